From an optimization exercise on the open Yosys and OpenROAD flow, aimed at small area and a short achievable clock period; shortcuts taken in it are not production practice. Only simulation tests tie the RTL to the original design; equivalence was not proved. Order is by start time. A run may have started before the one above it ended, and the first run may already hold edits. The series may have gaps, and a smaller design here may also do less where the tests do not look.

<file path="flow/config.mk">
export PLATFORM = sky130hd
export DESIGN_NAME = disp_content
export DESIGN_NICKNAME = disp_content
export VERILOG_FILES = /design/flow/design.v
export SDC_FILE = /design/flow/constraint.sdc
export NUM_CORES = 4
export LEC_CHECK = 0
export CAP_MARGIN = 20
export CORE_MARGIN = 2
export CORE_UTILIZATION = 40
export SLEW_MARGIN = 20
</file>
<file path="flow/design.v">
`timescale 1ns / 1ps
module sec2bcd(seconds,h1,h2,m1,m2,s1,s2);
    input [16:0] seconds;
    output [3:0] h1,h2,m1,m2,s1,s2;
    wire[31:0] s=seconds%60;
    wire[31:0] m=(seconds/60)%60;
    wire[31:0] h=(seconds/3600)%24;
    assign h1=h/10;
    assign h2=h%10;
    assign m1=m/10;
    assign m2=m%10;
    assign s1=s/10;
    assign s2=s%10;
endmodule
`timescale 1ns / 1ps
module bin2dec8(bin,q7,q6,q5,q4,q3,q2,q1,q0);
input [25:0] bin;
output reg [3:0] q7,q6,q5,q4,q3,q2,q1,q0;
reg [5:0] i;
always @(*)
begin
    q7=0;
    q6=0;
    q5=0;
    q4=0;
    q3=0;
    q2=0;
    q1=0;
    q0=0;
    for(i=26;i>0;i=i-1)
    begin
        if(q7>=5)
            q7 = q7+3;
        if(q6>=5)
            q6 = q6+3;
        if(q5>=5)
            q5 = q5+3;
        if(q4>=5)
            q4 = q4+3;
        if(q3>=5)
            q3 = q3+3;
        if(q2>=5)
            q2 = q2+3;
        if(q1>=5)
            q1 = q1+3;
        if(q0>=5)
            q0 = q0+3;
        q7=q7<<1;
        q7[0]=q6[3];
        q6=q6<<1;
        q6[0]=q5[3];
        q5=q5<<1;
        q5[0]=q4[3];
        q4=q4<<1;
        q4[0]=q3[3];
        q3=q3<<1;
        q3[0]=q2[3];
        q2=q2<<1;
        q2[0]=q1[3];
        q1=q1<<1;
        q1[0]=q0[3];
        q0=q0<<1;
        q0[0]=bin[i-1];            
    end
end
endmodule
`timescale 1ns / 1ps
module disp_content(clk,
cur_mode, clk_status, hour_check_en, onehz,
main_seconds, sw_timerec,
alr_cur_set, alr_cur_set_mode, alr_music_cur, alr_len_cur, alr_sec_cur,
cd_seconds,
digits, disp_en);
input clk;
input [1:0] cur_mode;
input [1:0] clk_status;
input hour_check_en;
input onehz;
input [16:0] main_seconds;
input [25:0] sw_timerec;
input [1:0] alr_cur_set;
input [1:0] alr_cur_set_mode;
input [1:0] alr_music_cur;
input [1:0] alr_len_cur;
input [16:0] alr_sec_cur;
input [16:0] cd_seconds;
output [31:0] digits;
output reg [7:0] disp_en;
reg [3:0] d7,d6,d5,d4,d3,d2,d1,d0;
assign digits = {d7,d6,d5,d4,d3,d2,d1,d0};
wire [4:0] hour_chk_en_show;
assign hour_chk_en_show = {3'b0,hour_check_en};  
wire [3:0] ch1,ch2,cm1,cm2,cs1,cs2;
sec2bcd clock_conv(main_seconds,ch1,ch2,cm1,cm2,cs1,cs2);
wire [16:0] sw_seconds;
wire [6:0] sw_mms;
assign sw_seconds = sw_timerec / 100;
assign sw_mms = sw_timerec % 100;
wire [3:0] tmp1, tmp2, tmp3, tmp4, tmp5, tmp6;
wire [3:0] swd7,swd6,swd5,swd4,swd3,swd2,swd1,swd0;
bin2dec8 convmm({19'd0,sw_mms},tmp1,tmp2,tmp3,tmp4,tmp5,tmp6,swd1,swd0);
sec2bcd convsec(sw_seconds,swd7,swd6,swd5,swd4,swd3,swd2);
wire [3:0] alr_cur_num_disp = {2'b00,alr_cur_set};
wire [3:0] alr_music_num_disp = {2'b00,alr_music_cur};
reg [5:0] alr_len_disp_dec;
wire [3:0] alr_len_disp_full1,alr_len_disp_full2;
always @(posedge clk) begin
    case(alr_len_cur)
        0: alr_len_disp_dec <= 15;
        1: alr_len_disp_dec <= 30;
        2: alr_len_disp_dec <= 45;
        3: alr_len_disp_dec <= 60;
    endcase
end
wire tmpn1,tmpn2,tmpn3,tmpn4,tmpn5,tmpn6;
bin2dec8 alr_len_disp_conv({20'b0,alr_len_disp_dec},tmpn1,tmpn2,tmpn3,tmpn4,tmpn5,tmpn6,alr_len_disp_full1,alr_len_disp_full2);
wire [3:0] alr_time_disp1, alr_time_disp2,alr_time_disp3,alr_time_disp4;
wire tmpq1,tmpq2;
sec2bcd alr_time_conv(alr_sec_cur,alr_time_disp1, alr_time_disp2,alr_time_disp3,alr_time_disp4,tmpq1,tmpq2);
wire [3:0] cd1,cd2,cd3,cd4,cd5,cd6;
sec2bcd cd_disp_conv(cd_seconds,cd1,cd2,cd3,cd4,cd5,cd6);
always @(posedge clk) begin
    if(cur_mode==0) begin
        if(clk_status==0) begin
            {d7,d6,d5,d4,d3,d2,d1,d0} <= {hour_chk_en_show,4'b0,ch1,ch2,cm1,cm2,cs1,cs2};
            disp_en <= 8'b10111111;
        end else if (clk_status==1) begin 
            {d7,d6,d5,d4,d3,d2,d1,d0} <= {{3'b0,hour_check_en},4'b0,ch1,ch2,cm1,cm2,cs1,cs2};
            disp_en <= 8'b10111111;
        end else begin
            {d7,d6,d5,d4,d3,d2,d1,d0} <= {hour_chk_en_show,4'b0,ch1,ch2,cm1,cm2,cs1,cs2};
            if(onehz)
                disp_en <= 8'b00111111;
            else
                disp_en <= 8'b10111111;
        end
    end else if(cur_mode==1) begin
        {d7,d6,d5,d4,d3,d2,d1,d0} <= {swd7,swd6,swd5,swd4,swd3,swd2,swd1,swd0};
        disp_en <= 8'hff;
    end else if(cur_mode==2) begin
        {d7,d6,d5,d4,d3,d2,d1,d0} <= {alr_cur_num_disp,alr_music_num_disp,alr_len_disp_full1,alr_len_disp_full2,
                    alr_time_disp1, alr_time_disp2,alr_time_disp3,alr_time_disp4};
        if(!onehz) begin
            disp_en <= 8'b11111111;
        end else begin
            case (alr_cur_set_mode)
                0: disp_en <= 8'b01111111;
                1: disp_en <= 8'b10111111;
                2: disp_en <= 8'b11001111;
                3: disp_en <= 8'b11110000;
            endcase
        end
    end else if (cur_mode==3) begin
        {d7,d6,d5,d4,d3,d2,d1,d0} <= {4'b0,4'b0,cd1,cd2,cd3,cd4,cd5,cd6};
        disp_en <= 8'b00111111;
    end
end
endmodule
</file>
<file path="flow/constraint.sdc">
create_clock -name core_clock -period 25.0 [get_ports {clk}]
set_input_delay 5.0000 -clock core_clock [delete_from_list [all_inputs] [get_ports {clk}]]
set_output_delay 5.0000 -clock core_clock [all_outputs]
set_load 0.01 [all_outputs]
</file>
<file path="flow/run.sh">
#!/bin/bash
# synth_recipe.tcl (not shown) runs the flow's synth.tcl, then flattens the netlist and writes it again
# the make line also repeats each setting of config.mk as NAME=value (left out here)
make -C /OpenROAD-flow-scripts/flow DESIGN_CONFIG=/design/flow/config.mk WORK_HOME=/design/flow/orfs CLKGATE_MAP_FILE= SYNTH_SCRIPT=/design/flow/synth_recipe.tcl finish
</file>
==> results of run 1 <==
logic make-up after synthesis:
logic type / count (synthesis) / share of synthesized area (%)
adder cells (fa/ha/maj): 94 / 6.36
AND/OR/NAND/NOR: 906 / 26.6
XOR/XNOR: 180 / 9.93
flip-flops: 40 / 6.60
buffers and inverters: 263 / 6.46
multiplexers: 107 / 7.74
other: 1 / 0.0227
AO/OA/AOI/OAI: 865 / 36.3
what timing repair did:
item                       CTS  global route
gates resized for setup      0            17
setup endpoints to repair    0             7
setup buffers                0             3
hold buffers                 0             0
metal layers:
layer  global-route usage (%)  part of all wire [%]  vias to the layer above
met4                     3.45                   1.4                        0
li1                         -                     -                     9217
met1                     29.0                    49                     8388
met5                        0                     0                        -
met3                    0.998                   3.5                       57
met2                     34.5                    46                      427
state kept, by name, summed over array words and instances, names as in the netlist:
| register | flops |
|---|---|
| alr_len_disp_dec | 4 |
| d0 | 4 |
| d1 | 4 |
| d2 | 4 |
| d3 | 4 |
| d4 | 4 |
| d5 | 4 |
| d6 | 4 |
| d7 | 4 |
| disp_en | 4 |
critical path: cells and delay by family:
kind                     cells  cell delay, ps
buffers and inverters        4             910
multiplexers                 4            1440
adder cells (fa/ha/maj)      8            2090
XOR/XNOR                     5            1550
AND/OR/NAND/NOR             15            3740
AO/OA/AOI/OAI               33            8830
path summary, 6_finish.rpt:
| path | end |
|---|---|
| max reg2reg | d4[3] |
| min | d4[0] |
| max | d1[1] |
| min reg2reg | d4[0] |
cell usage after synthesis, types with 19 or more instances:
library cell / n / area share, %
mux2_2: 31 / 2.1
or3_1: 20 / 0.76
ha_1: 44 / 3.3
a21o_1: 36 / 1.6
nand2_1: 270 / 6.1
o211ai_1: 30 / 1.4
buf_2: 22 / 0.67
a21oi_1: 201 / 6.1
xor2_1: 56 / 3.0
o21a_1: 32 / 1.5
nor3_1: 62 / 1.9
o21ai_0: 153 / 4.6
o31ai_1: 19 / 0.86
nor2b_1: 33 / 1.2
nor2_1: 233 / 5.3
nand3_1: 72 / 2.2
a31oi_1: 45 / 1.7
edfxtp_1: 29 / 5.3
o21ai_1: 38 / 1.2
maj3_1: 49 / 3.0
mux2i_1: 58 / 3.5
clkbuf_1: 98 / 2.2
nand2b_1: 43 / 1.6
inv_1: 118 / 2.7
and3_1: 24 / 0.91
o22ai_1: 26 / 0.98
and2_1: 39 / 1.5
a211oi_1: 36 / 1.6
xnor2_1: 117 / 6.2
layout make-up:
type                    instances  area share (%)
inverters                     125            2.55
multi-input cells            2181            79.4
repair buffers                146            7.72
well taps                     532            3.62
clock inverters                 3          0.0953
flip-flops and latches         40            5.94
clock buffers                   5           0.681
metrics by stage:
step / std cells / util (%) / TNS, ps / setup slack [ps]
after global placement: 3021 / 44.3 / 0 / 928
final: 3032 / 45.0 / 0 / 1520
after detailed placement: 3021 / 44.3 / 0 / 525
after CTS: 3029 / 44.7 / 0 / 799
after global routing: 3032 / 45.0 / -45.5 / -45.5
after floorplan: 2484 / - / 0 / 4690
==> out/qor.csv, run 1 <==
metric,value,unit
max_freq,0.0426,GHz
ys_warn_count,10,
fillCellCount,4130,
hold_class,register to register,
num_rows,74,
crit_required,25100,ps
finalSetupViolations,0,
fin_skew,6.64,ps
drv_slew,0,
start_util,40.5,%
crit_arrival,23580,ps
crit_type,input port to register,
clk_path_buf_depth,2,
cts_sinks,40,
antenna_found_initial,0,
clk_pin_slew,70,ps
cts_tree,built,
ys_ff_latch,40,
dr_total_vias,18089,
grt_first_pass_wirelength,77800,um
die_x,207,um
final_common_cell,nand2_1,
worstSetupStartpoint,sw_timerec[21],
avgSynthCellArea,6.73,um^2
syn-cell-area,16500,um^2
cp-end-kind,register,
htree_levels,2,
wl_per_cell,15.4,um
synthArstFlopShare,0,%
grt_pass1_vias,15940,
holdCritStartpoint,alr_len_disp_dec[0],
cts_buffers,5,
grt_max_degree,40,
r2r_slack,23350,ps
ant_nets,0,
place_area,18100,um^2
worstSetupStartpointType,input port,
routabilityCongestion,0.916,
cp_max_fo,19,
hpwl,36600,um
final_cell_area,18400,um^2
overflow,0,
firstDrtPassIters,5,
slowest_delay,740,ps
finalWirelength,46700,um
cts_root_buf,clkbuf_16,
boundaryPins,132,
finalHoldViolCount,0,
drc,0,
synthFlopType,edfxtp_1,
maxCapViolations,0,
seq_area,1090,um^2
holdPathStages,1,
gr-usage-all-layers,20.4,%
fin_crit_sh,93.9,%
drive_above_1_share,7.00,%
dieArea,43000,um^2
status,timing/DRC/antenna clean,
portBuffers,128,
core,40800,um^2
fin_crit,23480,ps
multi_input_area,14600,um^2
drt_iter0_drc,1355,
critPathSlowestCell,clkdlybuf4s50_1,
synth_edf_count,29,
syn_to_final_growth,11.2,%
tightest_slew,1030,ps
vias_per_cell,5.97,
synthDistinctLibCells,134,
slew_headroom,31.2,%
dieHeight,207,um
ys_seq_area_share,6.60,%
syn_inst,2456,
r2r_cells,6,
worstReg2RegStart,alr_len_disp_dec[4],
diodes,0,
final_nets,2635,
whs,662,ps
crit_top_cell,ha_1,
layout_common_cells,"270 x nand2_1, 233 x nor2_1, 201 x a21oi_1, 153 x o21ai_0, 124 x clkdlybuf4s50_1",
worstSkewPairLatency,290,ps
Power of run 1 is not shown: default switching activity piles up to over one toggle a cycle in this logic, so the estimate is an artifact.
==> run 2: changes to the inputs <==
==> flow/design.v (replaced) <==
`timescale 1ns / 1ps
module disp_content(clk,
cur_mode, clk_status, hour_check_en, onehz,
main_seconds, sw_timerec,
alr_cur_set, alr_cur_set_mode, alr_music_cur, alr_len_cur, alr_sec_cur,
cd_seconds,
digits, disp_en);
input clk;
input [1:0] cur_mode;
input [1:0] clk_status;
input hour_check_en;
input onehz;
input [16:0] main_seconds;
input [25:0] sw_timerec;
input [1:0] alr_cur_set;
input [1:0] alr_cur_set_mode;
input [1:0] alr_music_cur;
input [1:0] alr_len_cur;
input [16:0] alr_sec_cur;
input [16:0] cd_seconds;
output [31:0] digits;
output [7:0] disp_en;
localparam K = 14;    
function [3:0] fix10;
    input [3:0] a;
    begin
        fix10[3] = a[3] | (a[2] & a[0]) | (a[2] & a[1]);
        fix10[2] = (a[3] & a[0]) | (a[2] & ~a[1] & ~a[0]);
        fix10[1] = (a[3] & ~a[0]) | (~a[2] & a[1]) | (a[1] & a[0]);
        fix10[0] = (a[3] & ~a[0]) | (~a[3] & ~a[2] & a[0]) | (a[2] & a[1] & ~a[0]);
    end
endfunction
function [2:0] fix6;
    input [2:0] a;
    begin
        fix6[2] = a[2] | (a[1] & a[0]);
        fix6[1] = (a[1] & ~a[0]) | (a[2] & a[0]);
        fix6[0] = (~a[2] & ~a[1] & a[0]) | (a[2] & ~a[0]);
    end
endfunction
function [27:0] step;
    input [27:0] s;
    input sw;
    input b;
    reg [3:0] q0, q1, q2, q4, q6, c0, c1, c2, c4, c6;
    reg [2:0] q3, q5, c3, c5;
    reg [1:0] q7;
    begin
        {q7, q6, q5, q4, q3, q2, q1, q0} = s;
        c0 = fix10(q0);
        c1 = sw ? fix10(q1) : {1'b0, fix6(q1[2:0])};
        c2 = fix10(q2);
        c3 = fix6(q3);
        c4 = fix10(q4);
        c5 = sw ? fix6(q5) : q5;
        c6 = fix10(q6);
        q7 = {q7[0], c6[3]};
        q6 = {c6[2:0], c5[2]};
        q5 = {c5[1:0], c4[3]};
        q4 = {c4[2:0], c3[2]};
        q3 = {c3[1:0], c2[3]};
        q2 = {c2[2:0], sw ? c1[3] : c1[2]};
        q1 = sw ? {c1[2:0], c0[3]} : {1'b0, c1[1:0], c0[3]};
        q0 = {c0[2:0], b};
        step = {q7, q6, q5, q4, q3, q2, q1, q0};
    end
endfunction
wire sw = (cur_mode == 2'd1);
wire al = (cur_mode == 2'd2);
reg [23:0] x;
always @(*) begin
    case (cur_mode)
        2'd0: x = {7'd0, main_seconds};
        2'd1: x = sw_timerec[23:0];
        2'd2: x = {7'd0, alr_sec_cur};
        default: x = {7'd0, cd_seconds};
    endcase
end
reg [27:0] sa;
integer i;
always @(*) begin
    sa = 28'd0;
    for (i = 23; i >= 24 - K; i = i - 1)
        sa = step(sa, sw, x[i]);
end
reg [27:0] st;           
reg [23-K:0] xl;         
reg st_sw, st_al;
reg [1:0] a7, a6;        
reg [1:0] len_q, len_d;  
reg en7, en6, en5, en3;
always @(posedge clk) begin
    st <= sa;
    xl <= x[23-K:0];
    st_sw <= sw;
    st_al <= al;
    a7 <= cur_mode == 2'd0 ? {1'b0, hour_check_en} : al ? alr_cur_set : 2'd0;
    a6 <= al ? alr_music_cur : 2'd0;
    len_q <= alr_len_cur;
    len_d <= len_q;
    en7 <= cur_mode == 2'd0 ? ~(clk_status[1] & onehz) : sw | (al & ~(onehz & alr_cur_set_mode == 2'd0));
    en6 <= sw | (al & ~(onehz & alr_cur_set_mode == 2'd1));
    en5 <= ~(al & onehz & alr_cur_set_mode == 2'd2);
    en3 <= ~(al & onehz & alr_cur_set_mode == 2'd3);
end
reg [27:0] sb;
always @(*) begin
    sb = st;
    for (i = 23 - K; i >= 0; i = i - 1)
        sb = step(sb, st_sw, xl[i]);
end
wire [3:0] q0 = sb[3:0];
wire [3:0] q1 = sb[7:4];
wire [3:0] q2 = sb[11:8];
wire [2:0] q3 = sb[14:12];
wire [3:0] q4 = sb[18:15];
wire [2:0] q5 = sb[21:19];
wire [3:0] q6 = sb[25:22];
wire [1:0] q7 = sb[27:26];
wire [1:0] h7 = {q7[1] & ~q6[2], q7[0]};
wire [3:0] h6 = {q6[3], q6[2] & ~q7[1], q6[1:0]};
wire z5 = ~st_sw & q5[1] & q4[2];
wire [2:0] h5 = {q5[2], q5[1] & ~z5, q5[0]};
wire [3:0] h4 = {q4[3], q4[2] & ~z5, q4[1:0]};
wire [2:0] len_t = len_d == 2'd0 ? 3'd1 : len_d == 2'd1 ? 3'd3 : len_d == 2'd2 ? 3'd4 : 3'd6;
wire [3:0] len_u = len_d[0] ? 4'd0 : 4'd5;
wire [1:0] r7 = h7 | a7;
wire [3:0] r6 = h6 | {2'b00, a6};
wire [2:0] r5 = st_al ? len_t : h5;
wire [3:0] r4 = st_al ? len_u : h4;
wire [2:0] r3 = st_al ? h5 : q3;
wire [3:0] r2 = st_al ? h4 : q2;
wire [3:0] r1 = st_al ? {1'b0, q3} : q1;
wire [3:0] r0 = st_al ? q2 : q0;
assign digits = {2'b00, r7, r6, 1'b0, r5, r4, 1'b0, r3, r2, r1, r0};
assign disp_en = {en7, en6, en5, en5, en3, en3, en3, en3};
endmodule
==> flow/flow/run.sh (new file) <==
#!/bin/bash
# Layout flow: ORFS synthesis without the full/half-adder extraction step
# (so ABC sees all of the logic) and with an area-oriented ABC script;
# every other step is the standard flow.
set -euo pipefail
here=$(pwd)
fdir=$here/flow
# synthesis script: the standard flow's own, with abc calls pointed at our ABC script
{
  echo "proc abc {args} {"
  echo "  set i [lsearch -exact \$args -script]"
  echo "  if {\$i >= 0} { lset args [expr {\$i + 1}] $fdir/abc_deep.script }"
  echo "  yosys abc {*}\$args"
  echo "}"
  cat $here/synth_recipe.tcl
} > $here/my_synth.tcl
# the make command standard.sh runs, with our synthesis script and no adder mapping
cmd=$(grep '^make ' $here/standard.sh | sed -e "s#SYNTH_SCRIPT=[^ ]*#SYNTH_SCRIPT=$here/my_synth.tcl ADDER_MAP_FILE=#" -e 's#"\${@:-finish}"##')
eval "$cmd synth" > $here/synth.log 2>&1
bash $here/standard.sh > $here/layout.log 2>&1
==> flow/flow/abc_deep.script (new file) <==
strash
&get -n
&deepsyn -T 40
&put
dch -f
map -a
topo
stime -c
buffer -c
upsize -c
dnsize -c
==> flow/standard.sh (new file) <==
#!/bin/bash
# synth_recipe.tcl (not shown) runs the flow's synth.tcl, then flattens the netlist and writes it again
# the make line also repeats each setting of config.mk as NAME=value (left out here)
make -C /OpenROAD-flow-scripts/flow DESIGN_CONFIG=/design/flow/config.mk WORK_HOME=/design/flow/orfs CLKGATE_MAP_FILE= SYNTH_SCRIPT=/design/flow/synth_recipe.tcl "${@:-finish}"
removed: flow/run.sh
==> run 2 against run 1 <==
- still clean
- die area shrank 61%
- area after synthesis shrank 61%
- worst hold slack got worse by 330 ps
- sequential share of layout area rose by 5.1 points
- first-iteration DRC count decreased by 73%
- wire length down 66%
- design area fell by 57%
- register-to-register slack improved by 1200 ps
- critical path depth shrank 24
- cell count is 48% lower
- non-clock buffer count decreased by 16
- critical endpoint is now digits[5]
==> out/qor.csv, run 2 <==
metric,value,unit,change
status,timing/DRC/antenna clean,,unchanged
cts_resized,0,,unchanged
worstSkewPairLatency,300,ps,was 290 ps
rsz0062_at_grt,false,,
hpwl,13300,um,was 36600 um
grt_pass1_vias,6423,,was 15940
cts_tree,built,,unchanged
crit_type,register to primary output,,was input port to register
final_nets,1437,,was 2635
ys_seq_area_share,13.8,%,was 6.60%
routabilityCongestion,0.809,,was 0.916
synth_edf_count,0,,was 29
dieArea,16900,um^2,was 43000 um^2
worstSetupStartpointType,register,,was input port
finalSetupViolations,0,,unchanged
finalHoldViolCount,0,,unchanged
layout_common_cells,"263 x nand2_1, 217 x nor2_1, 191 x inv_1, 124 x clkdlybuf4s50_1, 106 x a21oi_1",,"was 270 x nand2_1, 233 x nor2_1, 201 x a21oi_1, 153 x o21ai_0, 124 x clkdlybuf4s50_1"
cts_hold_buf,0,,unchanged
num_rows,46,,was 74
syn_inst,1228,,was 2456
cp-end-kind,primary output,,was register
instances_no_fill,1562,,was 3032
syn-cell-area,6370,um^2,was 16500 um^2
clk_pin_slew,80,ps,was 70 ps
overflow,0,,unchanged
syn_to_final_growth,25.2,%,was 11.2%
core,15700,um^2,was 40800 um^2
synthFlopType,dfxtp_1,,was edfxtp_1
firstDrtPassIters,5,,unchanged
largest-register,st,,
finalWirelength,16000,um,was 46700 um
maxCapViolations,0,,unchanged
cts_buffers,5,,unchanged
clk_path_buf_depth,2,,unchanged
tightest_slew,713,ps,was 1030 ps
slowest_delay,550,ps,was 740 ps
gr-usage-all-layers,19.0,%,was 20.4%
portBuffers,124,,was 128
fin_crit,13010,ps,was 23480 ps
max_freq,0.0769,GHz,was 0.0426 GHz
drv_slew,0,,unchanged
wl_per_cell,10.3,um,was 15.4 um
ys_warn_count,1,,was 10
synth_most_common_cell,nand2_1,,unchanged
grt_first_pass_wirelength,27200,um,was 77800 um
drc,0,,unchanged
boundaryPins,132,,unchanged
avgSynthCellArea,5.19,um^2,was 6.73 um^2
final_common_cell,nand2_1,,unchanged
post-place-cells,1554,,was 3021
htree_levels,2,,unchanged
tns,0,ps,unchanged
slew_headroom,52.4,%,was 31.2%
largest_reg_flops,20,,
drt_iter0_drc,364,,was 1355
ys_ff_latch,44,,was 40
fin_skew,0.170,ps,was 6.64 ps
drive_above_1_share,6.09,%,was 7.00%
start_util,40.5,%,about the same
netlist.top_cell.by_area,nand2_1,,was xnor2_1
cts_root_buf,clkbuf_16,,unchanged
critPathSlowestCell,clkdlybuf4s50_1,,unchanged
grt_max_degree,24,,was 40
synthArstFlopShare,0,%,unchanged
diodes,0,,unchanged
crit_arrival,8010,ps,was 23580 ps
fin_crit_sh,52.0,%,was 93.9%
vias_per_cell,4.85,,was 5.97
cts_setup_buffers,0,,unchanged
ys_top_cells_by_count,"263 x nand2_1, 217 x nor2_1, 191 x inv_1",,"was 270 x nand2_1, 233 x nor2_1, 201 x a21oi_1"
fillCellCount,1672,,was 4130
antenna_found_initial,0,,unchanged
crit_required,20000,ps,was 25100 ps
crit_top_cell,nand2_1,,was ha_1
synthDistinctLibCells,50,,was 134
hold_class,register to register,,unchanged
top_regs,"st: 20 flops, xl: 10 flops",,
dr_total_vias,7573,,was 18089
fin_util,50.8,%,was 45.0%
cts_sinks,44,,was 40
dieHeight,130,um,was 207 um
cp_max_fo,23,,was 19
netlist_top_cells_area,"nand2_1 15%, dfxtp_1 14%, nor2_1 13%, inv_1 11%, a21oi_1 8.3%",,"was xnor2_1 6.2%, nand2_1 6.1%, a21oi_1 6.1%, nor2_1 5.3%, edfxtp_1 5.3%"
die_x,130,um,was 207 um
ant_nets,0,,unchanged
synth_top_area_share,15.5,%,was 6.20%
[run 2: cell families (layout without fill, tap and decap cells)]
kind of cell | Yosys count | in the layout | synth area share, %
simple gates | 566 | 566 | 36.3
compound gates | 332 | 332 | 30.3
buf+inv | 260 | 372 | 16.0
flops | 44 | 44 | 13.8
xor+xnor | 24 | 24 | 3.30
other cells | 1 | 7 | 0.0589
mux | 1 | 1 | 0.177
[run 2: layout make-up]
class	count	area [um^2]	area share, %
sequential	44	881	11.0
clock buffer	5	125	1.57
timing repair buffer	130	1290	16.1
multi-input combinational	930	4490	56.3
tap	216	270	3.39
clock inverter	3	46.3	0.580
inverter	234	878	11.0
[run 2: layer usage]
layer / up-vias / share of wire, % / global-route usage, %
li1: 4198 / - / -
met1: 3218 / 49 / 25.4
met2: 148 / 44 / 32.5
met3: 9 / 5.3 / 3.16
met4: 0 / 1.1 / 3.67
met5: - / 0 / 0
[run 2: worst paths after layout]
kind	startpoint	to	slack [ps]	depth (start not counted)
worst max-delay path	st_sw	digits[5]	11990	45
worst min-delay path	len_q[0]	len_d[0]	340	0
worst max register to register	len_q[1]	len_d[1]	24590	0
worst min register to register	len_q[0]	len_d[0]	340	0
[run 2: per-stage QoR]
stage | setup WS [ps] | area, um^2 | hold slack [ps]
2_1_floorplan | 14310 | 6390 | 310
3_5_place_dp | 12340 | 7800 | 316
6_report | 11990 | 7980 | 335
5_1_grt | 10820 | 7980 | 348
3_3_place_gp | 12290 | 7800 | 329
4_1_cts | 11950 | 7980 | 337
[run 2: critical path, delay by kind of cell, from the launching register on]
family / cells / cell delay, ps
buffers and inverters: 11 / 2060
AOI/OAI and AO/OA: 7 / 1590
DFF: 1 / 300
xor gates and xnor gates: 3 / 540
and+or+nand+nor: 24 / 3230
Power of run 2 is left out for the same reason.
==> run 3: changes to the inputs <==
==> flow/flow/abc_deep.script (replaced) <==
strash
&get -n
&deepsyn -T 40
&put
dch -f
map
topo
stime -c
buffer -c
upsize -c
dnsize -c
==> run 3 against run 2 <==
- global-route usage increased by 1.6 points
- first-iteration DRC count increased by 28%
- worst hold slack got worse by 0.71 ps
==> out/qor.csv, run 3 <==
metric,value,unit,change
status,timing/DRC/antenna clean,,unchanged
hpwl,17000,um,was 13300 um
yosys.area_share.xor_xnor,1.14,%,was 3.30%
synth_top_family_by_area,simple AND/OR/NAND/NOR gates,,unchanged
diodes,0,,unchanged
cts_root_buf,clkbuf_16,,unchanged
top_regs,"st: 20 flops, xl: 10 flops",,unchanged
tightest_slew,798,ps,was 713 ps
grt_max_degree,47,,was 24
hold_class,register to register,,unchanged
cts_sinks,44,,unchanged
synthArstFlopShare,0,%,unchanged
drc,0,,unchanged
largest_reg_flops,20,,unchanged
dr_total_vias,9057,,was 7573
crit_top_cell,nand3_1,,was nand2_1
clk_path_buf_depth,2,,unchanged
gr-usage-all-layers,20.6,%,was 19.0%
core,18600,um^2,was 15700 um^2
cp_num_buf_inv,4,,was 11
cts_tree,built,,unchanged
cts_buffers,5,,unchanged
cp_top_family,compound AO/OA/AOI/OAI gates,,was simple AND/OR/NAND/NOR gates
syn_to_final_growth,20.8,%,was 25.2%
whs,334,ps,was 335 ps
finalSetupViolations,0,,unchanged
firstDrtPassIters,5,,unchanged
pre_cts_ws,13680,ps,was 12340 ps
synth_top_area_share,16.3,%,was 15.5%
worstSkewPairLatency,300,ps,about the same
crit_type,register to primary output,,unchanged
slew_headroom,46.7,%,was 52.4%
wl_per_cell,12.3,um,was 10.3 um
synthDistinctLibCells,77,,was 50
routabilityCongestion,0.847,,was 0.809
yosys-mux-area-fraction,0,%,was 0.177%
worstSetupStartpointType,register,,unchanged
dieHeight,142,um,was 130 um
htree_levels,2,,unchanged
tns,0,ps,unchanged
boundaryPins,132,,unchanged
ys_warn_count,1,,unchanged
clk_pin_slew,80,ps,about the same
syn-cell-area,7570,um^2,was 6370 um^2
maxCapViolations,0,,unchanged
num_rows,50,,was 46
slowest_delay,610,ps,was 550 ps
netlist.top_cell.by_area,nand2_1,,unchanged
ys_ff_latch,44,,unchanged
cp_max_fo,46,,was 23
synth_compound_area_share,38.0,%,was 30.3%
fin_crit,11770,ps,was 13010 ps
dieArea,20000,um^2,was 16900 um^2
synthFlopType,dfxtp_1,,unchanged
cp-end-kind,primary output,,unchanged
setup_ws,13230,ps,was 11990 ps
final_nets,1536,,was 1437
antenna_found_initial,0,,unchanged
fin_crit_sh,47.1,%,was 52.0%
finalHoldViolCount,0,,unchanged
syn_inst,1333,,was 1228
largest-register,st,,unchanged
avgSynthCellArea,5.68,um^2,was 5.19 um^2
ys_top_cells_by_count,"329 x nand2_1, 167 x inv_1, 147 x nor2_1",,"was 263 x nand2_1, 217 x nor2_1, 191 x inv_1"
overflow,0,,unchanged
synth-simple-area-share,38.4,%,was 36.3%
fin_skew,0.0682,ps,was 0.170 ps
grt_pass1_vias,8238,,was 6423
cts_setup_buffers,0,,unchanged
cts_hold_buf,0,,unchanged
ant_nets,0,,unchanged
synth_most_common_cell,nand2_1,,unchanged
synthAdderAreaFrac,0,%,unchanged
vias_per_cell,5.39,,was 4.85
portBuffers,124,,unchanged
layout_common_cells,"329 x nand2_1, 167 x inv_1, 147 x nor2_1, 124 x clkdlybuf4s50_1, 87 x nand3_1",,"was 263 x nand2_1, 217 x nor2_1, 191 x inv_1, 124 x clkdlybuf4s50_1, 106 x a21oi_1"
max_freq,0.0850,GHz,was 0.0769 GHz
drive_above_1_share,6.85,%,was 6.09%
start_util,40.6,%,was 40.5%
netlist_top_cells_area,"nand2_1 16%, dfxtp_1 12%, inv_1 8.3%, nor2_1 7.3%, nand3_1 5.8%",,"was nand2_1 15%, dfxtp_1 14%, nor2_1 13%, inv_1 11%, a21oi_1 8.3%"
synth_edf_count,0,,unchanged
rsz0062_at_grt,false,,unchanged
drt_iter0_drc,466,,was 364
final_common_cell,nand2_1,,unchanged
critPathSlowestCell,inv_2,,was clkdlybuf4s50_1
grt_first_pass_wirelength,35600,um,was 27200 um
ys_seq_area_share,11.6,%,was 13.8%
finalWirelength,20600,um,was 16000 um
cts_resized,0,,unchanged
crit_arrival,6770,ps,was 8010 ps
crit_required,20000,ps,about the same
die_x,142,um,was 130 um
drv_slew,0,,unchanged
run 3: metal layers:
metal / share of wire, % / routed length (um) / track usage, %
met1: 49 / 10200 / 27.6
met2: 45 / 9320 / 35.5
met3: 4.4 / 910 / 2.97
met4: 1.1 / 229 / 4.11
met5: 0 / 0 / 0
run 3: area by class of cell:
cell class	instances	area, um^2
Inverter	175	657
Sequential cell	44	881
Tap cell	234	293
Multi-Input combinational cell	1090	5890
Clock buffer	5	125
Fill cell	2035	9500
Timing Repair Buffer	128	1270
Clock inverter	3	25.0
run 3: final timing paths:
check                start         end  slack (ps)  depth (start not counted)
setup / recovery     st_sw  digits[12]       13230                         28
hold / removal    len_q[1]    len_d[1]         330                          0
setup reg to reg  len_q[0]    len_d[0]       24600                          0
hold reg to reg   len_q[1]    len_d[1]         330                          0
run 3: logic make-up after synthesis:
logic type	after synthesis
buffers and inverters	205
xor gates and xnor gates	9
and+or+nand+nor	661
AOI/OAI and AO/OA	413
other	1
DFF	44
run 3: metrics by stage:
step / cells / instance area, um^2 / util (%)
floorplan: 1339 / 7590 / -
detailed placement: 1671 / 8990 / 48.2
finish: 1679 / 9140 / 49.0
global placement: 1671 / 8990 / 48.2
CTS: 1679 / 9140 / 49.0
global route: 1679 / 9140 / 49.0
Power of run 3 is left out for the same reason.
==> run 4: changes to the inputs <==
==> flow/flow/run.sh (replaced) <==
#!/bin/bash
# Layout flow: the standard flow (standard.sh) with three changes:
#  - synthesis skips the full/half-adder extraction step, so ABC sees all
#    of the logic, and maps it with an area-oriented ABC script;
#  - input and output ports get sky130_fd_sc_hd__buf_1 buffers.
set -euo pipefail
here=$(pwd)
fdir=$here/flow
# synthesis script: the standard flow's own, with abc calls pointed at our ABC script
{
  echo "proc abc {args} {"
  echo "  set i [lsearch -exact \$args -script]"
  echo "  if {\$i >= 0} { lset args [expr {\$i + 1}] $fdir/abc_deep.script }"
  echo "  yosys abc {*}\$args"
  echo "}"
  cat $here/synth_recipe.tcl
} > $here/my_synth.tcl
sed -e "s#SYNTH_SCRIPT=[^ ]*#SYNTH_SCRIPT=$here/my_synth.tcl ADDER_MAP_FILE= 'BUFFER_PORTS_ARGS=-buffer_cell sky130_fd_sc_hd__buf_1'#" \
    $here/standard.sh > $here/my_flow.sh
bash $here/my_flow.sh synth > $here/synth.log 2>&1
bash $here/my_flow.sh > $here/layout.log 2>&1
==> flow/flow/abc_deep.script (replaced) <==
strash
&get -n
&deepsyn -T 40
&dch -f
&nf -p -R 1000 -E 100
&put
topo
stime -c
--- a/flow/config.mk
+++ b/flow/config.mk
@@ -8,4 +8,5 @@
 export CAP_MARGIN = 20
 export CORE_MARGIN = 2
-export CORE_UTILIZATION = 40
+export CORE_UTILIZATION = 55
+export CTS_BUF_LIST = sky130_fd_sc_hd__clkbuf_4 sky130_fd_sc_hd__clkbuf_8
 export SLEW_MARGIN = 20
==> run 4 against run 3 <==
- flip-flop and latch count unchanged
- global-route usage grew 4.5 points
- worst hold slack gained 3.5 ps
- worst setup slack worse by 2700 ps
==> out/qor.csv, run 4 <==
metric,value,unit,change
cp_top_family,compound AO/OA/AOI/OAI gates,,unchanged
overflow,0,,unchanged
grt_pass1_vias,5897,,was 8238
firstDrtPassIters,5,,unchanged
holdPathStages,0,,unchanged
syn-cell-area,5940,um^2,was 7570 um^2
ys_ff_latch,44,,unchanged
grt_max_degree,49,,was 47
cts_resized,0,,unchanged
vias_per_cell,5.58,,was 5.39
fin_util,63.8,%,was 49.0%
core,10400,um^2,was 18600 um^2
portBuffers,124,,unchanged
cp_num_buf_inv,4,,unchanged
worstSetupStartpointType,input port,,was register
dr_total_vias,6805,,was 9057
final_common_cell,nand2_1,,unchanged
finalWirelength,14000,um,was 20600 um
max_freq,0.0689,GHz,was 0.0850 GHz
boundaryPins,132,,unchanged
clk_path_buf_depth,2,,unchanged
slew_headroom,37.8,%,was 46.7%
die_x,108,um,was 142 um
tightest_slew,924,ps,was 798 ps
top_regs,"st: 20 flops, xl: 10 flops",,unchanged
ys_top_cells_by_count,"152 x nand2_1, 107 x a21oi_1, 107 x nor2_1",,"was 329 x nand2_1, 167 x inv_1, 147 x nor2_1"
status,timing/DRC/antenna clean,,unchanged
clk_pin_slew,110,ps,was 80 ps
crit_required,25220,ps,was 20000 ps
hpwl,11200,um,was 17000 um
crit_type,input port to register,,was register to primary output
drive_above_1_share,1.39,%,was 6.85%
syn_to_final_growth,11.9,%,was 20.8%
pre_cts_ws,10200,ps,was 13680 ps
hold_class,register to register,,unchanged
dieHeight,108,um,was 142 um
cts_buffers,5,,unchanged
drc,0,,unchanged
largest_reg_flops,20,,unchanged
finalSetupViolations,0,,unchanged
antenna_found_initial,0,,unchanged
layout_common_cells,"152 x nand2_1, 124 x buf_1, 107 x nor2_1, 107 x a21oi_1, 99 x o21ai_0",,"was 329 x nand2_1, 167 x inv_1, 147 x nor2_1, 124 x clkdlybuf4s50_1, 87 x nand3_1"
ant_nets,0,,unchanged
tns,0,ps,unchanged
wl_per_cell,11.5,um,was 12.3 um
drv_slew,0,,unchanged
fillCellCount,1070,,was 2035
cts_hold_buf,0,,unchanged
fin_crit,14500,ps,was 11770 ps
gr-usage-all-layers,25.1,%,was 20.6%
rsz0062_at_grt,false,,unchanged
finalHoldViolCount,0,,unchanged
final_nets,1174,,was 1536
largest-register,st,,unchanged
maxCapViolations,0,,unchanged
routabilityCongestion,0.849,,was 0.847
start_util,57.0,%,was 40.6%
avgSynthCellArea,6.22,um^2,was 5.68 um^2
dieArea,11600,um^2,was 20000 um^2
synth_most_common_cell,nand2_1,,unchanged
worstSkewPairLatency,320,ps,was 300 ps
synthDistinctLibCells,50,,was 77
critPathSlowestCell,clkinv_1,,was inv_2
drt_iter0_drc,315,,was 466
cp_num_cells,44,,was 28
diodes,0,,unchanged
cp-end-kind,register,,was primary output
fin_crit_sh,58.0,%,was 47.1%
synthFlopType,dfxtp_1,,unchanged
fin_skew,0.186,ps,was 0.0682 ps
htree_levels,2,,unchanged
netlist.top_cell.by_area,dfxtp_1,,was nand2_1
synth_edf_count,0,,unchanged
num_rows,37,,was 50
cts_root_buf,clkbuf_8,,was clkbuf_16
grt_first_pass_wirelength,24700,um,was 35600 um
crit_arrival,14720,ps,was 6770 ps
setup_ws,10500,ps,was 13230 ps
cts_setup_buffers,0,,unchanged
netlist_top_cells_area,"dfxtp_1 15%, nand2_1 9.6%, a21oi_1 9.0%, o21ai_0 8.3%, nor2_1 6.8%",,"was nand2_1 16%, dfxtp_1 12%, inv_1 8.3%, nor2_1 7.3%, nand3_1 5.8%"
r2r_cells,0,,unchanged
ys_seq_area_share,14.8,%,was 11.6%
slowest_delay,710,ps,was 610 ps
synth_top_area_share,14.8,%,was 16.3%
cts_tree,built,,unchanged
syn_inst,954,,was 1333
cp_max_fo,27,,was 46
ys_warn_count,1,,unchanged
cts_sinks,44,,unchanged
synthArstFlopShare,0,%,unchanged
==> run 4: cell count changes in the layout (fill, tap and decap cells not counted), sizes merged, moves of 40 or more <==
cell           delta
nand2           -183
inv             -175
clkdlybuf4s50   -124
buf             +123
nand3            -72
clkinv           +64
nor2             -48
nand2b           +40
==> run 4: final timing paths <==
check / end / slack [ps] / start
worst min-delay path: len_d[1] / 340 / len_q[1]
worst max register to register: len_d[0] / 24600 / len_q[0]
worst min register to register: len_d[1] / 340 / len_q[1]
worst max-delay path: st[6] / 10500 / cur_mode[1]
==> run 4: logic make-up (layout without fill, tap and decap cells) <==
| logic type | after synthesis | after routing | share of synthesized area [%] |
|---|---|---|---|
| xor gates and xnor gates | 43 | 43 | 6.34 |
| AOI/OAI and AO/OA | 358 | 358 | 37.0 |
| DFF | 44 | 44 | 14.8 |
| and+or+nand+nor | 412 | 412 | 32.0 |
| muxes | 19 | 19 | 4.13 |
| buffers and inverters | 77 | 200 | 5.63 |
| other | 1 | 7 | 0.0632 |
==> run 4: per-layer routing <==
metal | routed length [um] | track usage (%) | vias up
li1 | - | - | 3691
met1 | 6680 | 30.5 | 3002
met2 | 6670 | 46.7 | 95
met5 | 0 | 0 | -
met4 | 229 | 6.04 | 0
met3 | 441 | 2.97 | 17
==> run 4: area by class of cell <==
cell class,count,area [um^2],share of cell area (%)
inverter,65,244,3.67
timing repair buffer,127,488,7.35
sequential,44,881,13.3
multi-input combinational,839,4740,71.4
tap,136,170,2.56
clock buffer,5,68.8,1.04
clock inverter,3,46.3,0.697
==> run 4: metrics by stage <==
| step | cells | cell area [um^2] | hold slack [ps] |
|---|---|---|---|
| 3_5_place_dp | 1211 | 6530 | 314 |
| 5_1_grt | 1219 | 6640 | 347 |
| 6_report | 1219 | 6640 | 338 |
| 4_1_cts | 1219 | 6640 | 340 |
| 3_3_place_gp | 1211 | 6530 | 310 |
| 2_1_floorplan | 960 | 5960 | 310 |
Power of run 4 is left out for the same reason.
==> run 5: changes to the inputs <==
--- a/flow/flow/run.sh
+++ b/flow/flow/run.sh
@@ -2,5 +2,5 @@
 # Layout flow: the standard flow (standard.sh) with three changes:
 #  - synthesis skips the full/half-adder extraction step, so ABC sees all
-#    of the logic, and maps it with an area-oriented ABC script;
+#    of the logic, and maps it with an ABC script of its own;
 #  - input and output ports get sky130_fd_sc_hd__buf_1 buffers.
 set -euo pipefail
==> flow/flow/abc_deep.script (replaced) <==
strash
&get -n
&deepsyn -T 40
&put
dch -f
map -a
topo
stime -c
buffer -c
upsize -c
dnsize -c
==> run 5 against run 4 <==
- register-to-register slack about the same
- non-clock buffer count shrank 1
- worst setup slack gained 1800 ps
- clock skew grew 4.1 ps
- design area rose by 5.7%
- worst hold slack about the same
- critical endpoint is now digits[5]
- area after synthesis rose by 7.3%
- flip-flop and latch count did not move
- critical path type is now register to primary output
==> out/qor.csv, run 5 <==
metric,value,unit,change
cts_root_buf,clkbuf_8,,unchanged
layout_common_cells,"263 x nand2_1, 217 x nor2_1, 191 x inv_1, 124 x buf_1, 106 x a21oi_1",,"was 152 x nand2_1, 124 x buf_1, 107 x nor2_1, 107 x a21oi_1, 99 x o21ai_0"
syn_inst,1228,,was 954
syn-cell-area,6370,um^2,was 5940 um^2
diodes,0,,unchanged
fin_util,61.8,%,was 63.8%
start_util,56.0,%,was 57.0%
cts_buffers,5,,unchanged
netlist.top_cell.by_area,nand2_1,,was dfxtp_1
worstReg2RegStart,len_q[1],,was len_q[0]
crit_arrival,7690,ps,was 14720 ps
cp_max_fo,31,,was 27
synthFlopType,dfxtp_1,,unchanged
ys_warn_count,1,,unchanged
boundaryPins,132,,unchanged
ant_nets,0,,unchanged
crit_required,20000,ps,was 25220 ps
cts_tree,built,,unchanged
status,timing/DRC/antenna clean,,unchanged
finalSetupViolations,0,,unchanged
maxCapViolations,0,,unchanged
critPathSlowestCell,dfxtp_1,,was clkinv_1
holdPathStages,0,,unchanged
ys_top_cells_by_count,"263 x nand2_1, 217 x nor2_1, 191 x inv_1",,"was 152 x nand2_1, 107 x a21oi_1, 107 x nor2_1"
num_rows,39,,was 37
drt_iter0_drc,346,,was 315
synth_top_area_share,15.5,%,was 14.8%
gr-usage-all-layers,23.6,%,was 25.1%
grt_pass1_vias,6410,,was 5897
worstSetupStartpoint,st_sw,,was cur_mode[1]
finalWirelength,14700,um,was 14000 um
dieHeight,112,um,was 108 um
clk_path_buf_depth,2,,unchanged
timing.rr.end,len_d[1],,was len_d[0]
largest-register,st,,unchanged
synth_edf_count,0,,unchanged
slew_headroom,33.9,%,was 37.8%
hold_class,register to register,,unchanged
wl_per_cell,9.91,um,was 11.5 um
max_freq,0.0788,GHz,was 0.0689 GHz
firstDrtPassIters,7,,was 5
crit_type,register to primary output,,was input port to register
vias_per_cell,5.05,,was 5.58
syn_to_final_growth,10.3,%,was 11.9%
r2r_cells,0,,unchanged
worstSetupStartpointType,register,,was input port
tightest_slew,990,ps,was 924 ps
dr_total_vias,7494,,was 6805
cts_sinks,44,,unchanged
htree_levels,2,,unchanged
synthArstFlopShare,0,%,unchanged
drive_above_1_share,5.81,%,was 1.39%
fin_skew,4.28,ps,was 0.186 ps
drc,0,,unchanged
synth_most_common_cell,nand2_1,,unchanged
final_nets,1433,,was 1174
tns,0,ps,unchanged
cts_hold_buf,0,,unchanged
avgSynthCellArea,5.19,um^2,was 6.22 um^2
r2r_slack,24600,ps,about the same
slowest_delay,980,ps,was 710 ps
crit_path_end,digits[5],,was st[6]
finalHoldViolCount,0,,unchanged
crit_top_cell,nand2_1,,
cts_setup_buffers,0,,unchanged
grt_first_pass_wirelength,25800,um,was 24700 um
core,11400,um^2,was 10400 um^2
die_x,112,um,was 108 um
fin_crit_sh,50.8,%,was 58.0%
overflow,0,,unchanged
portBuffers,124,,unchanged
ys_seq_area_share,13.8,%,was 14.8%
drv_slew,0,,unchanged
routabilityCongestion,0.843,,was 0.849
cp-end-kind,primary output,,was register
top_regs,"st: 20 flops, xl: 10 flops",,unchanged
clk_pin_slew,110,ps,about the same
grt_max_degree,32,,was 49
worstSkewPairLatency,330,ps,was 320 ps
synthDistinctLibCells,50,,unchanged
ys_ff_latch,44,,unchanged
final_common_cell,nand2_1,,unchanged
antenna_found_initial,0,,unchanged
hpwl,12100,um,was 11200 um
netlist_top_cells_area,"nand2_1 15%, dfxtp_1 14%, nor2_1 13%, inv_1 11%, a21oi_1 8.3%",,"was dfxtp_1 15%, nand2_1 9.6%, a21oi_1 9.0%, o21ai_0 8.3%, nor2_1 6.8%"
largest_reg_flops,20,,unchanged
dieArea,12500,um^2,was 11600 um^2
fin_crit,12690,ps,was 14500 ps
rsz0062_at_grt,false,,unchanged
cts_resized,0,,unchanged
[run 5: final cells by class]
cell class              instances  area [um^2]
clock buffers                   5         68.8
flip-flops and latches         44          881
clock inverters                 3         46.3
well taps                     143          179
fillers                      1202         4350
inverters                     234          878
multi-input cells             930         4490
repair buffers                126          480
[run 5: how the worst min path moves through the flow]
| stage | from | to | slack (ps) |
|---|---|---|---|
| detailed placement | len_q[1] | len_d[1] | 320 |
| finish | len_q[0] | len_d[0] | 340 |
| floorplan | len_q[0] | len_d[0] | 310 |
| global route | len_q[0] | len_d[0] | 340 |
| CTS | len_q[0] | len_d[0] | 340 |
| global placement | len_q[1] | len_d[1] | 310 |
[run 5: logic make-up (layout without fill, tap and decap cells)]
logic type / Yosys count / count (layout) / share of synthesized area (%)
AOI/OAI and AO/OA: 332 / 332 / 30.3
xor gates and xnor gates: 24 / 24 / 3.30
buffers and inverters: 260 / 368 / 16.0
DFF: 44 / 44 / 13.8
muxes: 1 / 1 / 0.177
other: 1 / 7 / 0.0589
and+or+nand+nor: 566 / 566 / 36.3
[run 5: per-layer routing]
metal  wire length, um  share of wire [%]  GRT usage, %  vias up
li1                  -                  -             -     4188
met1              7140                 49          29.9     3140
met2              6730                 46          42.9      160
met3               729                5.0          3.70        6
met4               111               0.75          4.28        0
met5                 0                  0             0        -
[run 5: critical path, delay by kind of cell, from the launching register on]
kind / cells / cell delay [ps]
compound gates: 7 / 1590
xor+xnor: 2 / 460
buf+inv: 11 / 1220
flops: 1 / 980
simple gates: 25 / 3110
[run 5: per-stage QoR]
stage	setup slack [ps]	hold WS, ps	area (um^2)	std cells
CTS	12250	339	7020	1485
detailed placement	12650	316	6910	1477
global route	11280	343	7020	1485
finish	12310	338	7020	1485
floorplan	14310	310	6390	1234
global placement	12620	311	6910	1477
Power of run 5 is left out for the same reason.
==> run 6: changes to the inputs <==
==> flow/design.v (replaced) <==
`timescale 1ns / 1ps
module disp_content(clk,
cur_mode, clk_status, hour_check_en, onehz,
main_seconds, sw_timerec,
alr_cur_set, alr_cur_set_mode, alr_music_cur, alr_len_cur, alr_sec_cur,
cd_seconds,
digits, disp_en);
input clk;
input [1:0] cur_mode;
input [1:0] clk_status;
input hour_check_en;
input onehz;
input [16:0] main_seconds;
input [25:0] sw_timerec;
input [1:0] alr_cur_set;
input [1:0] alr_cur_set_mode;
input [1:0] alr_music_cur;
input [1:0] alr_len_cur;
input [16:0] alr_sec_cur;
input [16:0] cd_seconds;
output [31:0] digits;
output [7:0] disp_en;
localparam K = 17;    
function [3:0] fix10;
    input [3:0] a;
    begin
        fix10[3] = a[3] | (a[2] & a[0]) | (a[2] & a[1]);
        fix10[2] = (a[3] & a[0]) | (a[2] & ~a[1] & ~a[0]);
        fix10[1] = (a[3] & ~a[0]) | (~a[2] & a[1]) | (a[1] & a[0]);
        fix10[0] = (a[3] & ~a[0]) | (~a[3] & ~a[2] & a[0]) | (a[2] & a[1] & ~a[0]);
    end
endfunction
function [5:0] fix60;
    input [5:0] a;
    begin
        fix60 = (a >= 6'd30) ? a + 6'd2 : a;
    end
endfunction
function [24:0] step;
    input [24:0] st;
    input a;
    input b;
    reg [3:0] c0, c1;
    reg [5:0] s, m;
    reg [4:0] h;
    begin
        {h, m, s, c1, c0} = st;
        c0 = fix10(c0);
        c1 = fix10(c1);
        s = fix60(s);
        m = fix60(m);
        h = {h[3:0], m[5]};
        m = {m[4:0], s[5]};
        s = {s[4:0], c1[3] | b};
        c1 = {c1[2:0], c0[3]};
        c0 = {c0[2:0], a};
        step = {h, m, s, c1, c0};
    end
endfunction
function [6:0] dec60;
    input [5:0] v;
    reg [2:0] t;
    reg [5:0] u;
    begin
        t = v / 10;
        u = v - t * 10;
        dec60 = {t, u[3:0]};
    end
endfunction
wire sw = (cur_mode == 2'd1);
wire al = (cur_mode == 2'd2);
wire [23:0] xa = sw ? sw_timerec[23:0] : 24'd0;
reg [16:0] xb;
always @(*) begin
    case (cur_mode)
        2'd0: xb = main_seconds;
        2'd2: xb = alr_sec_cur;
        2'd3: xb = cd_seconds;
        default: xb = 17'd0;
    endcase
end
reg [24:0] sa;
integer i;
always @(*) begin
    sa = 25'd0;
    for (i = 23; i >= 24 - K; i = i - 1)
        sa = step(sa, xa[i], (i <= 16) ? xb[i] : 1'b0);
end
reg [24:0] st;           
reg [23-K:0] xl;         
reg st_sw, st_al;
reg [1:0] a7, a6;        
reg [1:0] len_q, len_d;  
reg en7, en6, en5, en3;
always @(posedge clk) begin
    st <= sa;
    xl <= xa[23-K:0] | xb[23-K:0];
    st_sw <= sw;
    st_al <= al;
    a7 <= cur_mode == 2'd0 ? {1'b0, hour_check_en} : al ? alr_cur_set : 2'd0;
    a6 <= al ? alr_music_cur : 2'd0;
    len_q <= alr_len_cur;
    len_d <= len_q;
    en7 <= cur_mode == 2'd0 ? ~(clk_status[1] & onehz) : sw | (al & ~(onehz & alr_cur_set_mode == 2'd0));
    en6 <= sw | (al & ~(onehz & alr_cur_set_mode == 2'd1));
    en5 <= ~(al & onehz & alr_cur_set_mode == 2'd2);
    en3 <= ~(al & onehz & alr_cur_set_mode == 2'd3);
end
reg [24:0] sb;
always @(*) begin
    sb = st;
    for (i = 23 - K; i >= 0; i = i - 1)
        sb = step(sb, st_sw & xl[i], ~st_sw & xl[i]);
end
wire [3:0] c0 = sb[3:0];
wire [3:0] c1 = sb[7:4];
wire [5:0] s = sb[13:8];
wire [5:0] m = sb[19:14];
wire [4:0] hr = sb[24:20];
wire [4:0] h = {hr[4] & ~hr[3], hr[3] & ~hr[4], hr[2:0]};
wire [6:0] p01 = dec60(st_al ? m : s);
wire [6:0] p23 = dec60(st_sw ? s : st_al ? {1'b0, h} : m);
wire [6:0] p45 = dec60(st_sw ? m : {1'b0, h});
wire [6:0] p67 = dec60({1'b0, h});
wire [2:0] len_t = len_d == 2'd0 ? 3'd1 : len_d == 2'd1 ? 3'd3 : len_d == 2'd2 ? 3'd4 : 3'd6;
wire [3:0] len_u = len_d[0] ? 4'd0 : 4'd5;
wire [1:0] r7 = st_sw ? p67[5:4] : a7;
wire [3:0] r6 = st_sw ? p67[3:0] : {2'b00, a6};
wire [6:0] r54 = st_al ? {len_t, len_u} : p45;
wire [6:0] r32 = p23;
wire [7:0] r10 = st_sw ? {c1, c0} : {1'b0, p01};
assign digits = {2'b00, r7, r6, 1'b0, r54, 1'b0, r32, r10};
assign disp_en = {en7, en6, en5, en5, en3, en3, en3, en3};
endmodule
==> run 6 against run 5 <==
- critical path type unchanged
- global-route usage grew 1.7 points
- wire length shrank 2.3%
- worst setup slack gained 660 ps
- highest routed layer unchanged
- register-to-register slack is essentially flat
- sequential share of layout area shrank 0.27 points
- design area shrank 4.8%
==> out/qor.csv, run 6 <==
metric,value,unit,change
status,timing/DRC/antenna clean,,unchanged
ys_warn_count,1,,unchanged
post-place-cells,1308,,was 1477
grt_pass1_vias,5893,,was 6410
synthDistinctLibCells,69,,was 50
slew_headroom,54.0,%,was 33.9%
grt_first_pass_wirelength,24600,um,was 25800 um
seq_area,821,um^2,was 881 um^2
cp_max_fo,4,,was 31
gr-usage-all-layers,25.3,%,was 23.6%
finalWirelength,14400,um,was 14700 um
layout_common_cells,"207 x nand2_1, 158 x inv_1, 157 x nor2_1, 124 x buf_1, 66 x a21oi_1",,"was 263 x nand2_1, 217 x nor2_1, 191 x inv_1, 124 x buf_1, 106 x a21oi_1"
synth_edf_count,0,,unchanged
avgSynthCellArea,5.73,um^2,was 5.19 um^2
synthAdderAreaFrac,0,%,unchanged
largest-register,st,,unchanged
fin_util,61.7,%,was 61.8%
core,10800,um^2,was 11400 um^2
grt_max_degree,29,,was 32
drt_iter0_drc,326,,was 346
clk_pin_slew,90,ps,was 110 ps
yosys.area_share.xor_xnor,5.28,%,was 3.30%
die_x,109,um,was 112 um
ys_seq_area_share,13.5,%,was 13.8%
syn-cell-area,6090,um^2,was 6370 um^2
grt_util_met2,46.6,%,was 42.9%
instances_no_fill,1316,,was 1485
fin_skew,0.115,ps,was 4.28 ps
dieHeight,109,um,was 112 um
hpwl,12100,um,about the same
ant_nets,0,,unchanged
top_regs,"st: 20 flops, xl: 7 flops",,"was st: 20 flops, xl: 10 flops"
synth_compound_area_share,27.1,%,was 30.3%
htree_levels,2,,unchanged
synth_most_common_cell,nand2_1,,unchanged
hold_class,register to register,,unchanged
largest_reg_flops,20,,unchanged
critPathSlowestCell,nor4_2,,was dfxtp_1
cts_resized,0,,unchanged
diodes,0,,unchanged
cts_tree,built,,unchanged
syn_inst,1062,,was 1228
ys_ff_latch,41,,was 44
ys_top_cells_by_count,"207 x nand2_1, 158 x inv_1, 158 x nor2_1",,"was 263 x nand2_1, 217 x nor2_1, 191 x inv_1"
synth_top_area_share,13.5,%,was 15.5%
drive_above_1_share,14.4,%,was 5.81%
maxCapViolations,0,,unchanged
synthArstFlopShare,0,%,unchanged
cts_buffers,5,,unchanged
drc,0,,unchanged
final_nets,1267,,was 1433
antenna_found_initial,0,,unchanged
final_common_cell,nand2_1,,unchanged
crit_required,20000,ps,about the same
vias_per_cell,5.08,,was 5.05
boundaryPins,132,,unchanged
cts_hold_buf,0,,unchanged
wl_per_cell,10.9,um,was 9.91 um
tightest_slew,690,ps,was 990 ps
dieArea,11900,um^2,was 12500 um^2
clk_path_buf_depth,2,,unchanged
synth_top_family_by_area,simple AND/OR/NAND/NOR gates,,unchanged
multi_input_area,4350,um^2,was 4490 um^2
syn_to_final_growth,9.85,%,was 10.3%
fin_crit,12030,ps,was 12690 ps
busiest_layer,met2,,unchanged
cts_sinks,41,,was 44
rsz0062_at_grt,false,,unchanged
worstSetupStartpointType,register,,unchanged
overflow,0,,unchanged
finalHoldViolCount,0,,unchanged
crit_arrival,7030,ps,was 7690 ps
synth-simple-area-share,38.7,%,was 36.3%
cp-end-kind,primary output,,unchanged
grtUsageMet3,2.93,%,was 3.70%
routabilityCongestion,0.876,,was 0.843
synthFlopType,dfxtp_1,,unchanged
cts_root_buf,clkbuf_8,,unchanged
tns,0,ps,unchanged
grt_use_met1,31.0,%,was 29.9%
finalSetupViolations,0,,unchanged
worstSkewPairLatency,310,ps,was 330 ps
fillCellCount,1146,,was 1202
dr_total_vias,6680,,was 7494
start_util,56.2,%,was 56.0%
yosys-mux-area-fraction,0,%,was 0.177%
drv_slew,0,,unchanged
portBuffers,124,,unchanged
max_freq,0.0831,GHz,was 0.0788 GHz
firstDrtPassIters,5,,was 7
cts_setup_buffers,0,,unchanged
num_rows,38,,was 39
crit_type,register to primary output,,unchanged
netlist.top_cell.by_area,dfxtp_1,,was nand2_1
netlist_top_cells_area,"dfxtp_1 13%, nand2_1 13%, inv_1 9.7%, nor2_1 9.7%, a21oi_1 5.4%",,"was nand2_1 15%, dfxtp_1 14%, nor2_1 13%, inv_1 11%, a21oi_1 8.3%"
fin_crit_sh,48.1,%,was 50.8%
slowest_delay,390,ps,was 980 ps
==> run 6: cell count changes after synthesis, sizes merged, moves of 6 or more <==
cell,change
a22oi,-12
xor2,+12
nand3,+14
nand4,+6
nor2,-40
nand2,-37
o211ai,-8
o22ai,-18
o21ai,-28
or2,+8
inv,-31
a21oi,-32
==> run 6: metal layers <==
metal | up-vias | wire length [um]
met3 | 16 | 475
met5 | - | 0
met4 | 0 | 219
met2 | 132 | 7000
li1 | 3636 | -
met1 | 2896 | 6690
==> run 6: logic make-up after synthesis <==
| kind of cell | Yosys count |
|---|---|
| simple gates | 512 |
| compound gates | 249 |
| buf+inv | 224 |
| flops | 41 |
| xor+xnor | 35 |
| other cells | 1 |
==> run 6: final timing paths <==
check,start,to,slack (ps),depth (start not counted)
setup / recovery,st[16],digits[3],12970,55
hold / removal,len_q[1],len_d[1],330,0
setup reg to reg,len_q[0],len_d[0],24610,0
hold reg to reg,len_q[1],len_d[1],330,0
==> run 6: worst max-delay path: cells and delay by family, from the launching register on <==
family	cells	cell delay, ps
AOI/OAI and AO/OA	11	1520
xor gates and xnor gates	5	990
buffers and inverters	7	490
DFF	1	350
and+or+nand+nor	32	3340
==> run 6: final cells by class <==
| cell class | count | share of cell area, % |
|---|---|---|
| clock buffers | 6 | 1.14 |
| clock inverters | 2 | 0.225 |
| inverters | 198 | 11.3 |
| multi-input cells | 801 | 65.0 |
| flip-flops and latches | 41 | 12.3 |
| well taps | 140 | 2.62 |
| repair buffers | 128 | 7.41 |
==> run 6: per-stage QoR <==
step	setup slack, ps	hold slack (ps)	instance area [um^2]
2_1_floorplan	14080	310	6100
3_3_place_gp	12960	311	6600
3_5_place_dp	12890	316	6600
4_1_cts	12960	336	6690
5_1_grt	11870	348	6690
6_report	12970	333	6690
Power of run 6 is left out for the same reason.
==> run 7: changes to the inputs <==
--- a/flow/design.v
+++ b/flow/design.v
@@ -119,8 +119,11 @@
 wire [4:0] hr = sb[24:20];
 wire [4:0] h = {hr[4] & ~hr[3], hr[3] & ~hr[4], hr[2:0]};
-wire [6:0] p01 = dec60(st_al ? m : s);
-wire [6:0] p23 = dec60(st_sw ? s : st_al ? {1'b0, h} : m);
-wire [6:0] p45 = dec60(st_sw ? m : {1'b0, h});
-wire [6:0] p67 = dec60({1'b0, h});
+wire [6:0] ds = dec60(s);
+wire [6:0] dm = dec60(m);
+wire [6:0] dh = dec60({1'b0, h});
+wire [6:0] p01 = st_al ? dm : ds;
+wire [6:0] p23 = st_sw ? ds : st_al ? dh : dm;
+wire [6:0] p45 = st_sw ? dm : dh;
+wire [6:0] p67 = dh;
 wire [2:0] len_t = len_d == 2'd0 ? 3'd1 : len_d == 2'd1 ? 3'd3 : len_d == 2'd2 ? 3'd4 : 3'd6;
 wire [3:0] len_u = len_d[0] ? 4'd0 : 4'd5;
==> run 7 against run 6 <==
- clock skew hardly changed
- register-to-register slack worse by 20 ps
- global-route usage is 0.77 points higher
- utilization is 0.064 points higher
- still clean
- highest routed layer unchanged
- flip-flop and latch count stayed put
- design area is 6.0% lower
- via count is 3.4% lower
- critical endpoint is now digits[2]
- synthesized cell count is 3.0% lower
- area after synthesis is 6.4% lower
- critical path type unchanged
==> out/qor.csv, run 7 <==
metric,value,unit,change
status,timing/DRC/antenna clean,,unchanged
syn_to_final_growth,10.4,%,was 9.85%
fin_crit,12200,ps,was 12030 ps
drc,0,,unchanged
boundaryPins,132,,unchanged
dr_total_vias,6453,,was 6680
grt_first_pass_wirelength,24400,um,was 24600 um
finalHoldViolCount,0,,unchanged
synthAdderAreaFrac,0,%,unchanged
layout_common_cells,"198 x nand2_1, 175 x nor2_1, 171 x inv_1, 124 x buf_1, 64 x a21oi_1",,"was 207 x nand2_1, 158 x inv_1, 157 x nor2_1, 124 x buf_1, 66 x a21oi_1"
maxCapViolations,0,,unchanged
synth_most_common_cell,nand2_1,,unchanged
slew_headroom,46.3,%,was 54.0%
gr-usage-all-layers,26.1,%,was 25.3%
ant_nets,0,,unchanged
top_regs,"st: 20 flops, xl: 7 flops",,unchanged
crit_required,20000,ps,about the same
ys_warn_count,1,,unchanged
start_util,55.9,%,was 56.2%
ys_seq_area_share,14.4,%,was 13.5%
syn_inst,1030,,was 1062
cts_tree,built,,unchanged
num_rows,37,,was 38
slowest_delay,790,ps,was 390 ps
seq_area,821,um^2,unchanged
max_freq,0.0820,GHz,was 0.0831 GHz
cp_num_buf_inv,6,,was 7
fin_skew,0.0326,ps,was 0.115 ps
multi_input_area,3980,um^2,was 4350 um^2
drive_above_1_share,10.1,%,was 14.4%
finalSetupViolations,0,,unchanged
whs,337,ps,was 333 ps
routabilityCongestion,0.903,,was 0.876
tns,0,ps,unchanged
synth_top_family_by_area,simple AND/OR/NAND/NOR gates,,unchanged
final_nets,1234,,was 1267
fillCellCount,1074,,was 1146
synthFlopType,dfxtp_1,,unchanged
diodes,0,,unchanged
crit_top_cell,nor2_1,,
antenna_found_initial,0,,unchanged
grt_max_degree,28,,was 29
cts_buffers,5,,unchanged
netlist_top_cells_area,"dfxtp_1 14%, nand2_1 13%, nor2_1 12%, inv_1 11%, a21oi_1 5.6%",,"was dfxtp_1 13%, nand2_1 13%, inv_1 9.7%, nor2_1 9.7%, a21oi_1 5.4%"
rsz0062_at_grt,false,,unchanged
crit_arrival,7200,ps,was 7030 ps
finalWirelength,14200,um,was 14400 um
hpwl,11700,um,was 12100 um
die_x,106,um,was 109 um
worstSkewPairLatency,310,ps,about the same
htree_levels,2,,unchanged
yosys.area_share.xor_xnor,5.49,%,was 5.28%
cts_setup_buffers,0,,unchanged
worstSetupStartpointType,register,,unchanged
cts_hold_buf,0,,unchanged
cts_root_buf,clkbuf_8,,unchanged
synth-simple-area-share,36.3,%,was 38.7%
synth_compound_area_share,27.6,%,was 27.1%
dieArea,11200,um^2,was 11900 um^2
fin_crit_sh,48.8,%,was 48.1%
critPathSlowestCell,clkinv_1,,was nor4_2
synth_edf_count,0,,unchanged
drt_iter0_drc,344,,was 326
crit_type,register to primary output,,unchanged
largest_reg_flops,20,,unchanged
syn-cell-area,5700,um^2,was 6090 um^2
vias_per_cell,5.05,,was 5.08
drv_slew,0,,unchanged
fin_util,61.7,%,about the same
final_common_cell,nand2_1,,unchanged
overflow,0,,unchanged
yosys-mux-area-fraction,0,%,unchanged
cp-end-kind,primary output,,unchanged
ys_ff_latch,41,,unchanged
cp_top_family,simple AND/OR/NAND/NOR gates,,unchanged
ys_top_cells_by_count,"198 x nand2_1, 176 x nor2_1, 171 x inv_1",,"was 207 x nand2_1, 158 x inv_1, 158 x nor2_1"
cts_resized,0,,unchanged
synthDistinctLibCells,61,,was 69
synth_top_area_share,14.4,%,was 13.5%
hold_class,register to register,,unchanged
clk_pin_slew,100,ps,was 90 ps
cts_sinks,41,,unchanged
avgSynthCellArea,5.53,um^2,was 5.73 um^2
grt_pass1_vias,5825,,was 5893
clk_path_buf_depth,2,,unchanged
netlist.top_cell.by_area,dfxtp_1,,unchanged
firstDrtPassIters,5,,unchanged
tightest_slew,805,ps,was 690 ps
portBuffers,124,,unchanged
largest-register,st,,unchanged
dieHeight,106,um,was 109 um
wl_per_cell,11.1,um,was 10.9 um
core,10200,um^2,was 10800 um^2
synthArstFlopShare,0,%,unchanged
cp_max_fo,27,,was 4
-- run 7: cell count changes in the layout (fill, tap and decap cells not counted), sizes merged, moves of 4 or more --
cell / change
nor3: +6
nor2: +4
o221ai: +6
o22ai: -4
a211oi: -5
xor2: -4
or2: -11
nand2: -19
nand3: -9
inv: +7
-- run 7: metrics by stage --
stage          worst slack, ps  cells  instance area [um^2]
4_1_cts                  12800   1279                  6290
3_3_place_gp             12990   1271                  6200
2_1_floorplan            14390   1034                  5710
5_1_grt                  11630   1279                  6290
6_report                 12800   1279                  6290
3_5_place_dp             13050   1271                  6200
-- run 7: area by class of cell --
cell class,instances,area share [%]
Clock buffer,5,1.09
Multi-Input combinational cell,767,63.2
Inverter,201,12.0
Sequential cell,41,13.1
Timing Repair Buffer,126,7.64
Tap cell,136,2.71
Clock inverter,3,0.279
-- run 7: logic make-up (layout without fill, tap and decap cells) --
logic type	count (synthesis)	after routing
xor+xnor	34	34
buf+inv	226	335
simple gates	480	480
other cells	1	5
compound gates	248	248
flops	41	41
-- run 7: per-layer routing --
metal,global-route usage [%],vias up,part of all wire [%]
met5,0,-,0
li1,-,3531,-
met1,31.8,2762,46
met3,3.77,9,5.6
met2,48.1,151,47
met4,6.11,0,1.1
-- run 7: path summary, 6_finish.rpt --
path	start	endpoint	slack [ps]	depth (start not counted)
max reg2reg	len_q[0]	len_d[0]	24590	0
min reg2reg	len_q[1]	len_d[1]	340	0
max	st_sw	digits[2]	12800	42
min	len_q[1]	len_d[1]	340	0
Power of run 7 is left out for the same reason.
==> run 8: changes to the inputs <==
==> flow/flow/abc_deep.script (replaced) <==
strash
&get -n
&deepsyn -T 40
&dch -f
&nf -p -R 1000 -E 100
&put
topo
stime -c
buffer -c
upsize -c
dnsize -c
==> run 8 against run 7 <==
- design area is 3.7% lower
- first-iteration DRC count is 38% lower
- flip-flop and latch count did not move
- via count fell by 8.4%
- non-clock buffer count did not move
- wire length decreased by 0.90%
- register-to-register slack about the same
- critical path depth did not move
- maximum frequency fell by 2.6%
- worst setup slack worse by 320 ps
- critical endpoint is now digits[11]
- highest routed layer unchanged
==> out/qor.csv, run 8 <==
metric,value,unit,change
status,timing/DRC/antenna clean,,unchanged
ys_warn_count,1,,unchanged
grt_first_pass_wirelength,22700,um,was 24400 um
tns,0,ps,unchanged
clk_pin_slew,80,ps,was 100 ps
antenna_found_initial,0,,unchanged
finalSetupViolations,0,,unchanged
crit_arrival,7520,ps,was 7200 ps
worstReg2RegStart,len_q[0],,unchanged
diodes,0,,unchanged
cp-end-kind,primary output,,unchanged
syn-cell-area,5420,um^2,was 5700 um^2
cts_tree,built,,unchanged
finalWirelength,14100,um,was 14200 um
drive_above_1_share,12.0,%,was 10.1%
synth_edf_count,0,,unchanged
clk_path_buf_depth,2,,unchanged
worstSkewPairLatency,300,ps,was 310 ps
yosys-mux-area-fraction,1.22,%,was 0%
timing.rr.end,len_d[0],,unchanged
largest-register,st,,unchanged
ys_seq_area_share,15.1,%,was 14.4%
holdPathStages,0,,unchanged
finalHoldViolCount,0,,unchanged
syn_to_final_growth,11.7,%,was 10.4%
routabilityCongestion,0.871,,was 0.903
portBuffers,124,,unchanged
synth_top_family_by_area,simple AND/OR/NAND/NOR gates,,unchanged
hpwl,11800,um,was 11700 um
dr_total_vias,5914,,was 6453
overflow,0,,unchanged
cts_root_buf,clkbuf_8,,unchanged
critPathSlowestCell,o32ai_1,,was clkinv_1
r2r_cells,0,,unchanged
num_rows,36,,was 37
tightest_slew,845,ps,was 805 ps
ys_top_cells_by_count,"101 x nand2_1, 95 x nor2_1, 63 x a21oi_1",,"was 198 x nand2_1, 176 x nor2_1, 171 x inv_1"
fin_crit,12520,ps,was 12200 ps
largest_reg_flops,20,,unchanged
syn_inst,802,,was 1030
wl_per_cell,13.4,um,was 11.1 um
slew_headroom,43.4,%,was 46.3%
synthFlopType,dfxtp_1,,unchanged
fillCellCount,949,,was 1074
yosys.area_share.xor_xnor,9.65,%,was 5.49%
dieHeight,103,um,was 106 um
dieArea,10700,um^2,was 11200 um^2
netlist.top_cell.by_area,dfxtp_1,,unchanged
synth_compound_area_share,33.4,%,was 27.6%
cts_resized,0,,unchanged
drc,0,,unchanged
wl_met1,5880,um,was 6580 um
met2WireLength,7090,um,was 6670 um
synthDistinctLibCells,89,,was 61
synthAdderAreaFrac,0,%,unchanged
boundaryPins,132,,unchanged
met3_wirelength,699,um,was 792 um
ant_nets,0,,unchanged
avgSynthCellArea,6.76,um^2,was 5.53 um^2
synthArstFlopShare,0,%,unchanged
cp_max_fo,6,,was 27
r2r_slack,24600,ps,was 24590 ps
maxCapViolations,0,,unchanged
htree_levels,2,,unchanged
cts_setup_buffers,0,,unchanged
grt_max_degree,37,,was 28
fin_skew,0.131,ps,was 0.0326 ps
drt_iter0_drc,215,,was 344
holdCritStartpoint,len_q[1],,unchanged
cts_buffers,5,,unchanged
synth_most_common_cell,nand2_1,,unchanged
layout_common_cells,"124 x buf_1, 101 x nand2_1, 94 x nor2_1, 63 x a21oi_1, 42 x xnor2_1",,"was 198 x nand2_1, 175 x nor2_1, 171 x inv_1, 124 x buf_1, 64 x a21oi_1"
min_to,len_d[1],,unchanged
start_util,56.0,%,was 55.9%
top_regs,"st: 20 flops, xl: 7 flops",,unchanged
worstSetupStartpointType,register,,unchanged
fin_crit_sh,50.1,%,was 48.8%
rsz0062_at_grt,false,,unchanged
firstDrtPassIters,4,,was 5
cts_hold_buf,0,,unchanged
ys_ff_latch,41,,unchanged
synth_top_area_share,15.1,%,was 14.4%
top_layer,met4,,unchanged
max_freq,0.0799,GHz,was 0.0820 GHz
crit_required,20000,ps,about the same
final_nets,1004,,was 1234
slowest_delay,360,ps,was 790 ps
vias_per_cell,5.65,,was 5.05
netlist_top_cells_area,"dfxtp_1 15%, nand2_1 7.0%, xnor2_1 6.8%, nor2_1 6.6%, a21oi_1 5.8%",,"was dfxtp_1 14%, nand2_1 13%, nor2_1 12%, inv_1 11%, a21oi_1 5.6%"
core,9680,um^2,was 10200 um^2
cts_sinks,41,,unchanged
die_x,103,um,was 106 um
final_common_cell,buf_1,,was nand2_1
hold_class,register to register,,unchanged
synth-simple-area-share,34.5,%,was 36.3%
crit_type,register to primary output,,unchanged
grt_pass1_vias,5406,,was 5825
gr-usage-all-layers,26.1,%,about the same
fin_util,62.5,%,was 61.7%
drv_slew,0,,unchanged
==> run 8: cell count changes after synthesis, moves of 9 or more <==
cell	change
nor2b_1	+17
and2_1	+21
nand2_2	-11
inv_1	-132
nand2_1	-97
o21ai_0	-18
nor2_1	-81
nand2b_1	+21
xor2_1	-9
nand3_1	-9
inv_2	-21
xnor2_1	+33
a222oi_1	+12
==> run 8: layer usage <==
metal	global-route usage, %	vias up
met5	0	-
met4	10.3	0
li1	-	3052
met3	2.76	32
met2	50.4	165
met1	29.0	2665
==> run 8: cell families (layout without fill, tap and decap cells) <==
logic type | after synthesis | in the layout
other | 1 | 5
AOI/OAI and AO/OA | 263 | 263
DFF | 41 | 41
and+or+nand+nor | 360 | 360
muxes | 5 | 5
xor gates and xnor gates | 58 | 58
buffers and inverters | 74 | 181
==> run 8: worst max path at each step <==
stage	depth (start not counted)	slack, ps	end	from
5_1_grt	42	11810	digits[2]	st[10]
4_1_cts	42	12460	digits[11]	st[15]
3_3_place_gp	41	12810	st[12]	cur_mode[0]
2_1_floorplan	39	13750	digits[11]	st[15]
6_report	42	12480	digits[11]	st[15]
3_5_place_dp	44	12570	st[12]	cur_mode[0]
==> run 8: area by class of cell <==
class                   instances  area [um^2]  share of cell area, %
flip-flops and latches         41          821                   13.6
clock inverters                 2         38.8                  0.641
repair buffers                126          480                   7.94
clock buffers                   6         76.3                   1.26
multi-input cells             691         4290                   70.9
well taps                     133          166                   2.75
inverters                      47          176                   2.91
==> run 8: per-stage QoR <==
step | setup WS (ps) | hold WS (ps) | cell area, um^2 | cells
after floorplan | 13750 | 310 | 5440 | 806
after detailed placement | 12570 | 312 | 5940 | 1038
after global placement | 12810 | 313 | 5940 | 1038
after CTS | 12460 | 330 | 6050 | 1046
final | 12480 | 330 | 6050 | 1046
after global routing | 11810 | 333 | 6050 | 1046
==> run 8: critical path, delay by kind of cell, from the launching register on <==
kind | cells | cell delay (ps)
AND/OR/NAND/NOR | 20 | 3290
AO/OA/AOI/OAI | 14 | 2130
XOR/XNOR | 5 | 1120
flip-flops | 1 | 350
buffers and inverters | 3 | 270
Power of run 8 is left out for the same reason.
==> run 9: changes to the inputs <==
--- a/flow/config.mk
+++ b/flow/config.mk
@@ -8,5 +8,5 @@
 export CAP_MARGIN = 20
 export CORE_MARGIN = 2
-export CORE_UTILIZATION = 55
+export CORE_UTILIZATION = 65
 export CTS_BUF_LIST = sky130_fd_sc_hd__clkbuf_4 sky130_fd_sc_hd__clkbuf_8
 export SLEW_MARGIN = 20
==> run 9 against run 8 <==
- synthesized cell count is the same
- still clean
- worst hold slack is essentially flat
- design area shrank 0.31%
- register-to-register slack is essentially flat
- area after synthesis is the same
- clock skew is essentially flat
- critical path depth is the same
- global-route usage grew 4.4 points
- flip-flop and latch count is the same
- maximum frequency shrank 1.2%
- first-iteration DRC count grew 41%
- clock-buffer cell count shrank 1
==> out/qor.csv, run 9 <==
metric,value,unit,change
status,timing/DRC/antenna clean,,unchanged
syn_to_final_growth,11.3,%,was 11.7%
place_area,5900,um^2,was 5940 um^2
drc,0,,unchanged
htree_levels,2,,unchanged
synthDistinctLibCells,89,,unchanged
rsz0062_at_grt,false,,unchanged
cts_hold_buf,0,,unchanged
fin_crit_sh,50.7,%,was 50.1%
met3_wirelength,673,um,was 699 um
largest-register,st,,unchanged
ys_seq_area_share,15.1,%,unchanged
antenna_found_initial,0,,unchanged
wl_met1,5890,um,was 5880 um
cp-end-kind,primary output,,unchanged
synth_most_common_cell,nand2_1,,unchanged
fillCellCount,664,,was 949
ant_nets,0,,unchanged
grt_pass1_vias,5328,,was 5406
grt_first_pass_wirelength,22400,um,was 22700 um
synth_edf_count,0,,unchanged
top_regs,"st: 20 flops, xl: 7 flops",,unchanged
worstSkewPairLatency,300,ps,about the same
post-place-cells,1010,,was 1038
die_x,95.3,um,was 103 um
dieArea,9090,um^2,was 10700 um^2
drv_slew,0,,unchanged
fin_util,74.2,%,was 62.5%
final_nets,1004,,unchanged
crit_required,20000,ps,about the same
syn-cell-area,5420,um^2,unchanged
fin_crit,12670,ps,was 12520 ps
avgSynthCellArea,6.76,um^2,unchanged
hold_class,register to register,,unchanged
dieHeight,95.3,um,was 103 um
maxCapViolations,0,,unchanged
worstSetupStartpointType,register,,unchanged
slew_headroom,45.7,%,was 43.4%
diodes,0,,unchanged
finalSetupViolations,0,,unchanged
slowest_delay,400,ps,was 360 ps
overflow,0,,unchanged
critPathSlowestCell,o32ai_1,,unchanged
fin_skew,0.164,ps,was 0.131 ps
wl_per_cell,13.8,um,was 13.4 um
crit_arrival,7670,ps,was 7520 ps
finalWirelength,14000,um,was 14100 um
tns,0,ps,unchanged
cp_max_fo,6,,unchanged
instances_no_fill,1018,,was 1046
portBuffers,124,,unchanged
cts_root_buf,clkbuf_8,,unchanged
cts_setup_buffers,0,,unchanged
firstDrtPassIters,7,,was 4
hpwl,11400,um,was 11800 um
ys_top_cells_by_count,"101 x nand2_1, 95 x nor2_1, 63 x a21oi_1",,unchanged
grt_max_degree,37,,unchanged
clk_path_buf_depth,2,,unchanged
cts_tree,built,,unchanged
drive_above_1_share,11.9,%,was 12.0%
largest_reg_flops,20,,unchanged
ys_ff_latch,41,,unchanged
netlist_top_cells_area,"dfxtp_1 15%, nand2_1 7.0%, xnor2_1 6.8%, nor2_1 6.6%, a21oi_1 5.8%",,unchanged
layout_common_cells,"124 x buf_1, 101 x nand2_1, 95 x nor2_1, 63 x a21oi_1, 42 x xnor2_1",,"was 124 x buf_1, 101 x nand2_1, 94 x nor2_1, 63 x a21oi_1, 42 x xnor2_1"
final_cell_area,6030,um^2,was 6050 um^2
cts_resized,0,,unchanged
gr-usage-all-layers,30.5,%,was 26.1%
clk_pin_slew,90,ps,was 80 ps
synthArstFlopShare,0,%,unchanged
finalHoldViolCount,0,,unchanged
netlist.top_cell.by_area,dfxtp_1,,unchanged
max_freq,0.0789,GHz,was 0.0799 GHz
met2WireLength,7220,um,was 7090 um
core,8130,um^2,was 9680 um^2
synthFlopType,dfxtp_1,,unchanged
drt_iter0_drc,304,,was 215
ys_warn_count,1,,unchanged
final_common_cell,buf_1,,unchanged
tightest_slew,815,ps,was 845 ps
synth_top_area_share,15.1,%,unchanged
cts_sinks,41,,unchanged
cts_buffers,5,,unchanged
num_rows,33,,was 36
vias_per_cell,5.94,,was 5.65
crit_type,register to primary output,,unchanged
top_layer,met4,,unchanged
start_util,66.7,%,was 56.0%
syn_inst,802,,unchanged
boundaryPins,132,,unchanged
routabilityCongestion,0.884,,was 0.871
dr_total_vias,6047,,was 5914
## run 9: metal layers
metal | track usage [%] | vias to the layer above
met1 | 34.5 | 2769
met4 | 9.42 | 0
met3 | 3.56 | 21
li1 | - | 3053
met5 | 0 | -
met2 | 58.8 | 204
## run 9: path summary, 6_finish.rpt
kind	startpoint	cells after the start	to	slack, ps
worst min-delay path	len_q[0]	0	len_d[0]	330
worst min register to register	len_q[0]	0	len_d[0]	330
worst max register to register	len_q[1]	0	len_d[1]	24610
worst max-delay path	st[15]	42	digits[11]	12330
## run 9: stage by stage
stage,setup WS (ps),hold WS (ps)
finish,12330,331
floorplan,13750,310
global route,11640,337
global placement,12920,310
CTS,12430,332
detailed placement,12590,313
## run 9: final cells by class
cell class / count / area (um^2) / area share (%)
multi-input cells: 691 / 4290 / 71.1
flip-flops and latches: 41 / 821 / 13.6
well taps: 105 / 131 / 2.18
inverters: 47 / 176 / 2.92
repair buffers: 126 / 480 / 7.96
clock inverters: 3 / 65.1 / 1.08
clock buffers: 5 / 68.8 / 1.14
## run 9: cell families after synthesis
group	count (synthesis)	share of synthesized area [%]
and+or+nand+nor	360	34.5
xor gates and xnor gates	58	9.65
AOI/OAI and AO/OA	263	33.4
muxes	5	1.22
other	1	0.0692
buffers and inverters	74	5.98
DFF	41	15.1
## run 9: worst max-delay path, delay by kind of cell (launching register included)
kind / cells / cell delay [ps]
AO/OA/AOI/OAI: 15 / 2380
AND/OR/NAND/NOR: 20 / 3490
flip-flops: 1 / 350
XOR/XNOR: 4 / 870
buffers and inverters: 3 / 270
Power of run 9 is left out for the same reason.
==> run 10: changes to the inputs <==
--- a/flow/design.v
+++ b/flow/design.v
@@ -21,5 +21,4 @@
 output [31:0] digits;
 output [7:0] disp_en;
-localparam K = 17;    
 function [3:0] fix10;
     input [3:0] a;
@@ -80,37 +79,18 @@
     endcase
 end
-reg [24:0] sa;
+reg [24:0] sb;
 integer i;
 always @(*) begin
-    sa = 25'd0;
-    for (i = 23; i >= 24 - K; i = i - 1)
-        sa = step(sa, xa[i], (i <= 16) ? xb[i] : 1'b0);
+    sb = 25'd0;
+    for (i = 23; i >= 0; i = i - 1)
+        sb = step(sb, xa[i], (i <= 16) ? xb[i] : 1'b0);
 end
-reg [24:0] st;           
-reg [23-K:0] xl;         
-reg st_sw, st_al;
-reg [1:0] a7, a6;        
-reg [1:0] len_q, len_d;  
-reg en7, en6, en5, en3;
-always @(posedge clk) begin
-    st <= sa;
-    xl <= xa[23-K:0] | xb[23-K:0];
-    st_sw <= sw;
-    st_al <= al;
-    a7 <= cur_mode == 2'd0 ? {1'b0, hour_check_en} : al ? alr_cur_set : 2'd0;
-    a6 <= al ? alr_music_cur : 2'd0;
-    len_q <= alr_len_cur;
-    len_d <= len_q;
-    en7 <= cur_mode == 2'd0 ? ~(clk_status[1] & onehz) : sw | (al & ~(onehz & alr_cur_set_mode == 2'd0));
-    en6 <= sw | (al & ~(onehz & alr_cur_set_mode == 2'd1));
-    en5 <= ~(al & onehz & alr_cur_set_mode == 2'd2);
-    en3 <= ~(al & onehz & alr_cur_set_mode == 2'd3);
-end
-reg [24:0] sb;
-always @(*) begin
-    sb = st;
-    for (i = 23 - K; i >= 0; i = i - 1)
-        sb = step(sb, st_sw & xl[i], ~st_sw & xl[i]);
-end
+reg [1:0] len_q;         
+always @(posedge clk) len_q <= alr_len_cur;
+wire st_sw = sw;
+wire st_al = al;
+wire [1:0] a7 = cur_mode == 2'd0 ? {1'b0, hour_check_en} : al ? alr_cur_set : 2'd0;
+wire [1:0] a6 = al ? alr_music_cur : 2'd0;
+wire [1:0] len_d = len_q;
 wire [3:0] c0 = sb[3:0];
 wire [3:0] c1 = sb[7:4];
@@ -133,5 +113,14 @@
 wire [6:0] r32 = p23;
 wire [7:0] r10 = st_sw ? {c1, c0} : {1'b0, p01};
-assign digits = {2'b00, r7, r6, 1'b0, r54, 1'b0, r32, r10};
+reg [27:0] dig;
+reg en7, en6, en5, en3;
+always @(posedge clk) begin
+    dig <= {r7, r6, r54, r32, r10};
+    en7 <= cur_mode == 2'd0 ? ~(clk_status[1] & onehz) : sw | (al & ~(onehz & alr_cur_set_mode == 2'd0));
+    en6 <= sw | (al & ~(onehz & alr_cur_set_mode == 2'd1));
+    en5 <= ~(al & onehz & alr_cur_set_mode == 2'd2);
+    en3 <= ~(al & onehz & alr_cur_set_mode == 2'd3);
+end
+assign digits = {2'b00, dig[27:26], dig[25:22], 1'b0, dig[21:15], 1'b0, dig[14:8], dig[7:0]};
 assign disp_en = {en7, en6, en5, en5, en3, en3, en3, en3};
 endmodule
--- a/flow/config.mk
+++ b/flow/config.mk
@@ -8,5 +8,5 @@
 export CAP_MARGIN = 20
 export CORE_MARGIN = 2
-export CORE_UTILIZATION = 65
+export CORE_UTILIZATION = 55
 export CTS_BUF_LIST = sky130_fd_sc_hd__clkbuf_4 sky130_fd_sc_hd__clkbuf_8
 export SLEW_MARGIN = 20
==> run 10 against run 9 <==
- highest routed layer unchanged
- die area up 7.7%
- largest cell class unchanged
- register-to-register slack worse by 390 ps
- design area down 8.8%
- non-clock buffer count unchanged
- via count down 8.7%
- still clean on timing, DRC and antenna
==> out/qor.csv, run 10 <==
metric,value,unit,change
max_freq,0.0499,GHz,was 0.0789 GHz
synth_top_family_by_area,simple AND/OR/NAND/NOR gates,,unchanged
ys_warn_count,1,,unchanged
cts_hold_buf,0,,unchanged
drt_iter0_drc,317,,was 304
worstSetupStartpointType,input port,,was register
drc,0,,unchanged
netlist_top_cells_area,"dfxtp_1 14%, nand2_1 8.9%, nor2_1 6.1%, a21oi_1 5.4%, xnor2_1 4.6%",,"was dfxtp_1 15%, nand2_1 7.0%, xnor2_1 6.8%, nor2_1 6.6%, a21oi_1 5.8%"
num_rows,34,,was 33
drive_above_1_share,11.9,%,about the same
portBuffers,123,,was 124
die_x,98.9,um,was 95.3 um
finalWirelength,12600,um,was 14000 um
vias_per_cell,5.81,,was 5.94
synth_top_area_share,13.7,%,was 15.1%
synth-simple-area-share,38.6,%,was 34.5%
r2r_slack,24220,ps,was 24610 ps
ant_nets,0,,unchanged
top_regs,"dig: 28 flops, len_q: 2 flops",,"was st: 20 flops, xl: 7 flops"
yosys-mux-area-fraction,1.44,%,was 1.22%
core,8720,um^2,was 8130 um^2
boundaryPins,132,,unchanged
routabilityCongestion,0.888,,was 0.884
cp_max_fo,15,,was 6
crit_required,25170,ps,was 20000 ps
finalSetupViolations,0,,unchanged
slowest_delay,650,ps,was 400 ps
grt_pass1_vias,5044,,was 5328
dieHeight,98.9,um,was 95.3 um
cp-end-kind,register,,was primary output
ys_top_cells_by_count,"118 x nand2_1, 81 x nor2_1, 53 x a21oi_1",,"was 101 x nand2_1, 95 x nor2_1, 63 x a21oi_1"
clk_pin_slew,70,ps,was 90 ps
synthArstFlopShare,0,%,unchanged
grt_first_pass_wirelength,21500,um,was 22400 um
r2r_cells,2,,was 0
synth_edf_count,0,,unchanged
tightest_slew,835,ps,was 815 ps
synth_compound_area_share,32.3,%,was 33.4%
netlist.top_cell.by_area,dfxtp_1,,unchanged
overflow,0,,unchanged
cts_setup_buffers,0,,unchanged
dr_total_vias,5523,,was 6047
ys_seq_area_share,13.7,%,was 15.1%
maxCapViolations,0,,unchanged
final_common_cell,buf_1,,unchanged
rsz0062_at_grt,false,,unchanged
slew_headroom,44.3,%,was 45.7%
fillCellCount,873,,was 664
hold_class,register to register,,unchanged
synthFlopType,dfxtp_1,,unchanged
crit_top_cell,nand2_1,,
fin_crit_sh,80.1,%,was 50.7%
largest_reg_flops,28,,was 20
cts_sinks,34,,was 41
yosys.area_share.xor_xnor,7.90,%,was 9.65%
critPathSlowestCell,nor2b_2,,was o32ai_1
gr-usage-all-layers,25.5,%,was 30.5%
clk_path_buf_depth,2,,unchanged
syn-cell-area,4950,um^2,was 5420 um^2
final_nets,934,,was 1004
grt_max_degree,31,,was 37
antenna_found_initial,0,,unchanged
htree_levels,2,,unchanged
finalHoldViolCount,0,,unchanged
diodes,0,,unchanged
drv_slew,0,,unchanged
worstSkewPairLatency,280,ps,was 300 ps
cts_buffers,5,,unchanged
wl_per_cell,13.3,um,was 13.8 um
status,timing/DRC/antenna clean,,unchanged
dieArea,9780,um^2,was 9090 um^2
syn_inst,733,,was 802
crit_arrival,20200,ps,was 7670 ps
tns,0,ps,unchanged
crit_type,input port to register,,was register to primary output
hpwl,10300,um,was 11400 um
fin_skew,1.19,ps,was 0.164 ps
cts_root_buf,clkbuf_8,,unchanged
synthAdderAreaFrac,0.202,%,was 0%
fin_crit,20030,ps,was 12670 ps
ys_ff_latch,34,,was 41
firstDrtPassIters,5,,was 7
holdPathStages,1,,was 0
layout_common_cells,"123 x buf_1, 118 x nand2_1, 81 x nor2_1, 53 x a21oi_1",,"was 124 x buf_1, 101 x nand2_1, 95 x nor2_1, 63 x a21oi_1, 42 x xnor2_1"
synthDistinctLibCells,93,,was 89
syn_to_final_growth,11.1,%,was 11.3%
synth_most_common_cell,nand2_1,,unchanged
cts_resized,0,,unchanged
avgSynthCellArea,6.76,um^2,about the same
start_util,56.8,%,was 66.7%
largest-register,dig,,was st
cts_tree,built,,unchanged
-- run 10: cell count changes in the layout (fill, tap and decap cells not counted), sizes merged, moves of 5 or more --
cell / delta
nor2: -15
a21oi: -13
inv: -18
dfxtp: -7
o21ai: -24
a31oi: -5
o221ai: -5
nand2: +16
and2b: +5
and3: -6
o21a: -6
a221oi: +5
nand2b: +6
xnor2: -15
-- run 10: cells by family after synthesis --
group,after synthesis
multiplexers,7
buffers and inverters,55
adder cells (fa/ha/maj),1
XOR/XNOR,43
other,1
flip-flops,34
AO/OA/AOI/OAI,225
AND/OR/NAND/NOR,367
-- run 10: layout make-up --
| class | instances | area [um^2] | share of cell area [%] |
|---|---|---|---|
| inverter | 28 | 105 | 1.91 |
| timing repair buffer | 126 | 484 | 8.80 |
| sequential | 34 | 681 | 12.4 |
| multi-input combinational | 647 | 4000 | 72.7 |
| clock buffer | 6 | 82.6 | 1.50 |
| tap | 108 | 135 | 2.46 |
| clock inverter | 2 | 12.5 | 0.227 |
-- run 10: worst paths after layout --
path                from      end
max          cur_mode[0]   dig[3]
min             len_q[1]  dig[19]
max reg2reg     len_q[0]  dig[15]
min reg2reg     len_q[1]  dig[19]
-- run 10: layer usage --
layer  vias to the layer above  routed length [um]  GRT usage (%)
li1                       2847                   -              -
met1                      2497                5960           34.5
met2                       170                5840           44.6
met3                         9                 754           2.41
met4                         0                  93           4.21
met5                         -                   0              0
-- run 10: critical path: cells and delay by family --
kind                     cells  cell delay [ps]
AO/OA/AOI/OAI               29             5820
XOR/XNOR                     7             1800
adder cells (fa/ha/maj)      1              410
buffers and inverters        3              390
AND/OR/NAND/NOR             45             6740
-- run 10: per-stage QoR --
stage	util (%)	instances	cell area (um^2)	worst slack (ps)	hold WS [ps]
CTS	63.1	951	5500	5110	439
floorplan	-	736	4970	7210	408
global route	63.1	951	5500	3510	483
finish	63.1	951	5500	4970	436
global placement	62.0	943	5410	5330	426
detailed placement	62.0	943	5410	4910	430
Power of run 10 is left out for the same reason.
==> run 11: changes to the inputs <==
--- a/flow/design.v
+++ b/flow/design.v
@@ -21,4 +21,5 @@
 output [31:0] digits;
 output [7:0] disp_en;
+localparam K = 17;    
 function [3:0] fix10;
     input [3:0] a;
@@ -79,18 +80,37 @@
     endcase
 end
-reg [24:0] sb;
+reg [24:0] sa;
 integer i;
 always @(*) begin
-    sb = 25'd0;
-    for (i = 23; i >= 0; i = i - 1)
-        sb = step(sb, xa[i], (i <= 16) ? xb[i] : 1'b0);
+    sa = 25'd0;
+    for (i = 23; i >= 24 - K; i = i - 1)
+        sa = step(sa, xa[i], (i <= 16) ? xb[i] : 1'b0);
 end
-reg [1:0] len_q;         
-always @(posedge clk) len_q <= alr_len_cur;
-wire st_sw = sw;
-wire st_al = al;
-wire [1:0] a7 = cur_mode == 2'd0 ? {1'b0, hour_check_en} : al ? alr_cur_set : 2'd0;
-wire [1:0] a6 = al ? alr_music_cur : 2'd0;
-wire [1:0] len_d = len_q;
+reg [24:0] st;           
+reg [23-K:0] xl;         
+reg st_sw, st_al;
+reg [1:0] a7, a6;        
+reg [1:0] len_q, len_d;  
+reg en7, en6, en5, en3;
+always @(posedge clk) begin
+    st <= sa;
+    xl <= xa[23-K:0] | xb[23-K:0];
+    st_sw <= sw;
+    st_al <= al;
+    a7 <= cur_mode == 2'd0 ? {1'b0, hour_check_en} : al ? alr_cur_set : 2'd0;
+    a6 <= al ? alr_music_cur : 2'd0;
+    len_q <= alr_len_cur;
+    len_d <= len_q;
+    en7 <= cur_mode == 2'd0 ? ~(clk_status[1] & onehz) : sw | (al & ~(onehz & alr_cur_set_mode == 2'd0));
+    en6 <= sw | (al & ~(onehz & alr_cur_set_mode == 2'd1));
+    en5 <= ~(al & onehz & alr_cur_set_mode == 2'd2);
+    en3 <= ~(al & onehz & alr_cur_set_mode == 2'd3);
+end
+reg [24:0] sb;
+always @(*) begin
+    sb = st;
+    for (i = 23 - K; i >= 0; i = i - 1)
+        sb = step(sb, st_sw & xl[i], ~st_sw & xl[i]);
+end
 wire [3:0] c0 = sb[3:0];
 wire [3:0] c1 = sb[7:4];
@@ -113,14 +133,5 @@
 wire [6:0] r32 = p23;
 wire [7:0] r10 = st_sw ? {c1, c0} : {1'b0, p01};
-reg [27:0] dig;
-reg en7, en6, en5, en3;
-always @(posedge clk) begin
-    dig <= {r7, r6, r54, r32, r10};
-    en7 <= cur_mode == 2'd0 ? ~(clk_status[1] & onehz) : sw | (al & ~(onehz & alr_cur_set_mode == 2'd0));
-    en6 <= sw | (al & ~(onehz & alr_cur_set_mode == 2'd1));
-    en5 <= ~(al & onehz & alr_cur_set_mode == 2'd2);
-    en3 <= ~(al & onehz & alr_cur_set_mode == 2'd3);
-end
-assign digits = {2'b00, dig[27:26], dig[25:22], 1'b0, dig[21:15], 1'b0, dig[14:8], dig[7:0]};
+assign digits = {2'b00, r7, r6, 1'b0, r54, 1'b0, r32, r10};
 assign disp_en = {en7, en6, en5, en5, en3, en3, en3, en3};
 endmodule
--- a/flow/config.mk
+++ b/flow/config.mk
@@ -9,4 +9,5 @@
 export CORE_MARGIN = 2
 export CORE_UTILIZATION = 55
-export CTS_BUF_LIST = sky130_fd_sc_hd__clkbuf_4 sky130_fd_sc_hd__clkbuf_8
+export CTS_BUF_LIST = sky130_fd_sc_hd__clkbuf_4
+export CTS_CLUSTER_SIZE = 12
 export SLEW_MARGIN = 20
==> run 11 against run 10 <==
- register-to-register slack improved by 380 ps
- still clean on timing, DRC and antenna
- worst setup slack improved by 7500 ps
- sequential share of layout area rose by 1.3 points
- die area rose by 9.0%
- flip-flop and latch count rose by 7
- utilization fell by 0.93 points
- area after synthesis rose by 9.4%
- synthesized cell count rose by 9.4%
- design area rose by 9.4%
- global-route usage rose by 0.60 points
- non-clock buffer count did not move
==> out/qor.csv, run 11 <==
metric,value,unit,change
status,timing/DRC/antenna clean,,unchanged
firstDrtPassIters,5,,unchanged
grt_first_pass_wirelength,22600,um,was 21500 um
cts_setup_buffers,0,,unchanged
dieArea,10700,um^2,was 9780 um^2
max_freq,0.0796,GHz,was 0.0499 GHz
post-place-cells,1038,,was 943
grt_max_degree,37,,was 31
die_x,103,um,was 98.9 um
core,9680,um^2,was 8720 um^2
netlist_top_cells_area,"dfxtp_1 15%, nand2_1 7.0%, xnor2_1 6.8%, nor2_1 6.6%, a21oi_1 5.8%",,"was dfxtp_1 14%, nand2_1 8.9%, nor2_1 6.1%, a21oi_1 5.4%, xnor2_1 4.6%"
cts_tree,built,,unchanged
cp-end-kind,primary output,,was register
drive_above_1_share,12.0,%,was 11.9%
gr-usage-all-layers,26.1,%,was 25.5%
drc,0,,unchanged
finalHoldViolCount,0,,unchanged
ys_warn_count,1,,unchanged
whs,341,ps,was 436 ps
avgSynthCellArea,6.76,um^2,about the same
diodes,0,,unchanged
final_nets,1004,,was 934
seq_area,821,um^2,was 681 um^2
slew_headroom,44.1,%,was 44.3%
synthDistinctLibCells,89,,was 93
dr_total_vias,5913,,was 5523
fillCellCount,956,,was 873
slowest_delay,450,ps,was 650 ps
boundaryPins,132,,unchanged
top_regs,"st: 20 flops, xl: 7 flops",,"was dig: 28 flops, len_q: 2 flops"
cp_max_fo,6,,was 15
crit_type,register to primary output,,was input port to register
drv_slew,0,,unchanged
crit_arrival,7560,ps,was 20200 ps
ant_nets,0,,unchanged
routabilityCongestion,0.871,,was 0.888
fin_crit_sh,50.2,%,was 80.1%
num_rows,36,,was 34
cp_top_family,compound AO/OA/AOI/OAI gates,,was simple AND/OR/NAND/NOR gates
clk_pin_slew,120,ps,was 70 ps
htree_levels,2,,unchanged
overflow,0,,unchanged
layout_common_cells,"124 x buf_1, 101 x nand2_1, 94 x nor2_1, 63 x a21oi_1, 42 x xnor2_1",,"was 123 x buf_1, 118 x nand2_1, 81 x nor2_1, 53 x a21oi_1"
tightest_slew,836,ps,was 835 ps
drt_iter0_drc,196,,was 317
portBuffers,124,,was 123
ys_seq_area_share,15.1,%,was 13.7%
clk_path_buf_depth,2,,unchanged
ys_top_cells_by_count,"101 x nand2_1, 95 x nor2_1, 63 x a21oi_1",,"was 118 x nand2_1, 81 x nor2_1, 53 x a21oi_1"
synth_top_area_share,15.1,%,was 13.7%
tns,0,ps,unchanged
dieHeight,103,um,was 98.9 um
netlist.top_cell.by_area,dfxtp_1,,unchanged
largest_reg_flops,20,,was 28
cts_buffers,5,,unchanged
largest-register,st,,was dig
worstSetupStartpointType,register,,was input port
synthArstFlopShare,0,%,unchanged
cts_hold_buf,0,,unchanged
cp_num_buf_inv,3,,unchanged
synth_edf_count,0,,unchanged
vias_per_cell,5.65,,was 5.81
start_util,56.0,%,was 56.8%
maxCapViolations,0,,unchanged
crit_required,20000,ps,was 25170 ps
wl_per_cell,13.4,um,was 13.3 um
syn_to_final_growth,11.1,%,about the same
syn-cell-area,5420,um^2,was 4950 um^2
synthFlopType,dfxtp_1,,unchanged
hpwl,11800,um,was 10300 um
critPathSlowestCell,dfxtp_1,,was nor2b_2
cts_resized,0,,unchanged
rsz0062_at_grt,false,,unchanged
synth_most_common_cell,nand2_1,,unchanged
syn_inst,802,,was 733
antenna_found_initial,0,,unchanged
multi_input_area,4290,um^2,was 4000 um^2
instances_no_fill,1046,,was 951
finalWirelength,14000,um,was 12600 um
worstSkewPairLatency,360,ps,was 280 ps
hold_class,register to register,,unchanged
grt_pass1_vias,5394,,was 5044
fin_skew,0.127,ps,was 1.19 ps
final_common_cell,buf_1,,unchanged
crit_top_cell,nor2_1,,was nand2_1
finalSetupViolations,0,,unchanged
fin_crit,12560,ps,was 20030 ps
cts_sinks,41,,was 34
cts_root_buf,clkbuf_4,,was clkbuf_8
ys_ff_latch,41,,was 34
## run 11: cells by family after synthesis
group / synth area share (%)
buffers and inverters: 5.98
xor gates and xnor gates: 9.65
AOI/OAI and AO/OA: 33.4
muxes: 1.22
and+or+nand+nor: 34.5
other: 0.0692
DFF: 15.1
## run 11: area by class of cell
cell class	count	share of cell area, %
Clock buffer	6	0.748
Sequential cell	41	13.6
Clock inverter	2	0.644
Tap cell	133	2.76
Timing Repair Buffer	126	7.98
Inverter	47	2.93
Multi-Input combinational cell	691	71.3
## run 11: worst paths after layout
kind / slack (ps) / end / from / depth (start not counted)
max: 12440 / digits[2] / st[10] / 42
min: 340 / len_d[1] / len_q[1] / 0
max reg2reg: 24600 / len_d[0] / len_q[0] / 0
min reg2reg: 340 / len_d[1] / len_q[1] / 0
## run 11: layer usage
layer | track usage [%] | routed length (um) | vias up
li1 | - | - | 3053
met1 | 29.1 | 5860 | 2655
met3 | 2.96 | 687 | 30
met5 | 0 | 0 | -
met4 | 10.0 | 368 | 0
met2 | 50.1 | 7120 | 175
## run 11: per-stage QoR
step                      area, um^2  worst slack [ps]  util, %
final                           6020             12440     62.2
after global routing            6020             11720     62.2
after CTS                       6020             12400     62.2
after detailed placement        5940             12570     61.3
after global placement          5940             12810     61.3
after floorplan                 5440             13750        -
Power of run 11 is left out for the same reason.
==> run 12: changes to the inputs <==
--- a/flow/design.v
+++ b/flow/design.v
@@ -21,5 +21,5 @@
 output [31:0] digits;
 output [7:0] disp_en;
-localparam K = 17;    
+localparam K = 16;    
 function [3:0] fix10;
     input [3:0] a;
--- a/flow/config.mk
+++ b/flow/config.mk
@@ -9,5 +9,4 @@
 export CORE_MARGIN = 2
 export CORE_UTILIZATION = 55
-export CTS_BUF_LIST = sky130_fd_sc_hd__clkbuf_4
-export CTS_CLUSTER_SIZE = 12
+export CTS_BUF_LIST = sky130_fd_sc_hd__clkbuf_4 sky130_fd_sc_hd__clkbuf_8
 export SLEW_MARGIN = 20
==> run 12 against run 11 <==
- clock-buffer cell count unchanged
- worst hold slack better by 3.7 ps
- cell count increased by 1.3%
- utilization increased by 0.30 points
- non-clock buffer count did not move
- critical path depth down 6
- maximum frequency down 2.6%
- area after synthesis decreased by 0.46%
- global-route usage decreased by 0.48 points
- register-to-register slack about the same
==> out/qor.csv, run 12 <==
metric,value,unit,change
largest-register,st,,unchanged
firstDrtPassIters,8,,was 5
slowest_delay,650,ps,was 450 ps
drt_iter0_drc,290,,was 196
diodes,0,,unchanged
layout_common_cells,"124 x buf_1, 108 x nor2_1, 98 x nand2_1, 76 x a21oi_1, 42 x o21ai_0",,"was 124 x buf_1, 101 x nand2_1, 94 x nor2_1, 63 x a21oi_1, 42 x xnor2_1"
holdCritStartpoint,len_q[0],,was len_q[1]
synthDistinctLibCells,82,,was 89
fin_crit_sh,51.5,%,was 50.2%
drv_slew,0,,unchanged
crit_arrival,7890,ps,was 7560 ps
grt_pass1_vias,5475,,was 5394
ant_nets,0,,unchanged
synth_edf_count,0,,unchanged
ys_seq_area_share,15.2,%,was 15.1%
hold_class,register to register,,unchanged
timing.rr.end,len_d[1],,was len_d[0]
hpwl,11300,um,was 11800 um
finalWirelength,13600,um,was 14000 um
htree_levels,2,,unchanged
cp_max_fo,43,,was 6
max_freq,0.0776,GHz,was 0.0796 GHz
ys_top_cells_by_count,"109 x nor2_1, 98 x nand2_1, 76 x a21oi_1",,"was 101 x nand2_1, 95 x nor2_1, 63 x a21oi_1"
grt_util_met2,49.6,%,was 50.1%
syn_inst,818,,was 802
fin_skew,0.306,ps,was 0.127 ps
r2r_slack,24590,ps,was 24600 ps
dr_total_vias,5942,,was 5913
crit_required,20000,ps,about the same
grt_first_pass_wirelength,22600,um,about the same
cp-end-kind,primary output,,unchanged
grtUsageMet3,2.44,%,was 2.96%
r2r_cells,0,,unchanged
vias_per_cell,5.61,,was 5.65
clk_pin_slew,80,ps,was 120 ps
worstSetupStartpointType,register,,unchanged
synth_top_area_share,15.2,%,was 15.1%
rsz0062_at_grt,false,,unchanged
crit_type,register to primary output,,unchanged
holdPathStages,0,,unchanged
cts_sinks,41,,unchanged
slew_headroom,45.3,%,was 44.1%
die_x,103,um,about the same
fin_util,62.5,%,was 62.2%
top_regs,"st: 19 flops, xl: 8 flops",,"was st: 20 flops, xl: 7 flops"
final_nets,1018,,was 1004
grt_max_degree,44,,was 37
routabilityCongestion,0.833,,was 0.871
core,9640,um^2,was 9680 um^2
synth_most_common_cell,nor2_1,,was nand2_1
synthFlopType,dfxtp_1,,unchanged
maxCapViolations,0,,unchanged
busiest_layer,met2,,unchanged
boundaryPins,132,,unchanged
start_util,56.0,%,about the same
avgSynthCellArea,6.60,um^2,was 6.76 um^2
cts_tree,built,,unchanged
worstReg2RegStart,len_q[1],,was len_q[0]
finalSetupViolations,0,,unchanged
cts_buffers,5,,unchanged
final_common_cell,buf_1,,unchanged
cp_top_family,simple AND/OR/NAND/NOR gates,,was compound AO/OA/AOI/OAI gates
syn-cell-area,5400,um^2,was 5420 um^2
tightest_slew,817,ps,was 836 ps
fin_crit,12890,ps,was 12560 ps
worstSkewPairLatency,290,ps,was 360 ps
num_rows,36,,unchanged
syn_to_final_growth,11.6,%,was 11.1%
netlist_top_cells_area,"dfxtp_1 15%, nor2_1 7.6%, a21oi_1 7.0%, nand2_1 6.8%, xnor2_1 5.8%",,"was dfxtp_1 15%, nand2_1 7.0%, xnor2_1 6.8%, nor2_1 6.6%, a21oi_1 5.8%"
finalHoldViolCount,0,,unchanged
critPathSlowestCell,a211oi_1,,was dfxtp_1
wl_per_cell,12.8,um,was 13.4 um
ys_warn_count,1,,unchanged
cts_hold_buf,0,,unchanged
portBuffers,124,,unchanged
cts_setup_buffers,0,,unchanged
synthArstFlopShare,0,%,unchanged
crit_top_cell,nor2_1,,unchanged
grt_use_met1,28.6,%,was 29.1%
netlist.top_cell.by_area,dfxtp_1,,unchanged
cp_num_buf_inv,3,,unchanged
dieHeight,103,um,about the same
worstSetupStartpoint,st_sw,,was st[10]
clk_path_buf_depth,2,,unchanged
drc,0,,unchanged
largest_reg_flops,19,,was 20
antenna_found_initial,0,,unchanged
final_cell_area,6020,um^2,about the same
overflow,0,,unchanged
dieArea,10600,um^2,was 10700 um^2
ys_ff_latch,41,,unchanged
gr-usage-all-layers,25.6,%,was 26.1%
cts_root_buf,clkbuf_8,,was clkbuf_4
status,timing/DRC/antenna clean,,unchanged
cts_resized,0,,unchanged
drive_above_1_share,9.92,%,was 12.0%
place_area,5900,um^2,was 5940 um^2
min_to,len_d[0],,was len_d[1]
tns,0,ps,unchanged
-- run 12: cell count changes in the layout (fill, tap and decap cells not counted), moves of 4 or more --
cell / delta
nor2_1: +14
a21oi_1: +13
o21ai_2: -9
inv_1: -8
clkbuf_4: -6
clkbuf_8: +6
xnor2_1: -6
a22oi_1: +5
nor2b_1: +5
and2_4: -4
o211ai_1: +4
o21bai_1: +4
o22ai_1: -4
-- run 12: final cells by class --
| type | instances | area, um^2 |
|---|---|---|
| fill | 963 | 3620 |
| clock inverter | 2 | 37.5 |
| tap | 133 | 166 |
| inverter | 40 | 150 |
| timing repair buffer | 126 | 480 |
| clock buffer | 6 | 82.6 |
| sequential | 41 | 821 |
| multi-input combinational | 712 | 4290 |
-- run 12: logic make-up (layout without fill, tap and decap cells) --
| kind of cell | after synthesis | count (layout) | synth area share, % |
|---|---|---|---|
| other | 1 | 5 | 0.0695 |
| AO/OA/AOI/OAI | 272 | 272 | 33.4 |
| XOR/XNOR | 54 | 54 | 9.39 |
| buffers and inverters | 69 | 174 | 5.70 |
| multiplexers | 4 | 4 | 0.765 |
| flip-flops | 41 | 41 | 15.2 |
| AND/OR/NAND/NOR | 377 | 377 | 35.5 |
-- run 12: how the worst max path moves through the flow --
stage,endpoint,depth (start not counted)
final,digits[2],36
after global routing,digits[2],36
after CTS,digits[3],40
after detailed placement,st[1],41
after global placement,digits[3],40
after floorplan,digits[3],44
-- run 12: metrics by stage --
stage | hold WS, ps | instances | worst slack [ps]
after floorplan | 310 | 822 | 13610
after global placement | 314 | 1052 | 12590
after detailed placement | 324 | 1052 | 12370
after CTS | 342 | 1060 | 12160
after global routing | 355 | 1060 | 11270
final | 345 | 1060 | 12110
-- run 12: per-layer routing --
metal  up-vias  wire (um)
met5         -          0
met4         0        290
met3        15        479
met2       130       7020
met1      2681       5760
li1       3116          -
Power of run 12 is left out for the same reason.
==> run 13: changes to the inputs <==
--- a/flow/design.v
+++ b/flow/design.v
@@ -21,5 +21,5 @@
 output [31:0] digits;
 output [7:0] disp_en;
-localparam K = 16;    
+localparam K = 18;    
 function [3:0] fix10;
     input [3:0] a;
==> run 13 against run 12 <==
- still clean on timing, DRC and antenna
- non-clock buffer count decreased by 1
- sequential share of layout area increased by 0.44 points
- flip-flop and latch count decreased by 1
- worst hold slack got worse by 14 ps
- design area decreased by 5.5%
- wire length decreased by 0.31%
- via count decreased by 1.9%
- area after synthesis decreased by 5.7%
- worst setup slack got worse by 360 ps
- critical path depth increased by 11
- critical endpoint is now st[1]
==> out/qor.csv, run 13 <==
metric,value,unit,change
ant_nets,0,,unchanged
antenna_found_initial,0,,unchanged
overflow,0,,unchanged
finalSetupViolations,0,,unchanged
cp_top_family,simple AND/OR/NAND/NOR gates,,unchanged
fin_crit_sh,53.0,%,was 51.5%
dieArea,10000,um^2,was 10600 um^2
ys_ff_latch,40,,was 41
finalWirelength,13500,um,was 13600 um
synth_most_common_cell,nor2_1,,unchanged
worstSkewPairLatency,290,ps,about the same
final_common_cell,buf_1,,unchanged
whs,330,ps,was 345 ps
finalHoldViolCount,0,,unchanged
grt_first_pass_wirelength,21900,um,was 22600 um
r2r_slack,24600,ps,was 24590 ps
final_cell_area,5690,um^2,was 6020 um^2
hpwl,11100,um,was 11300 um
syn_to_final_growth,11.9,%,was 11.6%
cp-end-kind,register,,was primary output
gr-usage-all-layers,26.2,%,was 25.6%
largest_reg_flops,20,,was 19
netlist_top_cells_area,"dfxtp_1 16%, nor2_1 8.0%, nand2_1 7.0%, xnor2_1 6.9%, a21oi_1 6.5%",,"was dfxtp_1 15%, nor2_1 7.6%, a21oi_1 7.0%, nand2_1 6.8%, xnor2_1 5.8%"
timing.rr.end,len_d[1],,unchanged
tns,0,ps,unchanged
crit_required,25160,ps,was 20000 ps
slew_headroom,28.0,%,was 45.3%
cts_buffers,5,,unchanged
ys_warn_count,1,,unchanged
avgSynthCellArea,6.50,um^2,was 6.60 um^2
synth_top_area_share,15.7,%,was 15.2%
fin_util,62.5,%,about the same
clk_pin_slew,80,ps,about the same
drc,0,,unchanged
cts_resized,0,,unchanged
hold_class,register to register,,unchanged
cts_sinks,40,,was 41
cts_setup_buffers,0,,unchanged
clk_path_buf_depth,2,,unchanged
final_nets,983,,was 1018
fillCellCount,914,,was 963
rsz0062_at_grt,false,,unchanged
cts_tree,built,,unchanged
htree_levels,2,,unchanged
min_to,len_d[0],,unchanged
netlist.top_cell.by_area,dfxtp_1,,unchanged
drive_above_1_share,6.29,%,was 9.92%
cts_root_buf,clkbuf_8,,unchanged
grt_max_degree,37,,was 44
slowest_delay,500,ps,was 650 ps
cts_hold_buf,0,,unchanged
drt_iter0_drc,208,,was 290
syn-cell-area,5090,um^2,was 5400 um^2
wl_per_cell,13.5,um,was 12.8 um
start_util,55.9,%,was 56.0%
r2r_cells,0,,unchanged
tightest_slew,1080,ps,was 817 ps
fin_skew,0.352,ps,was 0.306 ps
status,timing/DRC/antenna clean,,unchanged
critPathSlowestCell,nand2b_1,,was a211oi_1
firstDrtPassIters,8,,unchanged
max_freq,0.0755,GHz,was 0.0776 GHz
routabilityCongestion,0.903,,was 0.833
fin_crit,13240,ps,was 12890 ps
core,9110,um^2,was 9640 um^2
crit_type,input port to register,,was register to primary output
synth_edf_count,0,,unchanged
drv_slew,0,,unchanged
vias_per_cell,5.82,,was 5.61
maxCapViolations,0,,unchanged
diodes,0,,unchanged
num_rows,35,,was 36
portBuffers,124,,unchanged
largest-register,st,,unchanged
crit_top_cell,nor2_1,,unchanged
ys_seq_area_share,15.7,%,was 15.2%
synthDistinctLibCells,79,,was 82
boundaryPins,132,,unchanged
dieHeight,100,um,was 103 um
worstSetupStartpointType,input port,,was register
crit_arrival,13410,ps,was 7890 ps
top_regs,"st: 20 flops, xl: 6 flops",,"was st: 19 flops, xl: 8 flops"
syn_inst,783,,was 818
holdPathStages,0,,unchanged
layout_common_cells,"124 x buf_1, 108 x nor2_1, 95 x nand2_1, 66 x a21oi_1, 49 x o21ai_0",,"was 124 x buf_1, 108 x nor2_1, 98 x nand2_1, 76 x a21oi_1, 42 x o21ai_0"
synthArstFlopShare,0,%,unchanged
holdCritStartpoint,len_q[0],,unchanged
dr_total_vias,5832,,was 5942
synthFlopType,dfxtp_1,,unchanged
worstReg2RegStart,len_q[1],,unchanged
place_area,5560,um^2,was 5900 um^2
die_x,100,um,was 103 um
cp_max_fo,27,,was 43
cp_num_buf_inv,2,,was 3
ys_top_cells_by_count,"108 x nor2_1, 95 x nand2_1, 66 x a21oi_1",,"was 109 x nor2_1, 98 x nand2_1, 76 x a21oi_1"
grt_pass1_vias,5185,,was 5475
==> run 13: cell count changes after synthesis, sizes merged, moves of 5 or more <==
cell | previous run | this run
o22ai | 13 | 20
inv | 38 | 43
nand3 | 18 | 12
a22oi | 15 | 9
nor2 | 121 | 113
nor3 | 12 | 21
a21oi | 84 | 72
or2 | 21 | 13
o21ai | 72 | 64
o21a | 12 | 5
==> run 13: worst max path at each step <==
stage / startpoint / endpoint / slack (ps) / cells after the start
after global placement: cur_mode[1] / st[1] / 11960 / 47
final: cur_mode[1] / st[1] / 11760 / 47
after CTS: st[10] / digits[3] / 11850 / 38
after detailed placement: cur_mode[1] / st[1] / 11600 / 47
after global routing: cur_mode[1] / st[1] / 10780 / 47
after floorplan: sw_timerec[21] / st[12] / 13180 / 51
==> run 13: cell families (layout without fill, tap and decap cells) <==
family                    after synthesis  count (layout)  share of synthesized area [%]
xor gates and xnor gates               54              54                           9.44
AOI/OAI and AO/OA                     250             250                           32.5
muxes                                   3               3                          0.615
other                                   1               4                         0.0737
DFF                                    40              40                           15.7
buffers and inverters                  71             176                           6.17
and+or+nand+nor                       364             364                           35.4
==> run 13: metrics by stage <==
| stage | instances | worst slack [ps] |
|---|---|---|
| 2_1_floorplan | 786 | 13180 |
| 3_3_place_gp | 995 | 11960 |
| 3_5_place_dp | 995 | 11600 |
| 4_1_cts | 1002 | 11850 |
| 5_1_grt | 1002 | 10780 |
| 6_report | 1002 | 11760 |
==> run 13: per-layer routing <==
layer	up-vias	global-route usage [%]	wire, um
met5	-	0	0
met4	0	8.54	334
met1	2665	28.9	5580
met2	148	51.5	6970
met3	25	2.79	632
li1	2994	-	-
==> run 13: area by class of cell <==
class / instances / area (um^2) / area share [%]
multi-input cells: 675 / 3990 / 70.0
flip-flops and latches: 40 / 801 / 14.1
repair buffers: 125 / 473 / 8.31
inverters: 44 / 165 / 2.90
well taps: 111 / 139 / 2.44
clock buffers: 5 / 68.8 / 1.21
clock inverters: 2 / 60.1 / 1.06
Power of run 13 is left out for the same reason.

[afterwards: timing with drivers on the ports]
The flow's constraints put no driver on any port. The routed layouts listed below were extracted and timed again, unchanged, in two steps.
Step 1 assumes that a clkbuf_16 drives the clock port and a buf_2 every other input.
Step 2, shift: input delay + t, output delay - t, t = (earliest + latest rising clock arrival at the registers) / 2. This alone moves slack from input paths to output paths.
Slacks: ideal ports / drivers / drivers and shift; pairs: ideal ports / drivers.
run	t (ns)	setup slack, ns	worst hold slack (ns)	slew at the worst register clock pin (ns)	worst data-port slew with drivers (ns)
run 1	0.330	1.517 / 1.537 / 1.208	0.662 / 0.662 / 0.662	0.07 / 0.07	0.11
run 2	0.334	11.994 / 11.955 / 12.289	0.335 / 0.335 / 0.335	0.08 / 0.08	0.04
run 3	0.336	13.230 / 13.190 / 13.525	0.334 / 0.334 / 0.334	0.08 / 0.08	0.05
run 4	0.350	10.496 / 10.508 / 10.159	0.338 / 0.338 / 0.338	0.11 / 0.11	0.04
run 5	0.354	12.310 / 12.281 / 12.635	0.338 / 0.338 / 0.338	0.11 / 0.11	0.04
run 6	0.345	12.971 / 12.934 / 12.899	0.333 / 0.333 / 0.333	0.09 / 0.09	0.05
run 7	0.341	12.802 / 12.764 / 13.008	0.337 / 0.337 / 0.337	0.10 / 0.10	0.05
run 8	0.330	12.479 / 12.447 / 12.494	0.330 / 0.330 / 0.330	0.08 / 0.08	0.05
run 9	0.338	12.329 / 12.293 / 12.531	0.331 / 0.331 / 0.331	0.09 / 0.09	0.04
run 10	0.308	4.973 / 4.974 / 4.666	0.436 / 0.436 / 0.436	0.07 / 0.07	0.04
run 11	0.388	12.443 / 12.413 / 12.489	0.341 / 0.341 / 0.341	0.12 / 0.12	0.05
run 12	0.319	12.113 / 12.084 / 12.241	0.345 / 0.345 / 0.345	0.09 / 0.09	0.04
run 13	0.323	11.756 / 11.763 / 11.443	0.330 / 0.330 / 0.330	0.08 / 0.08	0.05
After both steps setup and hold are still met in every run listed. The setup slack of run 4, which loses most, moves by +0.012 ns with the drivers and by -0.337 ns with both steps.
